Source: an optimization exercise on an open RTL-to-GDS flow (aim: small area and a short achievable clock period). Production flows keep margins and buffers that such runs may drop. Where RTL was checked, it was by simulation tests only, not by an equivalence proof against the original. The runs stand in the order in which they began. Some may have run side by side, so a run need not build on the results above it, and the first need not be the original design. Some runs may be left out. An edit can pass the tests and still lose a function that they never use. Function not checked in run 2: the RTL went through the layout flow alone. Power figures rest on the tool's default switching activity, not on a simulated workload.

`flow/config.mk`:
```
export PLATFORM = sky130hd
export DESIGN_NAME = MIPS
export DESIGN_NICKNAME = MIPS
export VERILOG_FILES = /design/flow/design.v
export SDC_FILE = /design/flow/constraint.sdc
export NUM_CORES = 4
export LEC_CHECK = 0
export CAP_MARGIN = 20
export CORE_MARGIN = 2
export CORE_UTILIZATION = 40
export SLEW_MARGIN = 20
```
`flow/design.v`:
```
module fetch_PC_REG ( clk, rst, hold_pc, old_pc, new_pc );
	input clk, rst, hold_pc;
	input [31:0] new_pc;
	output reg [31:0] old_pc;
	always_ff @( posedge clk, posedge rst )
		begin
			if (rst)
				old_pc <= 0;
			else if ( hold_pc==0 )
				old_pc <= new_pc;
		end
endmodule  
module fetch_MUX ( inc_pc, pc_branch, br, except, new_pc );
	input [31:0] inc_pc;	 
	input [31:0] pc_branch;
	input br, except;
	output reg [31:0] new_pc;
	always_comb
		begin
			case ( {br,except} )
				0: new_pc = inc_pc + 4;
				1: new_pc = 32'h8000_0180;
				2: new_pc = pc_branch;
				default: new_pc = inc_pc + 4;
			endcase
		end
endmodule  
module IF ( clk, inst_rom, rst, hold_pc, hold_if, pc_branch, br, except, pc_rom, pc_out, inst_out );
	input clk, rst, hold_pc, hold_if;
	input [31:0] pc_branch;
	input [31:0] inst_rom;
	input br, except;
	output [31:0] pc_rom;
	output reg [31:0] pc_out;
	output reg [31:0] inst_out;
	wire [31:0] pc;
	reg [31:0] pc_4;
	reg [31:0] inst_out_mux;
	fetch_PC_REG pc_REG(
      	.clk    	(	clk   	  ),  
      	.rst    	(	rst   	  ),  
      	.hold_pc  (	hold_pc   ),  
      	.old_pc 	(	pc    	  ),  
      	.new_pc 	(	pc_4  	  )   
	);
	fetch_MUX mux(
		.inc_pc   	(	pc				),  
		.pc_branch  (	pc_branch	),  
		.br  				(	br   			),  
		.except 		(	except  	),  
		.new_pc 		(	pc_4    	)   
	);
	assign pc_rom = pc;
	always_comb
		begin
			case( br )
					1: inst_out_mux = 0;
					0: inst_out_mux = inst_rom;
					default: inst_out_mux = inst_rom;
      endcase
		end
	always_ff @( posedge clk, posedge rst )
		begin
			if ( rst )
				begin
					pc_out <= 0;
					inst_out <= 0;
				end
			else
				begin
					pc_out <= pc;
					if ( hold_if==0 )
						inst_out <= inst_out_mux;
				end
		end
endmodule  
module decode_HAZARD_UNIT ( rt_id, rs_id, rt_ex, mem_Read, mux_ctrl_unit, hold_pc, hold_if );
	input [4:0] rt_id, rs_id, rt_ex;
	input mem_Read;
	output reg mux_ctrl_unit;
	output reg hold_pc, hold_if;
	always_comb
		begin
			hold_pc = 0;
			hold_if = 0;
			mux_ctrl_unit = 0;
			if ( mem_Read && (rt_ex==rs_id || rt_ex==rt_id) )
				begin
					hold_pc = 1;
					hold_if = 1;
					mux_ctrl_unit = 1;
				end
		end
endmodule  
module decode_REG_MAPP ( clk, rst, rs, rt, write_register, write_data_reg, reg_write, data_1, data_2 );
	input clk, rst;
	input [4:0] rs, rt;
	input reg_write;
	input [4:0] write_register;
	input [31:0] write_data_reg;
	output [31:0] data_1, data_2;
	reg [31:0] reg_file [0:31];
	integer i;
	assign data_1 = reg_file[rs]; 
	assign data_2 = reg_file[rt];
	always_ff @( negedge clk, posedge rst )  
		begin
			if ( rst )
				begin
					for ( i = 0; i < 32; i++ )
						reg_file[i] <= 0;
				end
			else if ( reg_write )
				reg_file[write_register] <= write_data_reg;
		end
endmodule  
module decode_CONTROL_UNIT ( inst_in, mux_ctrl_unit, flush_id, exception, jump, flush_ex, wb, m, ex );
	input mux_ctrl_unit, flush_id;
	input [31:26] inst_in;
	output flush_ex;
	output reg exception, jump;
	output reg [5:0] ex;
	output reg [3:0] m;
	output reg [1:0] wb;
	parameter R = 6'b000000;
	parameter J = 6'b000010;
	parameter JAL = 6'b000011;
	parameter BEQ = 6'b000100;
	parameter BNE = 6'b000101;
	parameter ADDI = 6'b001000;
	parameter ADDIU = 6'b001001;
	parameter SLTI = 6'b001010;
	parameter SLTIU = 6'b001011;
	parameter ANDI = 6'b001100;
	parameter ORI = 6'b001101;
	parameter XORI = 6'b001110;
	parameter LUI = 6'b001111;
	parameter LB = 6'b100000;
	parameter LW = 6'b100011;
	parameter LHU = 6'b100101;
	parameter SB = 6'b101000;
	parameter SH = 6'b101001;
	parameter SW = 6'b101011;
	parameter LBU = 6'b100100;
	assign flush_ex = flush_id;
	always_comb
		begin
			if ( mux_ctrl_unit || flush_id )
				begin
					ex = 6'b000000;
					m = 4'b0000;
					wb = 2'b00;
					jump = 0;
					exception = 0;
				end
			else begin
			case (inst_in[31:26])
				R:
				begin
					ex = 6'b100100;
					m = 4'b0000;
					wb = 2'b10;
					jump = 0;
					exception = 0;
				end
				ADDI:
				begin
					ex = 6'b000001;
					m = 4'b0000;
					wb = 2'b10;
					jump = 0;
					exception = 0;
				end
				ADDIU:
				begin
					ex = 6'b000001;
					m = 4'b0000;
					wb = 2'b10;
					jump = 0;
					exception = 0;
				end
				ANDI:
				begin
					ex = 6'b000111;
					m = 4'b0000;
					wb = 2'b10;
					jump = 0;
					exception = 0;
				end
				BEQ:
				begin
					ex = 6'b000010;
					m = 4'b0000;
					wb = 2'b00;
					jump = 1;
					exception = 0;
				end
				BNE:
				begin
					ex = 6'b000100;
					m = 4'b0000;
					wb = 2'b00;
					jump = 1;
					exception = 0;
				end
				J:
				begin
					ex = 6'b000110;
					m = 4'b0000;
					wb = 2'b00;
					jump = 1;
					exception = 0;
				end
				JAL:
				begin
					ex = 6'b001110;
					m = 4'b0000;
					wb = 2'b10;
					jump = 1;
					exception = 0;
				end
				ORI:
				begin
					ex = 6'b001001;
					m = 4'b0000;
					wb = 2'b10;
					jump = 0;
					exception = 0;
				end
				LUI:
				begin
					ex = 6'b001101;
					m = 4'b0000;
					wb = 2'b10;
					jump = 0;
					exception = 0;
				end
				SLTI:
				begin
					ex = 6'b001011;
					m = 4'b0000;
					wb = 2'b10;
					jump = 0;
					exception = 0;
				end
				SLTIU:
				begin
					ex = 6'b001011;
					m = 4'b0000;
					wb = 2'b10;
					jump = 0;
					exception = 0;
				end
				LB:
				begin
					ex = 6'b000001;
					m = 4'b0110;
					wb = 2'b11;
					jump = 0;
					exception = 0;
				end
				LW:
				begin
					ex = 6'b000001;
					m = 4'b0010;
					wb = 2'b11;
					jump = 0;
					exception = 0;
				end
				LHU:
				begin
					ex = 6'b000001;
					m = 4'b1010;
					wb = 2'b11;
					jump = 0;
					exception = 0;
				end
				LBU:
				begin
					ex = 6'b000001;
					m = 4'b1110;
					wb = 2'b11;
					jump = 0;
					exception = 0;
				end
				SB:
				begin
					ex = 6'b000001;
					m = 4'b0101;
					wb = 2'b00;
					jump = 0;
					exception = 0;
				end
				SH:
				begin
					ex = 6'b000001;
					m = 4'b1001;
					wb = 2'b00;
					jump = 0;
					exception = 0;
				end
				SW:
				begin
					ex = 6'b000001;
					m = 4'b0001;
					wb = 2'b00;
					jump = 0;
					exception = 0;
				end
				default:
				begin
					ex = 6'b000000;
					m = 4'b0000;
					wb = 2'b00;
					jump = 0;
					exception = 0;
				end
			endcase
		end
	end
endmodule  
module ID ( clk, rst, pc, inst_in, write_register, write_data_reg, reg_write, exception, jump, rs, rt, rd, imm, data_1, data_2, flush_id, wb, m, ex, br, pc_branch, hold_pc, hold_if, flush_ex, pc_ex );
	input clk, rst;
	input [31:0] inst_in, write_data_reg, pc;
	input reg_write, flush_id;
	input [4:0] write_register;
	output reg [31:0] pc_ex;
	output reg hold_pc, hold_if;
	output exception, jump, flush_ex;
	output reg [4:0] rs, rt, rd;
	output reg [31:0] imm, data_1, data_2;
	output reg br;
	output reg [31:0] pc_branch;
	output reg [5:0] ex;
	output reg [3:0] m;
	output reg [1:0] wb;
	reg mux_ctrl_unit;
	wire [4:0] old_rs, old_rt, old_rd;
	wire [31:0] old_imm;
	reg [5:0] old_ex;
	reg [3:0] old_m;
	reg [1:0] old_wb;
	reg [31:0] old_data_1, old_data_2;
	decode_REG_MAPP reg_MAPP ( clk, rst, old_rs, old_rt, write_register, write_data_reg, reg_write, old_data_1, old_data_2 );
	decode_CONTROL_UNIT control_UNIT ( inst_in[31:26], mux_ctrl_unit, flush_id, exception, jump, flush_ex, old_wb, old_m, old_ex );
	decode_HAZARD_UNIT hazard_unit ( old_rt, old_rs, rt, m[1], mux_ctrl_unit, hold_pc, hold_if);
	parameter ADDIU = 6'b001001;
	parameter SLTIU = 6'b001011;
	parameter LUI = 6'b001111;
	parameter LHU = 6'b100101;
	parameter LBU = 6'b100100;
	assign old_rs = inst_in[25:21];
	assign old_rt = inst_in[20:16];
	assign old_rd = ( old_ex == 6'b001110 ) ? 31 : inst_in[15:11];
	assign old_imm = ( inst_in[31:26] == ADDIU || inst_in[31:26] == SLTIU || inst_in[31:26] == LUI || inst_in[31:26] == LHU || inst_in[31:26] == LBU ) ? {16'h0000, inst_in[15:0]} : $signed(({inst_in[15:0], 16'h0000} >>> 16));
	always_comb
		begin
			pc_branch = {pc[31:16], pc[15:0] + (inst_in[15:0] << 2)};
			case ( old_ex[4:0] )
				5'b00010: br = (old_data_1 == old_data_2) & jump;
				5'b00100: br = (old_data_1 != old_data_2) & jump;
				5'b00110, 5'b01110: br = jump;
				default: br = 0;
			endcase
			if (old_ex == 6'b000110 || old_ex == 6'b001110 ) begin
				pc_branch = (pc & 32'hf0000000) | (inst_in[25:0] << 2);
			end
		end
	always_ff @( posedge clk, posedge rst )
		begin
			if ( rst )
				begin
					ex <= 0;
					m <= 0;
					wb <= 0;
					imm <= 0;
					rs <= 0;
					rt <= 0;
					rd <= 0;
					data_1 <= 0;
					data_2 <= 0;
					pc_ex <= 0;
				end
			else
				begin
			ex <= old_ex;
			m <= old_m;
			wb <= old_wb;
			imm <= old_imm;
			rs <= old_rs;
			rt <= old_rt;
			rd <= old_rd;
			data_1 <= old_data_1;
			data_2 <= old_data_2;
			pc_ex <= pc;
				end
		end
endmodule  
module forwarding_unit ( rs_id, rt_id, rd_ex, reg_write_ex, rd_wb, reg_write_wb, forward_a, forward_b );
	input [4:0] rs_id, rt_id, rd_ex, rd_wb;
	input reg_write_ex, reg_write_wb;
	output [1:0] forward_a, forward_b;
	reg [1:0] fw_a, fw_b;
	always_comb
		begin
			fw_a = 0;
			fw_b = 0;
			if ( reg_write_ex && (rd_ex!=0) && (rd_ex==rs_id) )
				fw_a = 2;
          if ( (reg_write_wb && (rd_wb!=0)) && !(reg_write_ex && rd_ex!=0 && rd_ex==rs_id) && (rd_wb==rs_id) )
				fw_a = 1;
			if ( reg_write_ex && (rd_ex!=0) && (rd_ex==rt_id) )
				fw_b = 2;
          if ( (reg_write_wb && (rd_wb!=0)) && !(reg_write_ex && rd_ex!=0 && rd_ex==rt_id) && (rd_wb==rt_id) )
				fw_b = 1;
		end
	assign forward_a = fw_a;
	assign forward_b = fw_b;
endmodule  
module execute_MUX_RTRD ( rt, rd, ex, write_register );
	input [4:0] rt, rd;
	input [5:0] ex;
	output [4:0] write_register;
	assign write_register = ( ex == 6'b001110 ) ? rd : (ex[5] ? rd : rt);
endmodule  
module ALU_ctrl_unit ( ALU_op, fnc_code, ALU_ctrl );
	input [3:0] ALU_op;
	input [5:0] fnc_code;
	output reg [3:0] ALU_ctrl;
	parameter ADD = 4'b0000;
	parameter SUB = 4'b0001;
	parameter AND = 4'b0010;
	parameter  OR = 4'b0011;
	parameter XOR = 4'b0100;
	parameter NOR = 4'b0101;
	parameter SLT = 4'b0110;
	parameter SLL = 4'b1010;
	parameter SRL = 4'b1011;
	parameter SRA = 4'b1100;
	parameter LUI = 4'b1101;
	always_comb
		begin
        	case( ALU_op )
				0: ALU_ctrl = ADD;
				1: ALU_ctrl = SUB;
				2: begin
						case(fnc_code)
							0: ALU_ctrl = SLL;  
							2: ALU_ctrl = SRL;  
							3: ALU_ctrl = SRA;  
							4: ALU_ctrl = SLL;  
							6: ALU_ctrl = SRL;  
							7: ALU_ctrl = SRA;  
							32: ALU_ctrl = ADD;  
							6'b100001: ALU_ctrl = ADD;  
							34: ALU_ctrl = SUB;  
							36: ALU_ctrl = AND;  
							37: ALU_ctrl = OR;   
							38: ALU_ctrl = XOR;
							39: ALU_ctrl = NOR;  
							42: ALU_ctrl = SLT;  
							default: ALU_ctrl = 4'b1111;
						endcase
					end
				3: ALU_ctrl = AND;
				4: ALU_ctrl = OR;
				5: ALU_ctrl = SLT;
				6: ALU_ctrl = LUI;
				7: ALU_ctrl = ADD;
				default: ALU_ctrl = 4'b1111;
			endcase
		end
endmodule  
module ALU ( op_1, fnc_code, op_2, ALU_ctrl, zero, over, res );
	input [3:0] ALU_ctrl;
	input [5:0] fnc_code;
	input signed [31:0] op_1, op_2;
	output zero;
	output reg over;
	output reg [31:0] res;
	parameter ADD = 4'b0000;
	parameter SUB = 4'b0001;
	parameter AND = 4'b0010;
	parameter  OR = 4'b0011;
	parameter XOR = 4'b0100;
	parameter NOR = 4'b0101;
	parameter SLT = 4'b0110;
	parameter SLL = 4'b1010;
	parameter SRL = 4'b1011;
	parameter SRA = 4'b1100;
	parameter LUI = 4'b1101;
	assign zero = (res==0);  
	always_comb
		begin
			case(ALU_ctrl)
				AND: res =   	op_1 & op_2;
				OR:  res =   	op_1 | op_2;
				ADD: res = 		op_1 + op_2;
				SUB: res = 		op_1 - op_2;
				XOR: res = 		op_1 ^ op_2;
				NOR: res =    ~(op_1 | op_2);
				SLT: res =   	op_1 < op_2 ? 1 : 0;   
				SLL: res =	  op_2 << op_1;
				SRA: res =	 	op_2 >>> op_1;
				SRL: res =	 	op_2 >> op_1;
				LUI: res = 		op_2 << 16;
			   default: res = 0;
			endcase
			if( fnc_code==32 || fnc_code==34 )
				over = (op_1[31] == op_2[31]) && (res[31] == ~op_1[31]);
			else
				over = 0;
		end
endmodule  
module EX ( clk, rst, pc, data_1, data_2, rs, rt, rd, ex, m_EX, wb_EX, wb_WB, rd_WB, flush_ex, write_data_reg, imm, zero, over, res, write_register_ex, write_data_ex, m_MEM, wb_MEM );
	input clk, rst;
	input [31:0] pc;
	input [4:0] rs, rt, rd, rd_WB;
	input [31:0] imm, data_1, data_2;
	input [5:0] ex;
	input [3:0] m_EX;
	input wb_WB;
	input [1:0] wb_EX;
	input flush_ex;
  input [31:0] write_data_reg;
	output reg zero;
  output over;
	output reg [31:0] res;
	output reg [4:0] write_register_ex;
	output reg [3:0] m_MEM;
	output reg [1:0] wb_MEM;
	output reg [31:0] write_data_ex;
	wire overflow, old_zero;
	wire [1:0] forward_a, forward_b;
	wire [3:0] ALU_op;
	wire [3:0] ALU_ctrl;
	wire [5:0] fnc_code;
	reg [31:0] op_1, op_2, op_21;
	wire [3:0] m_EX_mux;
	wire [1:0] wb_EX_mux;
	reg [31:0] old_res;
	reg [4:0] old_write_register_ex;
	execute_MUX_RTRD mux_RTRD ( rt, rd, ex, old_write_register_ex );
	ALU_ctrl_unit alu_ctrl_unit(
  		.ALU_op   	(	ALU_op	  ),  
  		.fnc_code   (	fnc_code  ),  
  		.ALU_ctrl  	(	ALU_ctrl  )   
	);
	ALU alu(
		.op_1 	  (	op_1		  ),  
		.fnc_code (	imm[5:0]	),  
		.op_2 	  (	op_2  		),  
		.ALU_ctrl (	ALU_ctrl	),  
		.zero 	  (	old_zero	),  
		.over 	  (	overflow	    ),  
		.res 	  	(	old_res		)   
	);
	forwarding_unit fw_unit ( rs, rt, write_register_ex, wb_MEM[1], rd_WB, wb_WB, forward_a, forward_b );
	assign over = ex==6'b100100 ? overflow : 0;
	assign ALU_op 	= ex[4:1];		   
	assign fnc_code = imm[5:0]; 	   
	always_comb
		begin
			if ( ex == 6'b001110 ) begin
				op_1 = pc;
				op_21 = 8;
			end
			else
				begin
					if ( ex == 6'b100100 && fnc_code <= 3 )
						op_1 = imm[10:6];
					else
						begin
							case(forward_a)
								0: op_1 = data_1;
								1: op_1 = write_data_reg;
								2: op_1 = res;
								default: op_1 = data_1;
							endcase
						end
					case(forward_b)
						0: op_21 = data_2;
						1: op_21 = write_data_reg;
						2: op_21 = res;
						default: op_21 = data_2;
					endcase
				end
				case(ex[0])
						1: op_2 = imm;
						0: op_2 = op_21;
						default: op_2 = op_21;
					endcase
			end
	assign m_EX_mux  = flush_ex ? 0 : m_EX;
	assign wb_EX_mux = flush_ex ? 0 : wb_EX;
	always_ff @( posedge clk, posedge rst )
		begin
			if ( rst )
				begin
					m_MEM <= 0;
					wb_MEM <= 0;
					res <= 0;
					write_register_ex <= 0;
					zero <= 0;
					write_data_ex <= 0;
				end
			else
				begin
			m_MEM <= m_EX_mux;
			wb_MEM <= wb_EX_mux;
			res <= old_res;
			write_register_ex <= old_write_register_ex;
			zero <= old_zero;
			write_data_ex <= op_21;
				end
		end
endmodule  
module MEM ( clk, rst, ram_word, wb_MEM, m, address_MEM, write_data_mem, write_register_ex, wb, read_data, address_WB, write_register_mem, ram_data, ram_adr, ram_read, ram_write, ram_size );
	input clk, rst;
	input [3:0] m;
	input [1:0] wb_MEM;
	input [4:0] write_register_ex;
	input [31:0] address_MEM, write_data_mem;
	input [31:0] ram_word;
	output ram_read, ram_write;
	output [1:0] ram_size;
	output reg [31:0] read_data, address_WB;
	output reg [1:0] wb;
	output reg [4:0] write_register_mem;
	output [31:0] ram_data;
	output [31:0] ram_adr;
	wire [31:0] old_address_WB;
	wire [31:0] old_read_data;
	assign old_address_WB = address_MEM;
	assign old_read_data = ram_word;
	assign ram_size = m[3:2];
	assign ram_read = m[1];
	assign ram_write = m[0];
  assign ram_adr = address_MEM;
	assign ram_data = write_data_mem;
  always_ff @ ( posedge clk, posedge rst )
		begin
			if ( rst )
				begin
					wb <= 0;
					write_register_mem <= 0;
					address_WB <= 0;
					read_data <= 0;
				end
			else
				begin
			wb <= wb_MEM;
			write_register_mem <= write_register_ex;
			address_WB <= old_address_WB;
			read_data <= old_read_data;
				end
		end
endmodule  
module WB ( wb, read_data, address_WB, write_register_mem, write_data_reg, write_register, reg_write );
	input [31:0] read_data, address_WB;
	input [1:0] wb;
	input [4:0] write_register_mem;
	output  [31:0] write_data_reg;
	output  [4:0] write_register;
	output reg_write;
	assign reg_write = wb[1];
	assign write_data_reg = wb[0] ? read_data : address_WB;
	assign write_register = write_register_mem;
endmodule  
module MIPS (clk, rst, pc_rom, inst_rom, ram_size, ram_read, ram_write, ram_data, ram_word, ram_adr);
    input clk, rst;
    input [31:0] inst_rom;
    input [31:0] ram_word;
    output [31:0] pc_rom;
    output [1:0] ram_size;
    output ram_read, ram_write;
    output [31:0] ram_data;
    output [31:0] ram_adr;
      reg hold_pc, hold_if;
      reg [31:0] pc_out;
      reg [31:0] inst_out;
      wire br;
      reg [31:0] pc_ex;
      wire [31:0] write_data_reg;
      wire reg_write;
      reg [4:0] write_register;
      wire [4:0] rs, rt, rd;
      wire [31:0] imm, pc_branch;
      reg [31:0] data_1, data_2;
      reg jump;
      reg exception;
      reg [5:0] ex;
      reg [3:0] m;
      reg [1:0] wb;
      reg flush_ex;
      reg [3:0] m_MEM;
      reg [1:0] wb_MEM;
      reg [31:0] res;
      reg [31:0] write_data_ex;
      reg [4:0] write_register_ex;
      wire zero, over;
      reg [4:0] write_register_mem;
      reg [1:0] wb_WB;
      reg [31:0] address_WB, read_data;
  IF instruction_fetch ( clk, inst_rom, rst, hold_pc, hold_if, pc_branch, br, exception, pc_rom, pc_out, inst_out );
  ID instruction_decode ( .clk(clk), .rst(rst), .pc(pc_out), .inst_in (inst_out), .write_register(write_register),
              .write_data_reg(write_data_reg), .reg_write(reg_write), .exception(exception),
              .jump(jump), .rs(rs), .rt(rt), .rd(rd), .imm(imm), .data_1(data_1), .data_2(data_2),
              .flush_id(over), .wb(wb), .m(m), .ex(ex), .pc_branch(pc_branch), .br(br), .hold_pc(hold_pc),
              .hold_if(hold_if), .flush_ex(flush_ex), .pc_ex(pc_ex)
              );
  EX execute ( clk, rst, pc_ex, data_1, data_2, rs, rt, rd, ex, m, wb, wb_WB[1], write_register_mem, flush_ex, write_data_reg, imm, zero, over, res, write_register_ex, write_data_ex, m_MEM, wb_MEM );
  MEM memory ( clk, rst, ram_word, wb_MEM, m_MEM, res, write_data_ex, write_register_ex, wb_WB, read_data, address_WB, write_register_mem, ram_data, ram_adr, ram_read, ram_write, ram_size );
  WB writeback ( wb_WB, read_data, address_WB, write_register_mem, write_data_reg, write_register, reg_write );
endmodule
```
`flow/constraint.sdc`:
```
create_clock -name core_clock -period 10.0 [get_ports {clk}]
set_input_delay 2.0000 -clock core_clock [delete_from_list [all_inputs] [get_ports {clk}]]
set_output_delay 2.0000 -clock core_clock [all_outputs]
set_load 0.01 [all_outputs]
```
`flow/run.sh`:
```
#!/bin/bash
# synth_recipe.tcl (not shown) runs the flow's synth.tcl, then flattens the netlist and writes it again
# the make line also repeats each setting of config.mk as NAME=value (left out here)
make -C /OpenROAD-flow-scripts/flow DESIGN_CONFIG=/design/flow/config.mk WORK_HOME=/design/flow/orfs CLKGATE_MAP_FILE= SYNTH_SCRIPT=/design/flow/synth_recipe.tcl finish
```
==> summary.txt, run 1 <==
- The clock net in this run drives a total of approximately 1,400 sinks.
- Wire length of the first global-routing pass: 573,000 um
- Delay contributed by the slowest stage of the critical path: 690 ps
- Transition time of the tightest slew-check pin: between 1000 and 1500 ps
* Core box area: about 190,000 um2
* Worst setup path class: flip-flop to flip-flop
* Area of combinational cells with multiple inputs: 38,900 um2
- Antenna viol nets, final: 0
- After detailed routing, the total wire length is 406,000 um.
* Synthesized cell area: 77,000 um2
- For this run, asynchronously set or reset flops after synthesis account for 100%.
- Drc violations: 0
* Req. time, crit path: 10,670 ps
- Setup repair after global routing left no endpoint under its margin.
* Master of the slowest instance on the critical path: a2111oi_1
- DR vias/cell: slightly below 7
- The synthesized design contains 1,402 register bits.
- For the final routed database, the setup TNS stands at 0 ps.
- Counting both buffers and inverters, the worst setup path holds a total of 2.
* Number of vias after detailed routing: 80,400
- Hold Buf Count CTS: 0
- Type of origin of the critical path: flip-flop
- Final Slew Violations: 0
* Maximum fanout count along the critical path: 39
- VDD sags by at most 0.159 mV.
- The share of synthesized area in the top cell type comes to 33.3%.
- Post-synth cell types: 100
- Grouping stages by cell kind, the critical path spends the most delay in compound AO/OA/AOI/OAI gates.
- Between clock sinks in the finished design, the worst skew comes to ~130 ps.
* Capturing element of the worst setup path: instruction_fetch.pc_REG.old_pc[2]
- R2R setup slack: between 300 and 400 ps
* Number of port buffers: 165
* H-tree level count: 4
- Net count reported at finish: 9,181
* RR Endpoint: instruction_fetch.pc_REG.old_pc[2]
- Num ports: between 150 and 200
* Number of global-route vias before repair: between 70,000 and 80,000
- Pwr dens: 250 nW/um2
- During synthesis, Yosys emitted a total of 13 warnings.
* Worst setup EP type: flip-flop
* Maximum number of buffers from clock root to sink: 3
- Area growth from synthesis to layout: 14.3%
- Initial cell density of the core: 40.1%
- Largest net degree at the start of global routing: around 160
- The number of antenna violations at the first check in global routing was 33.
- Clock root cell: clkbuf_16
- The most numerous cell type found on the critical path is nand4_1.
- TritonCTS created 159 clock buffers.
- Summing all non-filler instances in the final layout gives an area of 88,000 um2.
* Area of the die: roughly 200,000 um2
- Detailed Routing Iterations Pass 1: 11
- In this run the worst hold path is classified as flip-flop to flip-flop.
- Counting cells, the worst reg-to-reg path comes to 15.
- Measured against its own limit, the worst slew margin works out to between 10% and 20%.
- The largest total area in the synthesized netlist belongs to dfrtn_1.
- TritonCTS clock tree: built
* Crit Reg-Reg Startpoint: instruction_decode.reg_MAPP.reg_file[28][31]
- At the end of routability-driven placement, the weighted congestion stood at 1.03.
- Final hold analysis gives a worst-case slack of 379 ps.
- Arrival time reported for the critical path endpoint: between 10,000 and 15,000 ps
- From left edge to right edge, the die measures 443 um.
* Grt total ovfl: 0
- Number of hold violations in the final report: 0
- Setup violations remaining at the end of the flow were counted as 0.
* Die span in y: around 440 um
- Leakage power figure: about 38 nW
- In this run the core area contains ~160 standard-cell rows.
- Number of buffers inserted by post-CTS setup repair: 0
* Max_cap viols: 0
* Synthesized netlist cell count: approximately 9,200
* Estimated wirelength of the detail-placed design: 261,000 um
* Area after DPL: just over 80,000 um2
- In the post-route analysis, the smallest setup slack over all paths is between 300 and 400 ps.
* All-Layer GR Usage: around two fifths
- Clock transition at path regs: roughly 60 ps
- Yosys mapped a number of flops with a built-in enable equal to 0.
- The later pin in the worst-skew pair is clocked with a latency of 850 ps.
- The detailed router finished its first iteration with 14,000 violations.
* Sequential element share of the synthesized area: 45.5%
- Dominant synthesized flop cell: dfrtn_1
- Wire length per cell: 34.8 um
- Fraction of layout cells with a size suffix above 1: 9.23%
* Sequential cell area in the final layout: roughly 35,000 um2
- Number of logic stages on the critical path including buffering: 15
- Traced cell by cell, the critical path runs through and3_1, a2111oi_0, nand4_1, o22ai_1, xor2_1, a2111oi_1, buf_4, nand4_1, and4b_1, mux2i_1, a21oi_4, nand3b_4, buf_12, o41ai_1, a211oi_1.
- FILL cells: 18,600
* Cells taking the most area after synthesis: dfrtn_1 (33%), dfrtp_1 (12%), nand3_1 (6.8%)
* Start point of the critical path: instruction_decode.reg_MAPP.reg_file[28][31]
- The run finished with no timing, DRC or antenna violations.
- After clock tree synthesis, the repair step resized 0 gates.
- In this run the mean area of a mapped cell was 8.37 um2.
- Setup WS pre-CTS: 474 ps
-- worst min path at each step --
stage,startpoint,to,slack (ps),cells after the start
2_1_floorplan,instruction_fetch.pc_out[16],instruction_decode.pc_ex[16],350,0
3_3_place_gp,instruction_fetch.pc_out[2],instruction_decode.pc_ex[2],360,0
3_5_place_dp,instruction_fetch.pc_out[2],instruction_decode.pc_ex[2],360,0
4_1_cts,instruction_fetch.pc_out[2],instruction_decode.pc_ex[2],380,0
5_1_grt,instruction_fetch.pc_out[9],instruction_decode.pc_ex[9],390,0
6_report,instruction_fetch.pc_out[2],instruction_decode.pc_ex[2],380,0
-- cell usage in the layout (no fill, tap or decap), drive strengths merged, types with 29 or more instances in the layout --
cell           instances
a211oi                61
a2111oi               68
ha                   120
mux2i                109
nand3               1047
nor3                  90
nor2b                 29
clkbuf               228
a22oi                278
o211ai                50
nand2b                35
dfrtn               1024
and3                 252
buf                  335
clkinv                42
xnor2                 63
a21oi                959
mux2                  41
a221oi                55
nand3b                33
nor2                1133
o21ai                639
inv                  151
xor2                  36
clkdlybuf4s50        165
nand2                772
dfrtp                378
nand4                327
nor4                  95
-- registers in the layout, summed over array words and instances, names as in the netlist, 2 cells and up --
name / cells
instruction_decode.reg_MAPP.reg_file: 1024
execute.res: 32
execute.write_data_ex: 32
instruction_decode.data_1: 32
instruction_decode.data_2: 32
instruction_decode.pc_ex: 32
instruction_fetch.inst_out: 32
instruction_fetch.pc_REG.old_pc: 32
instruction_fetch.pc_out: 32
memory.address_WB: 32
memory.read_data: 32
instruction_decode.imm: 16
execute.write_register_ex: 5
instruction_decode.ex: 5
instruction_decode.rd: 5
instruction_decode.rs: 5
instruction_decode.rt: 5
memory.write_register_mem: 5
execute.m_MEM: 4
instruction_decode.m: 4
memory.wb: 2
-- cells by family after synthesis --
logic type	after synthesis	share of synthesized area, %
and+or+nand+nor	3944	24.4
AOI/OAI and AO/OA	2466	19.5
DFF	1402	45.5
buffers and inverters	1014	5.30
muxes	150	2.02
adders and majority gates	123	2.03
xor gates and xnor gates	99	1.13
-- synth_stat cells, drive strengths merged (33+ instances only) --
cell	instances
a221oi	55
buf	227
and3	252
xnor2	63
dfrtp	378
dfrtn	1024
ha	120
mux2i	109
nand3	1047
nand3b	33
nor2	1133
nand4	327
nor4	95
a2111oi	68
inv	146
o211ai	50
a21oi	959
a211oi	61
nand2	772
nor3	90
xor2	36
nand2b	35
clkbuf	640
o21ai	639
a22oi	278
mux2	41
-- metal layers --
layer  vias up  routed length [um]  global-route usage (%)
met1     38700              146000                    50.0
met5         -                 128                       0
met2      6833              165000                    57.0
met3      2111               56700                    14.8
li1      32800                   -                       -
met4        18               38800                    30.6
-- final cells by class --
cell class                 count  share of cell area, %
multi-input combinational   6782                   44.2
sequential                  1402                   39.9
timing repair buffer         500                   5.43
clock buffer                 228                   5.24
tap                         2526                   3.59
clock inverter                64                  0.985
inverter                     147                  0.631
antenna                       22                 0.0626
-- metrics by stage --
stage / util (%) / cells / power, mW
after CTS: 45.7 / 11600 / 21.6
after floorplan: - / 9198 / 12.2
after global routing: 45.8 / 11700 / 22.8
final: 45.8 / 11700 / 22.0
after global placement: 42.9 / 11300 / 15.4
after detailed placement: 42.9 / 11400 / 15.5
-- power breakdown --
group | internal, mW | total, mW | switching (mW) | leakage (nW)
registers | 7.19 | 8.80 | 1.61 | 18.3
logic | 2.31 | 7.03 | 4.72 | 17.2
clock network | 3.53 | 6.20 | 2.67 | 2.68
==> run 2, diff against run 1 <==
==> flow/design.v (replaced) <==
module MIPS (clk, rst, pc_rom, inst_rom, ram_size, ram_read, ram_write, ram_data, ram_word, ram_adr);
  input clk, rst;
  input [31:0] inst_rom;
  input [31:0] ram_word;
  output [31:0] pc_rom;
  output [1:0] ram_size;
  output ram_read, ram_write;
  output [31:0] ram_data;
  output [31:0] ram_adr;
  reg [31:2] pc;
  reg [31:0] id_inst;
  reg [31:2] id_pc;
  reg        ex_we, ex_mrd, ex_mwr;
  reg [1:0]  ex_msz;
  reg        ex_useimm, ex_sub, ex_ovf;
  reg        ex_add, ex_and, ex_or, ex_xor, ex_nor, ex_slt, ex_sll, ex_srl, ex_sra, ex_lui;
  reg [15:0] ex_imm;
  reg [4:0]  ex_rt, ex_wreg;
  reg [31:0] ex_d1, ex_d2;
  reg        ex_fa_m, ex_fa_w, ex_fa_d, ex_fb_m, ex_fb_w, ex_fb_d;
  reg        mem_we, mem_rd, mem_wr;
  reg [1:0]  mem_sz;
  reg [4:0]  mem_wreg;
  reg [31:0] mem_res, mem_sd;
  reg        wb_we;
  reg [4:0]  wb_wreg;
  reg [31:0] wb_data;
  reg [31:0] rf [0:31];
  reg [31:0] rf_valid;
  assign ram_size  = mem_sz;
  assign ram_read  = mem_rd;
  assign ram_write = mem_wr;
  assign ram_adr   = mem_res;
  assign ram_data  = mem_sd;
  wire [31:0] mem_data = mem_rd ? ram_word : mem_res;
  always @(posedge clk) begin
    if (mem_we) rf[mem_wreg] <= mem_data;
  end
  integer k;
  always @(posedge clk or posedge rst) begin
    if (rst) rf_valid <= 32'b0;
    else if (mem_we)
      for (k = 0; k < 32; k = k + 1)
        if (mem_wreg == k) rf_valid[k] <= 1'b1;
  end
  always @(posedge clk or posedge rst) begin
    if (rst) wb_we <= 1'b0;
    else wb_we <= mem_we;
  end
  always @(posedge clk) begin
    wb_wreg <= mem_wreg;
    wb_data <= mem_data;
  end
  wire [5:0] op = id_inst[31:26];
  wire [5:0] fn = id_inst[5:0];
  wire [4:0] rs = id_inst[25:21];
  wire [4:0] rt = id_inst[20:16];
  wire [4:0] rd = id_inst[15:11];
  wire [31:0] rdA = rf_valid[rs] ? rf[rs] : 32'b0;
  wire [31:0] rdB = rf_valid[rt] ? rf[rt] : 32'b0;
  wire isR    = op == 6'b000000;
  wire isJ    = op == 6'b000010;
  wire isJAL  = op == 6'b000011;
  wire isBEQ  = op == 6'b000100;
  wire isBNE  = op == 6'b000101;
  wire isADDI = op == 6'b001000 || op == 6'b001001;
  wire isSLTI = op == 6'b001010 || op == 6'b001011;
  wire isANDI = op == 6'b001100;
  wire isORI  = op == 6'b001101;
  wire isLUI  = op == 6'b001111;
  wire isLB   = op == 6'b100000;
  wire isLW   = op == 6'b100011;
  wire isLHU  = op == 6'b100101;
  wire isLBU  = op == 6'b100100;
  wire isSB   = op == 6'b101000;
  wire isSH   = op == 6'b101001;
  wire isSW   = op == 6'b101011;
  wire isLoad  = isLB | isLW | isLHU | isLBU;
  wire isStore = isSB | isSH | isSW;
  wire fSLL  = fn == 6'd0 || fn == 6'd4;
  wire fSRL  = fn == 6'd2 || fn == 6'd6;
  wire fSRA  = fn == 6'd3 || fn == 6'd7;
  wire fADD  = fn == 6'd32 || fn == 6'd33;
  wire fSUB  = fn == 6'd34;
  wire fAND  = fn == 6'd36;
  wire fOR   = fn == 6'd37;
  wire fXOR  = fn == 6'd38;
  wire fNOR  = fn == 6'd39;
  wire fSLT  = fn == 6'd42;
  wire fShamt = fn[5:2] == 4'b0000;    
  wire stall = ex_mrd & ((ex_rt == rs) | (ex_rt == rt));
  wire over;
  wire eq = rdA == rdB;
  wire br_raw = (isBEQ & eq) | (isBNE & ~eq) | isJ | isJAL;
  wire br = br_raw & ~over;            
  wire [31:2] target = (isJ | isJAL) ? {id_pc[31:28], id_inst[25:0]}
                                     : {id_pc[31:16], id_pc[15:2] + id_inst[13:0]};
  wire kill = stall | over;
  wire [4:0] wreg = isJAL ? 5'd31 : (isR ? rd : rt);
  wire noFwdA = isJAL | (isR & fShamt);
  wire [31:3] link_hi = id_pc[31:3] + 29'd1;
  wire [31:0] d1 = isJAL ? {link_hi, id_pc[2], 2'b00}
                 : (isR & fShamt) ? {27'b0, id_inst[10:6]} : rdA;
  wire exw  = ex_we & ~over & (ex_wreg != 5'd0);
  wire memw = mem_we & (mem_wreg != 5'd0);
  wire fa_m = ~noFwdA & exw & (ex_wreg == rs);
  wire fa_w = ~noFwdA & ~fa_m & memw & (mem_wreg == rs);
  wire fb_m = exw & (ex_wreg == rt);
  wire fb_w = ~fb_m & memw & (mem_wreg == rt);
  always @(posedge clk or posedge rst) begin
    if (rst) begin
      ex_we <= 1'b0; ex_mrd <= 1'b0; ex_mwr <= 1'b0; ex_msz <= 2'b0;
      ex_useimm <= 1'b0; ex_sub <= 1'b0; ex_ovf <= 1'b0;
      ex_add <= 1'b0; ex_and <= 1'b0; ex_or <= 1'b0; ex_xor <= 1'b0; ex_nor <= 1'b0;
      ex_slt <= 1'b0; ex_sll <= 1'b0; ex_srl <= 1'b0; ex_sra <= 1'b0; ex_lui <= 1'b0;
    end else begin
      ex_we     <= ~kill & (isR | isADDI | isSLTI | isANDI | isORI | isLUI | isLoad | isJAL);
      ex_mrd    <= ~kill & isLoad;
      ex_mwr    <= ~kill & isStore;
      ex_msz    <= kill ? 2'b00 : {isLHU | isLBU | isSH, isLB | isLBU | isSB};
      ex_useimm <= ~kill & (isADDI | isSLTI | isANDI | isORI | isLUI | isLoad | isStore | isJAL);
      ex_sub    <= ~kill & ((isR & (fSUB | fSLT)) | isSLTI);
      ex_ovf    <= ~kill & isR & (fADD & ~fn[0] | fSUB);
      ex_add    <= ~kill & ((isR & (fADD | fSUB)) | isADDI | isLoad | isStore | isJAL);
      ex_and    <= ~kill & ((isR & fAND) | isANDI);
      ex_or     <= ~kill & ((isR & fOR) | isORI);
      ex_xor    <= ~kill & isR & fXOR;
      ex_nor    <= ~kill & isR & fNOR;
      ex_slt    <= ~kill & ((isR & fSLT) | isSLTI);
      ex_sll    <= ~kill & isR & fSLL;
      ex_srl    <= ~kill & isR & fSRL;
      ex_sra    <= ~kill & isR & fSRA;
      ex_lui    <= ~kill & isLUI;
    end
  end
  always @(posedge clk) begin
    ex_imm  <= isJAL ? 16'b0 : id_inst[15:0];
    ex_rt   <= rt;
    ex_wreg <= wreg;
    ex_d1   <= d1;
    ex_d2   <= rdB;
    ex_fa_m <= fa_m; ex_fa_w <= fa_w; ex_fa_d <= ~fa_m & ~fa_w;
    ex_fb_m <= fb_m; ex_fb_w <= fb_w; ex_fb_d <= ~fb_m & ~fb_w;
  end
  assign pc_rom = {pc, 2'b00};
  always @(posedge clk or posedge rst) begin
    if (rst) begin
      pc <= 30'b0;
      id_inst <= 32'b0;
    end else if (~stall) begin
      pc <= br ? target : pc + 30'd1;
      id_inst <= br ? 32'b0 : inst_rom;
    end
  end
  always @(posedge clk) id_pc <= pc;
  wire [31:0] op1  = ({32{ex_fa_m}} & mem_res) | ({32{ex_fa_w}} & wb_data) | ({32{ex_fa_d}} & ex_d1);
  wire [31:0] op21 = ({32{ex_fb_m}} & mem_res) | ({32{ex_fb_w}} & wb_data) | ({32{ex_fb_d}} & ex_d2);
  wire [31:0] op2  = ex_useimm ? {16'b0, ex_imm} : op21;
  wire [31:0] sum = op1 + (op2 ^ {32{ex_sub}}) + {31'b0, ex_sub};
  wire lt = (op1[31] ^ op2[31]) ? op1[31] : sum[31];
  function [31:0] rev32(input [31:0] x);
    integer i;
    for (i = 0; i < 32; i = i + 1) rev32[i] = x[31 - i];
  endfunction
  wire        big  = |op1[31:5];
  wire        fill = ex_sra & op2[31];
  wire [31:0] shin = ex_sll ? rev32(op2) : op2;
  wire signed [32:0] shx = $signed({fill, shin}) >>> op1[4:0];
  wire [31:0] shr  = big ? {32{fill}} : shx[31:0];
  wire [31:0] shres = ex_sll ? rev32(shr) : shr;
  wire [31:0] res = ({32{ex_add}} & sum)
                  | ({32{ex_and}} & (op1 & op2))
                  | ({32{ex_or}}  & (op1 | op2))
                  | ({32{ex_xor}} & (op1 ^ op2))
                  | ({32{ex_nor}} & ~(op1 | op2))
                  | {31'b0, ex_slt & lt}
                  | ({32{ex_sll | ex_srl | ex_sra}} & shres)
                  | ({32{ex_lui}} & {ex_imm, 16'b0});
  assign over = ex_ovf & (op1[31] == op2[31]) & (sum[31] != op1[31]);
  always @(posedge clk or posedge rst) begin
    if (rst) begin
      mem_we <= 1'b0; mem_rd <= 1'b0; mem_wr <= 1'b0; mem_sz <= 2'b0;
    end else begin
      mem_we <= ex_we & ~over;
      mem_rd <= ex_mrd;
      mem_wr <= ex_mwr;
      mem_sz <= ex_msz;
    end
  end
  always @(posedge clk) begin
    mem_wreg <= ex_wreg;
    mem_res  <= res;
    mem_sd   <= op21;
  end
endmodule
==> run 2 against run 1 <==
Against the previous run:
- critical path depth rose by 2
- synthesized area shrank 11%
- via count decreased by 41%
- critical endpoint is now pc[21]
- register-to-register slack gained 3100 ps
- utilization shrank 0.64 points
- sequential cell count shrank 34
- sequential power shrank about 20%
- critical path type unchanged
- first-iteration DRC count shrank 48%
- sequential share of layout area grew 9.6 points
- largest cell class is now registers
==> summary.txt, run 2 <==
- Area growth from synthesis to layout: 12.6% (was 14.3%)
- The number of CTS-inserted buffers is 150 (was 159).
- Core box area: 171,000 um2 (was 192,000 um2)
* #FFs+latches synth: 1,368 (was 1,402)
- The post-synthesis cell count was 4,844 (was 9,198).
- The timing startpoint of the critical path is id_inst[24] (was instruction_decode.reg_MAPP.reg_file[28][31]).
- Sum of negative setup slack: 0 ps (unchanged)
* DR vias/cell: 6.54 (was 6.89)
- Number of global-route vias before repair: 46,100 (was 75,200)
* Largest net degree at the start of global routing: 128 (was 157)
- Final cycle utilization of the critical path: 65.6%
- Standard-cell rows: 152 (was 161)
- The die area is 175,000 um2 (was 196,000 um2).
- The number of buffers inserted for hold repair after clock tree synthesis came to 0 (unchanged).
- Worst vdd ir: 0.129 mV (was 0.159 mV)
* Transition time of the tightest slew-check pin: 1260 ps (was 1290 ps)
* Width of the chip: 418 um (was 443 um)
- Number of hold violations in the final report: 0 (unchanged)
* Cells taking the most area after synthesis: edfxtp_1 (45%), mux4_2 (15%), dfxtp_1 (6.6%) (was dfrtn_1 (33%), dfrtp_1 (12%), nand3_1 (6.8%))
* Routed Wire Length: 250,000 um (was 406,000 um)
- Highest-count cells in the layout ignoring fill and taps: edfxtp_1 (1,024), mux4_2 (451), nand2_1 (338) (was nor2_1 (1,072), nand3_1 (1,047), dfrtn_1 (1,024))
- The area occupied by multi-input gates came to 28,300 um2 (was 38,900 um2).
- The sequential group share of total power is 43.5% (was 39.9%).
- The first-pass GRT wire length is 349,000 um (was 573,000 um).
- The filler cell count was 15,000 (was 18,600).
- Detailed Routing Iterations Pass 1: 12 (was 11)
* Number of enable flip-flop cells after synthesis: 1,024 (was 0)
- The startpoint type of the worst setup path is a flip-flop (unchanged).
- Clock transition at path regs: 60 ps (about the same)
- The root buffer cell is clkbuf_16 (unchanged).
- Cell internal power dissipation: 11.0 mW (was 13.0 mW)
- Initial cell density of the core: 40.1% (about the same)
- The startpoint of the worst register-to-register path was id_inst[24] (was instruction_decode.reg_MAPP.reg_file[28][31]).
- Maximum fanout count along the critical path: 50 (was 39)
- The area of all sequential standard cells was 38,300 um2 (was 35,100 um2).
- Worst min-delay path startpoint: ex_msz[1] (was instruction_fetch.pc_out[2])
* Dominant synthesized flop cell: edfxtp_1 (was dfrtn_1)
- The global-route usage over all layers came to 28.1% (was 40.3%).
* Number of buffers inserted by post-CTS setup repair: 0 (unchanged)
* Total chip power: 16.1 mW (was 22.0 mW)
- Leakage power figure: 27.5 nW (was 38.2 nW)
- Syn Area/Cell: 14.2 um2 (was 8.37 um2)
* TritonCTS clock tree: built (unchanged)
- Fraction of power consumed by the clock network: 33.4% (was 28.1%)
* Cell breakdown of the critical path: buf_4, and3b_2, buf_4, a22oi_1, nand2_1, nor3_1, a21oi_1, o22ai_1, o22ai_1, nor4_2, nand3_1, mux2i_1, o21ai_2, nor2_4, buf_4, a21oi_1, a311o_1 (was and3_1, a2111oi_0, nand4_1, o22ai_1, xor2_1, a2111oi_1, buf_4, nand4_1, and4b_1, mux2i_1, a21oi_4, nand3b_4, buf_12, o41ai_1, a211oi_1)
- The worst setup slack for register-to-register paths is 3440 ps (was 350 ps).
- Number of endpoints failing setup at the final stage: 0 (unchanged)
- Max_cap viols: 0 (unchanged)
- The most repeated cell in the gate-level netlist after synthesis is edfxtp_1 (was nor2_1).
- Total number of yosys warnings: 1 (was 13)
- Number of instances on the worst hold path: 0 (unchanged)
- The routed wirelength normalized by instance count was 34.2 um (was 34.8 um).
- Sequential element share of the synthesized area: 55.7% (was 45.5%)
* Flip-flop count of the largest register, all copies and words added: 1,024 (unchanged)
- Register ranked first by flip-flop count: rf (was instruction_decode.reg_MAPP.reg_file)
- Switching power of the nets: 5.09 mW (was 9.01 mW)
- R2R cell count: 17 (was 15)
- Net count reported at finish: 5,122 (was 9,181)
* Number of vias after detailed routing: 47,800 (was 80,400)
* Cell total after placement: 7,025 (was 11,400)
- The vertical die dimension was 418 um (was 443 um).
* Area after DPL: 72,500 um2 (was 82,300 um2)
- Estimated wirelength of the detail-placed design: 161,000 um (was 261,000 um)
* Top-area cell type share of the netlist area: 44.8% (was 33.3%)
- Cell accounting for the most synthesized area: edfxtp_1 (was dfrtn_1)
- Drc violations: 0 (unchanged)
- Antenna viol nets, final: 0 (unchanged)
- Commonest cells in the synthesized netlist: edfxtp_1 (1,024), mux4_2 (451), nand2_1 (340) (was nor2_1 (1,126), nand3_1 (1,047), dfrtn_1 (1,024))
- The worst setup skew after layout is 36.2 ps (was 131 ps).
* Fraction of layout cells with a size suffix above 1: 19.3% (was 9.23%)
- Arrival time reported for the critical path endpoint: 7210 ps (was 10,310 ps)
- The capturing point of the worst reg2reg path is pc[21] (was instruction_fetch.pc_REG.old_pc[2]).
- Minimum period implied by the final worst setup slack: 6560 ps
- The remaining max-slew budget at the tightest pin is 15.7% (was 13.7%).
* Worst-skew pair later-pin latency: 800 ps (was 850 ps)
- The maximum count of clock buffers along a single path was 3 (unchanged).
- The area of all placed cells without fillers came to 77,300 um2 (was 88,000 um2).
* Hold crit path type: flip-flop to flip-flop (unchanged)
- Post-CTS sizing: 0 (unchanged)
* H-tree level count: 4 (unchanged)
* Most common cell after layout, fill and taps aside: edfxtp_1 (was nor2_1)
* Req. time, crit path: 10,660 ps (was 10,670 ps)
- Max Fclk: 153 MHz
- The combinational group share of total power came to 23.1% (was 31.9%).
- The critical path capture point type is a flip-flop (unchanged).
* Iter 0 DRT Violations: 7,330 (was 14,000)
- The power per standard cell area is 209 nW/um2 (was 250 nW/um2).
* Most used cell, CP: buf_4 (was nand4_1)
- Final Wtd Congestion: 0.965 (was 1.03)
- RSZ-0062 raised after global routing: false (unchanged)
* Switching portion of total power: 31.6% (was 40.9%)
- The critical path's slowest cell is nor3_1 (was a2111oi_1).
- The number of I/O port buffers was 163 (was 165).
* Synthesized cell area: 68,600 um2 (was 77,000 um2)
- The async set or reset register ratio after synthesis came to 8.55% (was 100%).
- Capturing element of the worst setup path: pc[21] (was instruction_fetch.pc_REG.old_pc[2])
* Status: no timing/DRC/antenna violations (unchanged)
- The final-report max-slew violation count came to 0 (unchanged).
- Clock sink total: 1,368 (was 1,402)
* Final cell count without fillers: 7,303 (was 11,700)
- The total congestion overflow after global routing came to 0 (unchanged).
- The delay of the slowest cell on the worst path was 980 ps (was 690 ps).
- Num ports: 166 (unchanged)
- The type of the worst setup path is flip-flop to flip-flop (unchanged).
- The count of distinct cell types in the synthesized netlist is 97 (was 100).
* Initial antenna violation count: 16 (was 33)
==> run 2: cell types whose count changed after synthesis, sizes merged, moves of 227 or more <==
cell	previous run	this run
o21ai	639	178
dfxtp	0	227
clkbuf	640	144
dfrtn	1024	0
nand4	327	36
a21oi	959	142
edfxtp	0	1024
mux4	0	452
nand3	1047	69
nor2	1133	241
nand2	772	340
dfrtp	378	117
==> run 2: kinds of logic after synthesis <==
kind of cell | Yosys count | synth area share, %
buffers and inverters | 473 | 3.53
muxes | 816 | 20.3
xor gates and xnor gates | 142 | 1.81
other | 1 | 0.00546
AOI/OAI and AO/OA | 949 | 9.63
adders and majority gates | 111 | 2.05
and+or+nand+nor | 984 | 7.01
DFF | 1368 | 55.7
==> run 2: worst min-delay path by stage <==
stage	endpoint	slack, ps
5_1_grt	mem_sz[1]	370
2_1_floorplan	mem_sz[0]	330
3_5_place_dp	mem_sz[1]	330
6_report	mem_sz[1]	350
4_1_cts	mem_sz[1]	350
3_3_place_gp	mem_wr	330
==> run 2: critical path: cells and delay by family (launching register included) <==
family / cells / cell delay, ps
AND/OR/NAND/NOR: 6 / 2300
buffers and inverters: 3 / 1560
AO/OA/AOI/OAI: 7 / 1430
flip-flops: 1 / 780
multiplexers: 1 / 190
==> run 2: stage by stage <==
step                      hold slack, ps  worst slack, ps  util [%]
after global placement               334             3790      42.4
after detailed placement             335             3650      42.4
after floorplan                      331             4900         -
after global routing                 368             3150      45.2
after CTS                            347             3620      45.2
final                                346             3440      45.2
==> run 2: final cells by class <==
class,count,share of cell area [%]
multi-input combinational,3004,36.6
tap,2233,3.61
timing repair buffer,284,3.41
clock buffer,201,5.34
clock inverter,72,0.811
antenna,4,0.0130
sequential,1368,49.5
inverter,137,0.669
==> run 2: power by group through the flow <==
stage,Sequential [mW],Combinational (mW),Clock (mW)
floorplan,6.95,2.30,0
global placement,7.11,3.62,0
detailed placement,7.12,3.64,0
CTS,7.00,3.65,5.44
global route,7.04,3.93,5.67
finish,7.02,3.73,5.38
==> run 2: per-layer routing <==
metal | wire length (um) | vias to the layer above | global-route usage (%)
met2 | 116000 | 2979 | 44.1
li1 | - | 19500 | -
met3 | 24900 | 651 | 6.13
met5 | 30 | - | 0
met1 | 95200 | 24600 | 36.8
met4 | 14400 | 4 | 14.2
==> run 3, diff against run 2 <==
==> flow/design.v (replaced) <==
module MIPS (clk, rst, pc_rom, inst_rom, ram_size, ram_read, ram_write, ram_data, ram_word, ram_adr);
  input clk, rst;
  input [31:0] inst_rom;
  input [31:0] ram_word;
  output [31:0] pc_rom;
  output [1:0] ram_size;
  output ram_read, ram_write;
  output [31:0] ram_data;
  output [31:0] ram_adr;
  reg [31:2] pc_a, pc_b;
  reg        br_q;
  reg [31:0] id_inst;
  reg        id_nop;
  reg [31:2] id_pc;
  reg [31:0] id_selA, id_selB;    
  reg        ex_we, ex_mrd, ex_mwr, ex_ovf;      
  reg [1:0]  ex_msz;
  reg        ex_useimm, ex_sub;
  reg        ex_add, ex_and, ex_or, ex_xor, ex_nor, ex_slt, ex_sll, ex_srl, ex_sra, ex_lui;
  reg [15:0] ex_imm;
  reg [4:0]  ex_rt, ex_wreg;
  reg [31:0] ex_d1, ex_d2;
  reg        ex_fa_m, ex_fb_m;
  reg        mem_we, mem_rd, mem_wr;
  reg [1:0]  mem_sz;
  reg [4:0]  mem_wreg;
  reg [31:0] mem_res, mem_sd;
  reg [31:0] rf [0:31];
  reg [31:0] rf_valid;
  assign ram_size  = mem_sz;
  assign ram_read  = mem_rd;
  assign ram_write = mem_wr;
  assign ram_adr   = mem_res;
  assign ram_data  = mem_sd;
  wire [31:0] mem_data = mem_rd ? ram_word : mem_res;
  wire [31:0] mem_wsel = mem_we ? (32'b1 << mem_wreg) : 32'b0;
  wire [31:0] valid_next = rf_valid | mem_wsel;
  always @(posedge clk) begin
    if (mem_we) rf[mem_wreg] <= mem_data;
  end
  always @(posedge clk or posedge rst) begin
    if (rst) rf_valid <= 32'b0;
    else rf_valid <= valid_next;
  end
  wire [31:0] inst = id_nop ? 32'b0 : id_inst;
  wire [5:0] op = inst[31:26];
  wire [5:0] fn = inst[5:0];
  wire [4:0] rs = inst[25:21];
  wire [4:0] rt = inst[20:16];
  wire [4:0] rd = inst[15:11];
  reg [31:0] rdA, rdB;
  integer j;
  always @* begin
    rdA = 32'b0;
    rdB = 32'b0;
    for (j = 0; j < 32; j = j + 1) begin
      rdA = rdA | ({32{id_selA[j]}} & rf[j]);
      rdB = rdB | ({32{id_selB[j]}} & rf[j]);
    end
  end
  wire [31:0] r0val = rf_valid[0] ? rf[0] : 32'b0;
  wire isR    = op == 6'b000000;
  wire isJ    = op == 6'b000010;
  wire isJAL  = op == 6'b000011;
  wire isBEQ  = op == 6'b000100;
  wire isBNE  = op == 6'b000101;
  wire isADDI = op == 6'b001000 || op == 6'b001001;
  wire isSLTI = op == 6'b001010 || op == 6'b001011;
  wire isANDI = op == 6'b001100;
  wire isORI  = op == 6'b001101;
  wire isLUI  = op == 6'b001111;
  wire isLB   = op == 6'b100000;
  wire isLW   = op == 6'b100011;
  wire isLHU  = op == 6'b100101;
  wire isLBU  = op == 6'b100100;
  wire isSB   = op == 6'b101000;
  wire isSH   = op == 6'b101001;
  wire isSW   = op == 6'b101011;
  wire isLoad  = isLB | isLW | isLHU | isLBU;
  wire isStore = isSB | isSH | isSW;
  wire fSLL  = fn == 6'd0 || fn == 6'd4;
  wire fSRL  = fn == 6'd2 || fn == 6'd6;
  wire fSRA  = fn == 6'd3 || fn == 6'd7;
  wire fADD  = fn == 6'd32 || fn == 6'd33;
  wire fSUB  = fn == 6'd34;
  wire fAND  = fn == 6'd36;
  wire fOR   = fn == 6'd37;
  wire fXOR  = fn == 6'd38;
  wire fNOR  = fn == 6'd39;
  wire fSLT  = fn == 6'd42;
  wire fShamt = fn[5:2] == 4'b0000;    
  wire stall = ex_mrd & ((ex_rt == rs) | (ex_rt == rt));
  wire over;
  wire kill = stall | over;
  wire eq = rdA == rdB;
  wire br = ((isBEQ & eq) | (isBNE & ~eq) | isJ | isJAL) & ~over;
  wire [31:2] target = (isJ | isJAL) ? {id_pc[31:28], inst[25:0]}
                                     : {id_pc[31:16], id_pc[15:2] + inst[13:0]};
  wire [4:0] wreg = isJAL ? 5'd31 : (isR ? rd : rt);
  wire noFwdA = isJAL | (isR & fShamt);
  wire memw = mem_we & (mem_wreg != 5'd0);
  wire byA = memw & (mem_wreg == rs);
  wire byB = memw & (mem_wreg == rt);
  wire [31:3] link_hi = id_pc[31:3] + 29'd1;
  wire [31:0] d1 = isJAL ? {link_hi, id_pc[2], 2'b00}
                 : (isR & fShamt) ? {27'b0, inst[10:6]}
                 : byA ? mem_data : rdA;
  wire [31:0] d2 = byB ? mem_data : id_nop ? r0val : rdB;
  wire exw  = ex_we & ~over & (ex_wreg != 5'd0);
  wire fa_m = ~noFwdA & exw & (ex_wreg == rs);
  wire fb_m = exw & (ex_wreg == rt);
  always @(posedge clk or posedge rst) begin
    if (rst) begin
      ex_we <= 1'b0; ex_mrd <= 1'b0; ex_mwr <= 1'b0; ex_ovf <= 1'b0;
    end else begin
      ex_we  <= ~kill & (isR | isADDI | isSLTI | isANDI | isORI | isLUI | isLoad | isJAL);
      ex_mrd <= ~kill & isLoad;
      ex_mwr <= ~kill & isStore;
      ex_ovf <= ~kill & isR & (fADD & ~fn[0] | fSUB);
    end
  end
  always @(posedge clk) begin
    ex_msz    <= {isLHU | isLBU | isSH, isLB | isLBU | isSB};
    ex_useimm <= isADDI | isSLTI | isANDI | isORI | isLUI | isLoad | isStore | isJAL;
    ex_sub    <= (isR & (fSUB | fSLT)) | isSLTI;
    ex_add    <= (isR & (fADD | fSUB)) | isADDI | isLoad | isStore | isJAL;
    ex_and    <= (isR & fAND) | isANDI;
    ex_or     <= (isR & fOR) | isORI;
    ex_xor    <= isR & fXOR;
    ex_nor    <= isR & fNOR;
    ex_slt    <= (isR & fSLT) | isSLTI;
    ex_sll    <= isR & fSLL;
    ex_srl    <= isR & fSRL;
    ex_sra    <= isR & fSRA;
    ex_lui    <= isLUI;
    ex_imm  <= isJAL ? 16'b0 : inst[15:0];
    ex_rt   <= rt;
    ex_wreg <= wreg;
    ex_d1   <= d1;
    ex_d2   <= d2;
    ex_fa_m <= fa_m;
    ex_fb_m <= fb_m;
  end
  wire [31:2] pc = br_q ? pc_a : pc_b;
  assign pc_rom = {pc, 2'b00};
  always @(posedge clk or posedge rst) begin
    if (rst) begin
      pc_b   <= 30'b0;
      br_q   <= 1'b0;
      id_nop <= 1'b1;
    end else begin
      pc_b   <= stall ? pc : pc + 30'd1;
      br_q   <= ~stall & br;
      if (~stall) id_nop <= br;
    end
  end
  wire [4:0] nrs = stall ? rs : inst_rom[25:21];
  wire [4:0] nrt = stall ? rt : inst_rom[20:16];
  always @(posedge clk) begin
    pc_a    <= target;
    id_pc   <= pc;
    if (~stall) id_inst <= inst_rom;
    id_selA <= (32'b1 << nrs) & valid_next;
    id_selB <= (32'b1 << nrt) & valid_next;
  end
  wire [31:0] op1  = ex_fa_m ? mem_res : ex_d1;
  wire [31:0] op21 = ex_fb_m ? mem_res : ex_d2;
  wire [31:0] op2  = ex_useimm ? {16'b0, ex_imm} : op21;
  wire [31:0] sum = op1 + (op2 ^ {32{ex_sub}}) + {31'b0, ex_sub};
  wire lt = (op1[31] ^ op2[31]) ? op1[31] : sum[31];
  function [31:0] rev32(input [31:0] x);
    integer i;
    for (i = 0; i < 32; i = i + 1) rev32[i] = x[31 - i];
  endfunction
  wire        big  = |op1[31:5];
  wire        fill = ex_sra & op2[31];
  wire [31:0] shin = ex_sll ? rev32(op2) : op2;
  wire signed [32:0] shx = $signed({fill, shin}) >>> op1[4:0];
  wire [31:0] shr  = big ? {32{fill}} : shx[31:0];
  wire [31:0] shres = ex_sll ? rev32(shr) : shr;
  wire [31:0] res = ({32{ex_add}} & sum)
                  | ({32{ex_and}} & (op1 & op2))
                  | ({32{ex_or}}  & (op1 | op2))
                  | ({32{ex_xor}} & (op1 ^ op2))
                  | ({32{ex_nor}} & ~(op1 | op2))
                  | {31'b0, ex_slt & lt}
                  | ({32{ex_sll | ex_srl | ex_sra}} & shres)
                  | ({32{ex_lui}} & {ex_imm, 16'b0});
  assign over = ex_ovf & (op1[31] == op2[31]) & (sum[31] != op1[31]);
  always @(posedge clk or posedge rst) begin
    if (rst) begin
      mem_we <= 1'b0; mem_rd <= 1'b0; mem_wr <= 1'b0;
    end else begin
      mem_we <= ex_we & ~over;
      mem_rd <= ex_mrd;
      mem_wr <= ex_mwr;
    end
  end
  always @(posedge clk) begin
    mem_sz   <= ex_msz;
    mem_wreg <= ex_wreg;
    mem_res  <= res;
    mem_sd   <= op21;
  end
endmodule
--- a/flow/config.mk
+++ b/flow/config.mk
@@ -7,5 +7,6 @@
 export LEC_CHECK = 0
 export CAP_MARGIN = 20
 export CORE_MARGIN = 2
-export CORE_UTILIZATION = 40
+export CORE_UTILIZATION = 60
+export SETUP_SLACK_MARGIN = 5
 export SLEW_MARGIN = 20
==> run 3 against run 2 <==
Against the previous run:
- still clean
- sequential power is 1% higher
- sequential share of layout area rose by 4.4 points
- final cell count decreased by 6.5%
- combinational power fell by 21%
- worst setup slack better by 1400 ps
- sequential cell count grew 60
- via count up 20%
- utilization grew 23 points
- count of clock-buffer cells in the layout fell by 1
- fmax grew 28%
- hold slack got worse by 19 ps
- critical endpoint is now id_nop
- largest cell class unchanged
- largest power group unchanged
==> summary.txt, run 3 <==
* Status: no timing/DRC/antenna violations (unchanged)
- The final routed DRC violation total is 0 (unchanged).
* Maximum fanout count along the critical path: 19 (was 50)
- The clock transition at the registers of the reported paths came to 60 ps (about the same).
* Synthesized cell area: 64,900 um2 (was 68,600 um2)
- The simple-gate area share of the yosys netlist is 8.60% (was 7.01%).
* Wire length per cell: 44.8 um (was 34.2 um)
- The violation count after the first detailed-route iteration was 14,700 (was 7,330).
- Worst vdd ir: 0.207 mV (was 0.129 mV)
- The complex-gate fraction of the synthesized area came to 17.2% (was 9.63%).
- Multiplexer area fraction after synthesis: 5.55% (was 20.3%)
- The die area was 111,000 um2 (was 175,000 um2).
* Max Fclk: 196 MHz (was 153 MHz)
- The fraction of post-synthesis cell area in the top cell type by area is 48.8% (was 44.8%).
* Total number of yosys warnings: 1 (unchanged)
- The clock latency at the later pin of the worst-skew pair came to 790 ps (was 800 ps).
- The count of standard-cell rows came to 120 (was 152).
- The most common cell after layout, fill and taps aside is edfxtp_1 (unchanged).
- The capturing point of the worst reg2reg path is id_nop (was pc[21]).
- The final period utilization came to 51.1% (was 65.6%).
- H-tree level count: 4 (unchanged)
- The global-route usage over all layers is 53.9% (was 28.1%).
- The number of global-route vias before repair came to 52,500 (was 46,100).
- The worst path arrival time came to 5790 ps (was 7210 ps).
- The number of I/O port buffers is 163 (unchanged).
* Num ports: 166 (unchanged)
- The power per standard cell area came to 214 nW/um2 (was 209 nW/um2).
- The time the final worst path needs with I/O delays and setup came to 5110 ps (was 6560 ps).
- The worst hold path endpoint is mem_sz[0] (was mem_sz[1]).
* #FFs+latches synth: 1,428 (was 1,368)
- Final cell count without fillers: 6,826 (was 7,303)
- The final-report max-slew violation count was 0 (unchanged).
* Adder-Cell Fraction of Synth Area: 2.18% (was 2.05%)
* Number of enable flip-flop cells after synthesis: 1,056 (was 1,024)
* Dominant synthesized flop cell: edfxtp_1 (unchanged)
- Final Wtd Congestion: 1.04 (was 0.965)
* Hold Buf Count CTS: 0 (unchanged)
- The post-synthesis cell type with the largest combined area is edfxtp_1 (unchanged).
- The average size of a mapped cell came to 12.6 um2 (was 14.2 um2).
- Xor/xnor share of the synthesized area: 2.44% (was 1.81%)
- The largest net degree at the start of global routing is 74 (was 128).
- The worst setup skew after layout is 34.8 ps (was 36.2 ps).
- The chip width came to 333 um (was 418 um).
- The setup TNS after final layout was 0 ps (unchanged).
* Clock root cell: clkbuf_16 (unchanged)
* Core box area: 107,000 um2 (was 171,000 um2)
- The number of placed instances with taps included was 6,520 (was 7,025).
- Type of origin of the critical path: flip-flop (unchanged)
- The number of antenna violations at the first check in global routing is 22 (was 16).
* Number of instances on the worst hold path: 0 (unchanged)
- Worst setup path class: flip-flop to flip-flop (unchanged)
* Highest-count cells in the layout ignoring fill and taps: edfxtp_1 (1,056), a22oi_1 (975), nand4_1 (243) (was edfxtp_1 (1,024), mux4_2 (451), nand2_1 (338))
- Clock sink total: 1,428 (was 1,368)
- The HPWL after detailed placement is 179,000 um (was 161,000 um).
- The TritonCTS clock tree was built (unchanged).
- Transition time of the tightest slew-check pin: 1340 ps (was 1260 ps)
* Maximum number of buffers from clock root to sink: 3 (unchanged)
- Leakage power figure: 25.9 nW (was 27.5 nW)
- Initial cell density of the core: 60.6% (was 40.1%)
- The async set or reset register ratio after synthesis came to 4.97% (was 8.55%).
* R2R cell count: 11 (was 17)
- Worst min-delay path startpoint: ex_msz[0] (was ex_msz[1])
* Net count reported at finish: 5,444 (was 5,122)
* Detailed Routing Iterations Pass 1: 14 (was 12)
* Antenna viol nets, final: 0 (unchanged)
* Die span in y: 333 um (was 418 um)
* Req. time, crit path: 10,680 ps (was 10,660 ps)
- Crit Reg-Reg Startpoint: id_selA[26] (was id_inst[24])
- The number of CTS-inserted buffers came to 146 (was 150).
- FILL cells: 7,782 (was 15,000)
- Total chip power: 15.8 mW (was 16.1 mW)
* Post-synth cell types: 97 (unchanged)
- Grt total ovfl: 0 (unchanged)
- Number of hold violations in the final report: 0 (unchanged)
* Max_cap viols: 0 (unchanged)
- The total routed wirelength came to 306,000 um (was 250,000 um).
- Max-slew headroom: 9.62% (was 15.7%)
- The ratio of cells with drive above 1 in the final layout came to 12.7% (was 19.3%).
* DR vias/cell: 8.39 (was 6.54)
- Cells taking the most area after synthesis: edfxtp_1 (49%), a22oi_1 (11%), dfxtp_1 (9.3%) (was edfxtp_1 (45%), mux4_2 (15%), dfxtp_1 (6.6%)).
- The post-synthesis cell count came to 5,141 (was 4,844).
* RSZ-0062 raised after global routing: true (was false)
- R2R setup slack: 4890 ps (was 3440 ps)
- The number of flip-flops in the largest register came to 1,024 (unchanged).
- Most frequent cell after synthesis: edfxtp_1 (unchanged)
- The combinational family with the most area after synthesis is compound AO/OA/AOI/OAI gates (was multiplexers).
- Commonest cells in the synthesized netlist: edfxtp_1 (1,056), a22oi_1 (975), dfxtp_1 (301) (was edfxtp_1 (1,024), mux4_2 (451), nand2_1 (340)).
- Number of vias after detailed routing: 57,300 (was 47,800)
- Register ranked first by flip-flop count: rf (unchanged)
- The sequential-to-total area share from yosys stat came to 60.9% (was 55.7%).
* Area growth from synthesis to layout: 13.3% (was 12.6%)
* Hold crit path type: flip-flop to flip-flop (unchanged)
- The critical path capture point type was a flip-flop (unchanged).
* Wire length of the first global-routing pass: 413,000 um (was 349,000 um)
- The number of setup violations in the final report is 0 (unchanged).
run 3: cell count changes in the layout (fill, tap and decap cells not counted), sizes merged, moves of 74 or more:
cell / change
nand2: -149
mux4: -424
dfxtp: +74
nand4: +207
mux2i: -137
a22oi: +787
run 3: report_power, final:
group | internal, mW | total (mW) | leakage (nW) | switching [mW]
registers | 6.78 | 7.12 | 13.2 | 0.335
logic | 1.01 | 2.96 | 10.3 | 1.94
clock network | 3.26 | 5.68 | 2.41 | 2.42
total | 11.1 | 15.8 | 25.9 | 4.70
run 3: logic make-up after synthesis:
kind of cell,after synthesis
buf+inv,514
xor+xnor,181
other cells,1
flops,1428
fa+ha+maj,112
simple gates,1068
mux,304
compound gates,1533
run 3: repair_timing:
action                                  4_1_cts  5_1_grt
pin swaps                                     0        0
endpoints found under the setup margin       11       14
cloned                                        0        0
buffers inserted                              0        0
gates resized for setup                       4       10
run 3: worst max-delay path by stage:
stage | cells after the start | end | startpoint
detailed placement | 14 | mem_res[30] | ex_fa_m
floorplan | 17 | id_nop | ex_fa_m
CTS | 16 | mem_res[30] | ex_fa_m
global placement | 14 | id_nop | ex_fa_m
finish | 11 | id_nop | id_selA[26]
global route | 14 | mem_res[30] | ex_fa_m
run 3: cell type report:
class                   instances  area (um2)  area share (%)
diodes                         34        85.1           0.116
multi-input cells            3200       23700            32.2
repair buffers                313        2770            3.76
clock inverters                70         795            1.08
inverters                     178         681           0.926
clock buffers                 200        4150            5.64
well taps                    1403        1760            2.39
flip-flops and latches       1428       39600            53.9
run 3: through the flow:
stage	utilization, %	setup WS [ps]	hold WS, ps	area (um2)
6_report	68.6	4890	327	73500
5_1_grt	68.5	4960	334	73500
4_1_cts	68.4	5060	330	73400
3_5_place_dp	63.8	4830	315	68400
3_3_place_gp	63.8	4730	316	68400
2_1_floorplan	-	5960	310	64900
run 3: per-layer routing:
metal | global-route usage, % | routed length (um) | share of wire (%) | vias up
met5 | 2.48 | 608 | 0.20 | -
met4 | 37.6 | 30700 | 10 | 36
met3 | 28.5 | 59000 | 19 | 2250
met2 | 70.4 | 117000 | 38 | 7049
met1 | 67.9 | 99000 | 32 | 27100
li1 | - | - | - | 20900
run 3: critical path: stages, from the launching register on:
cell and delay (ps):
dfxtp_2 640, buf_4 470, a22oi_1 260, nand4_1 130, nor4_1 1030, xor2_1 210
nor4_1 440, nand4_1 340, nor4_1 900, mux2i_1 270, a21boi_1 90, o21bai_1 190
==> run 4, diff against run 3 <==
--- a/flow/design.v
+++ b/flow/design.v
@@ -8,17 +8,19 @@
   output [31:0] ram_data;
   output [31:0] ram_adr;
   reg [31:2] pc_a, pc_b;
-  reg        br_q;
+  reg        br_q, nbr_q;          
   reg [31:0] id_inst;
   reg        id_nop;
   reg [31:2] id_pc;
   reg [31:0] id_selA, id_selB;    
   reg        ex_we, ex_mrd, ex_mwr, ex_ovf;      
   reg [1:0]  ex_msz;
-  reg        ex_useimm, ex_sub;
+  reg        ex_sub;
   reg        ex_add, ex_and, ex_or, ex_xor, ex_nor, ex_slt, ex_sll, ex_srl, ex_sra, ex_lui;
-  reg [15:0] ex_imm;
-  reg [4:0]  ex_rt, ex_wreg;
+  reg [31:0] ex_op2x;             
+  reg        ex_fb2;
+  reg [4:0]  ex_wreg;
+  reg        ex_rt_rs, ex_rt_rt, ex_rt_0;   
   reg [31:0] ex_d1, ex_d2;
   reg        ex_fa_m, ex_fb_m;
   reg        mem_we, mem_rd, mem_wr;
@@ -89,7 +91,7 @@
   wire fNOR  = fn == 6'd39;
   wire fSLT  = fn == 6'd42;
   wire fShamt = fn[5:2] == 4'b0000;    
-  wire stall = ex_mrd & ((ex_rt == rs) | (ex_rt == rt));
+  wire stall = ex_mrd & (id_nop ? ex_rt_0 : (ex_rt_rs | ex_rt_rt));
   wire over;
   wire kill = stall | over;
   wire eq = rdA == rdB;
@@ -119,10 +121,11 @@
       ex_ovf <= ~kill & isR & (fADD & ~fn[0] | fSUB);
     end
   end
+  wire useimm = isADDI | isSLTI | isANDI | isORI | isLUI | isLoad | isStore | isJAL;
+  wire sub    = (isR & (fSUB | fSLT)) | isSLTI;
   always @(posedge clk) begin
     ex_msz    <= {isLHU | isLBU | isSH, isLB | isLBU | isSB};
-    ex_useimm <= isADDI | isSLTI | isANDI | isORI | isLUI | isLoad | isStore | isJAL;
-    ex_sub    <= (isR & (fSUB | fSLT)) | isSLTI;
+    ex_sub    <= sub;
     ex_add    <= (isR & (fADD | fSUB)) | isADDI | isLoad | isStore | isJAL;
     ex_and    <= (isR & fAND) | isANDI;
     ex_or     <= (isR & fOR) | isORI;
@@ -133,24 +136,29 @@
     ex_srl    <= isR & fSRL;
     ex_sra    <= isR & fSRA;
     ex_lui    <= isLUI;
-    ex_imm  <= isJAL ? 16'b0 : inst[15:0];
-    ex_rt   <= rt;
+    ex_op2x <= (useimm ? {16'b0, isJAL ? 16'b0 : inst[15:0]} : d2) ^ {32{sub}};
+    ex_fb2  <= fb_m & ~useimm;
+    ex_rt_rs <= rt == inst_rom[25:21];
+    ex_rt_rt <= rt == inst_rom[20:16];
+    ex_rt_0  <= rt == 5'd0;
     ex_wreg <= wreg;
     ex_d1   <= d1;
     ex_d2   <= d2;
     ex_fa_m <= fa_m;
     ex_fb_m <= fb_m;
   end
-  wire [31:2] pc = br_q ? pc_a : pc_b;
+  wire [31:2] pc = ({30{br_q}} & pc_a) | ({30{nbr_q}} & pc_b);
   assign pc_rom = {pc, 2'b00};
   always @(posedge clk or posedge rst) begin
     if (rst) begin
       pc_b   <= 30'b0;
       br_q   <= 1'b0;
+      nbr_q  <= 1'b0;
       id_nop <= 1'b1;
     end else begin
       pc_b   <= stall ? pc : pc + 30'd1;
       br_q   <= ~stall & br;
+      nbr_q  <= stall | ~br;
       if (~stall) id_nop <= br;
     end
   end
@@ -165,9 +173,11 @@
   end
   wire [31:0] op1  = ex_fa_m ? mem_res : ex_d1;
   wire [31:0] op21 = ex_fb_m ? mem_res : ex_d2;
-  wire [31:0] op2  = ex_useimm ? {16'b0, ex_imm} : op21;
-  wire [31:0] sum = op1 + (op2 ^ {32{ex_sub}}) + {31'b0, ex_sub};
-  wire lt = (op1[31] ^ op2[31]) ? op1[31] : sum[31];
+  wire [31:0] op2x = ex_fb2 ? (mem_res ^ {32{ex_sub}}) : ex_op2x;
+  wire [31:0] op2  = op2x;           
+  wire        op2s = op2x[31] ^ ex_sub;
+  wire [31:0] sum = op1 + op2x + {31'b0, ex_sub};
+  wire lt = (op1[31] ^ op2s) ? op1[31] : sum[31];
   function [31:0] rev32(input [31:0] x);
     integer i;
     for (i = 0; i < 32; i = i + 1) rev32[i] = x[31 - i];
@@ -185,8 +195,8 @@
                   | ({32{ex_nor}} & ~(op1 | op2))
                   | {31'b0, ex_slt & lt}
                   | ({32{ex_sll | ex_srl | ex_sra}} & shres)
-                  | ({32{ex_lui}} & {ex_imm, 16'b0});
-  assign over = ex_ovf & (op1[31] == op2[31]) & (sum[31] != op1[31]);
+                  | ({32{ex_lui}} & {op2[15:0], 16'b0});
+  assign over = ex_ovf & (op1[31] == op2s) & (sum[31] != op1[31]);
   always @(posedge clk or posedge rst) begin
     if (rst) begin
       mem_we <= 1'b0; mem_rd <= 1'b0; mem_wr <= 1'b0;
==> flow/flow/run.sh (new file) <==
#!/bin/bash
# Layout flow: the standard ORFS flow (standard.sh) with two changes:
# repair_timing aims for 6 ns of setup slack (the clock and constraints are
# unchanged), and the port buffers are buf_4 cells.
set -euo pipefail
bash standard.sh SETUP_SLACK_MARGIN=6 "BUFFER_PORTS_ARGS=-buffer_cell sky130_fd_sc_hd__buf_4" finish > flow.log 2>&1
==> flow/standard.sh (new file) <==
#!/bin/bash
# synth_recipe.tcl (not shown) runs the flow's synth.tcl, then flattens the netlist and writes it again
# the make line also repeats each setting of config.mk as NAME=value (left out here)
make -C /OpenROAD-flow-scripts/flow DESIGN_CONFIG=/design/flow/config.mk WORK_HOME=/design/flow/orfs CLKGATE_MAP_FILE= SYNTH_SCRIPT=/design/flow/synth_recipe.tcl "${@:-finish}"
--- a/flow/config.mk
+++ b/flow/config.mk
@@ -8,5 +8,6 @@
 export CAP_MARGIN = 20
 export CORE_MARGIN = 2
 export CORE_UTILIZATION = 60
-export SETUP_SLACK_MARGIN = 5
+export CTS_CLUSTER_DIAMETER = 80
+export CTS_CLUSTER_SIZE = 24
 export SLEW_MARGIN = 20
removed: flow/run.sh
==> run 4 against run 3 <==
Against the previous run:
- highest routed layer unchanged
- design area fell by 2.2%
- still clean
- routed wire length is 0.90% higher
- clock power shrank 38%
- critical path type unchanged
- largest power group unchanged
==> summary.txt, run 4 <==
* Register ranked first by flip-flop count: rf (unchanged)
* Status: no timing/DRC/antenna violations (unchanged)
* Largest net degree at the start of global routing: 73 (was 74)
- Most common cell after layout, fill and taps aside: edfxtp_1 (unchanged)
- Total number of yosys warnings: 1 (unchanged)
- Arrival time reported for the critical path endpoint: 4850 ps (was 5790 ps)
- The fraction of post-synthesis cell area in the top cell type by area came to 48.8% (about the same).
- The ratio of routed vias to standard cells was 8.39 (about the same).
- Max-slew headroom: 12.9% (was 9.62%)
* Number of port buffers: 163 (unchanged)
- Net count reported at finish: 5,544 (was 5,444)
- Antenna viol nets, final: 0 (unchanged)
* Wire length of the first global-routing pass: 413,000 um (about the same)
- The layout overhead on the synthesized area was 10.7% (was 13.3%).
- Max Fclk: 238 MHz (was 196 MHz)
- The post-synthesis cell type with the largest combined area is edfxtp_1 (unchanged).
* Drc violations: 0 (unchanged)
* Req. time, crit path: 10,650 ps (was 10,680 ps)
- The post-route non-filler standard cell count is 6,854 (was 6,826).
- The startpoint type of the worst setup path is a flip-flop (unchanged).
- Final Wtd Congestion: 1.05 (was 1.04)
- The leakage power summed over all cells came to 25.0 nW (was 25.9 nW).
- Number of global-route vias before repair: 52,400 (was 52,500)
- The filler cell count came to 7,994 (was 7,782).
- The starting density of the core was 60.6% (about the same).
- Number of hold violations in the final report: 0 (unchanged)
- The number of setup violations in the final report is 0 (unchanged).
- Minimum period implied by the final worst setup slack: 4200 ps (was 5110 ps)
- Grt total ovfl: 0 (unchanged)
* Most frequent cell after synthesis: edfxtp_1 (unchanged)
* Transition time of the tightest slew-check pin: 1290 ps (was 1340 ps)
* Final cycle utilization of the critical path: 42.0% (was 51.1%)
- Routed Wire Length: 309,000 um (was 306,000 um)
* Num ports: 166 (unchanged)
* H-tree level count: 3 (was 4)
* #FFs+latches synth: 1,443 (was 1,428)
- The count of distinct cell types in the synthesized netlist came to 90 (was 97).
* Clock Skew: 79.3 ps (was 34.8 ps)
- The clock latency at the later pin of the worst-skew pair was 730 ps (was 790 ps).
- Estimated wirelength of the detail-placed design: 177,000 um (was 179,000 um)
- Clock root cell: clkbuf_16 (unchanged)
- Iter 0 DRT Violations: 14,600 (was 14,700)
- The sequential-to-total area share from yosys stat is 61.3% (was 60.9%).
* Final Slew Violations: 0 (unchanged)
* Cell breakdown of the critical path: buf_4, a221oi_1, nand3_1, or4_1, xnor2_2, nand4_1, nor4_2, buf_4, mux2i_1, o211ai_2, nand2_1 (was buf_4, a22oi_1, nand4_1, nor4_1, xor2_1, nor4_1, nand4_1, nor4_1, mux2i_1, a21boi_1, o21bai_1)
- The delay of the slowest cell on the worst path came to 650 ps (was 1030 ps).
- Synthesized netlist cell count: 5,274 (was 5,141)
- Width of the chip: 333 um (about the same)
* CTS buffer count: 75 (was 146)
- Cell total after placement: 6,643 (was 6,520)
- Cells taking the most area after synthesis: edfxtp_1 (49%), a22oi_1 (12%), dfxtp_1 (9.7%) (was edfxtp_1 (49%), a22oi_1 (11%), dfxtp_1 (9.3%)).
- Hold Buf Count CTS: 0 (unchanged)
- Sum of negative setup slack: 0 ps (unchanged)
- The global-route usage over all layers is 54.0% (was 53.9%).
- The path type of the worst min-delay path is flip-flop to flip-flop (unchanged).
- The placeable core region came to 107,000 um2 (unchanged).
- Commonest cells in the synthesized netlist: edfxtp_1 (1,056), a22oi_1 (1,003), dfxtp_1 (315) (was edfxtp_1 (1,056), a22oi_1 (975), dfxtp_1 (301)).
* Async set-reset flop share out of synthesis: 4.99% (was 4.97%)
* Most used cell, CP: buf_4 (was nor4_1)
- The maximum net fanout on the critical path is 17 (was 19).
- The count of standard-cell rows was 120 (unchanged).
* Area of the die: 111,000 um2 (about the same)
* Initial antenna violation count: 21 (was 22)
* Max_cap viols: 0 (unchanged)
- The worst supply voltage drop on vdd is 0.175 mV (was 0.207 mV).
- Worst setup path class: flip-flop to flip-flop (unchanged)
- The final core utilization came to 67.1% (was 68.6%).
* Synthesized cell area: 65,000 um2 (was 64,900 um2)
- Highest-count cells in the layout ignoring fill and taps: edfxtp_1 (1,056), a22oi_1 (992), buf_4 (353) (was edfxtp_1 (1,056), a22oi_1 (975), nand4_1 (243)).
- The vertical die dimension came to 333 um (about the same).
* Number of enable flip-flop cells after synthesis: 1,056 (unchanged)
* Dominant synthesized flop cell: edfxtp_1 (unchanged)
* Clock sink total: 1,443 (was 1,428)
- The tightest hold margin was 343 ps (was 327 ps).
- The critical path's slowest cell is or4_1 (was nor4_1).
* TritonCTS clock tree: built (unchanged)
* Clock transition at path regs: 100 ps (was 60 ps)
- Syn Area/Cell: 12.3 um2 (was 12.6 um2)
- The ratio of cells with drive above 1 in the final layout is 15.4% (was 12.7%).
- Pwr dens: 194 nW/um2 (was 214 nW/um2)
- The routed wirelength normalized by instance count is 45.1 um (was 44.8 um).
- The critical path capture point type was a flip-flop (unchanged).
- RSZ-0062 raised after global routing: true (unchanged)
- Maximum number of buffers from clock root to sink: 3 (unchanged)
- The first-pass iteration count of the detailed router is 17 (was 14).
* Flip-flop count of the largest register, all copies and words added: 1,024 (unchanged)
- Number of vias after detailed routing: 57,500 (was 57,300)
[run 4: cell count changes after synthesis, moves of 26 or more]
cell,change
a21oi_1,+77
a211oi_1,+27
a22oi_1,+28
mux2_2,-37
ha_1,-30
a22o_1,+26
nand2_1,+85
nor2_1,+57
mux2i_1,-37
[run 4: area by class of cell]
cell class                      count  area, um2  area share, %
Multi-Input combinational cell   3317      24100           33.5
Timing Repair Buffer              384       3220           4.47
Inverter                          174        676          0.939
Clock buffer                      100       2020           2.81
Tap cell                         1403       1760           2.44
Clock inverter                     13        199          0.276
Sequential cell                  1443      39900           55.5
Timing Repair inverter              1       5.00        0.00696
Antenna cell                       19       47.5         0.0661
[run 4: power breakdown]
part	total (mW)	leakage, nW	internal [mW]	switching (mW)
Clock	3.50	1.08	1.47	2.02
Combinational	3.21	10.6	1.07	2.14
Sequential	7.28	13.3	6.92	0.361
Total	14.0	25.0	9.46	4.53
[run 4: stage by stage]
stage               total power, mW  area (um2)  worst slack (ps)
finish                         14.0       72000              5800
global route                   14.2       71900              5930
CTS                            13.6       70900              5900
detailed placement             10.2       68100              4380
global placement               10.2       68000              4490
floorplan                      8.95       65000              6010
[run 4: cell families after synthesis]
family                   share of synthesized area, %
AO/OA/AOI/OAI                                    18.5
XOR/XNOR                                         2.72
adder cells (fa/ha/maj)                          1.63
buffers and inverters                            3.19
flip-flops                                       61.3
multiplexers                                     3.70
other                                         0.00577
AND/OR/NAND/NOR                                  9.00
[run 4: timing repair]
item	in CTS	in global routing
buffers inserted	21	43
cloned	5	5
gates resized for setup	61	97
pin swaps	7	23
endpoints found under the setup margin	139	77
[run 4: final timing paths]
path | slack (ps) | from | end | depth (start not counted)
setup / recovery | 5800 | id_selA[27] | id_nop | 11
hold / removal | 340 | ex_msz[0] | mem_sz[0] | 0
setup reg to reg | 5800 | id_selA[27] | id_nop | 11
hold reg to reg | 340 | ex_msz[0] | mem_sz[0] | 0
max in group asynchronous | 7960 | rst | mem_rd | 3
min in group asynchronous | 1460 | rst | pc_b[7] | 3
[run 4: worst max-delay path: cells and delay by family (launching register included)]
family,cells,cell delay (ps)
AOI/OAI and AO/OA,2,510
buffers and inverters,2,710
xor gates and xnor gates,1,380
muxes,1,240
DFF,1,610
and+or+nand+nor,5,1610
[run 4: metal layers]
layer	global-route usage (%)	share of wire (%)	vias up
met5	1.13	0.18	-
met4	37.4	9.7	26
met3	28.3	20	2120
met2	70.8	38	7026
met1	68.1	32	27200
li1	-	-	21100
==> run 5, diff against run 4 <==
--- a/flow/design.v
+++ b/flow/design.v
@@ -13,7 +13,12 @@
   reg        id_nop;
   reg [31:2] id_pc;
   reg [31:0] id_selA, id_selB;    
-  reg        ex_we, ex_mrd, ex_mwr, ex_ovf;      
+  reg        ex_we_r, ex_mrd_r, ex_mwr_r, ex_ovf_r;  
+  reg        ex_okill;           
+  wire ex_we  = ex_we_r  & ~ex_okill;
+  wire ex_mrd = ex_mrd_r & ~ex_okill;
+  wire ex_mwr = ex_mwr_r & ~ex_okill;
+  wire ex_ovf = ex_ovf_r & ~ex_okill;
   reg [1:0]  ex_msz;
   reg        ex_sub;
   reg        ex_add, ex_and, ex_or, ex_xor, ex_nor, ex_slt, ex_sll, ex_srl, ex_sra, ex_lui;
@@ -93,9 +98,11 @@
   wire fShamt = fn[5:2] == 4'b0000;    
   wire stall = ex_mrd & (id_nop ? ex_rt_0 : (ex_rt_rs | ex_rt_rt));
   wire over;
-  wire kill = stall | over;
   wire eq = rdA == rdB;
-  wire br = ((isBEQ & eq) | (isBNE & ~eq) | isJ | isJAL) & ~over;
+  wire jmp = isJ | isJAL;
+  wire tEQ = ~over & (jmp | isBEQ);    
+  wire tNE = ~over & (jmp | isBNE);    
+  wire br  = eq ? tEQ : tNE;
   wire [31:2] target = (isJ | isJAL) ? {id_pc[31:28], inst[25:0]}
                                      : {id_pc[31:16], id_pc[15:2] + inst[13:0]};
   wire [4:0] wreg = isJAL ? 5'd31 : (isR ? rd : rt);
@@ -113,12 +120,14 @@
   wire fb_m = exw & (ex_wreg == rt);
   always @(posedge clk or posedge rst) begin
     if (rst) begin
-      ex_we <= 1'b0; ex_mrd <= 1'b0; ex_mwr <= 1'b0; ex_ovf <= 1'b0;
+      ex_we_r <= 1'b0; ex_mrd_r <= 1'b0; ex_mwr_r <= 1'b0; ex_ovf_r <= 1'b0;
+      ex_okill <= 1'b0;
     end else begin
-      ex_we  <= ~kill & (isR | isADDI | isSLTI | isANDI | isORI | isLUI | isLoad | isJAL);
-      ex_mrd <= ~kill & isLoad;
-      ex_mwr <= ~kill & isStore;
-      ex_ovf <= ~kill & isR & (fADD & ~fn[0] | fSUB);
+      ex_we_r  <= ~stall & (isR | isADDI | isSLTI | isANDI | isORI | isLUI | isLoad | isJAL);
+      ex_mrd_r <= ~stall & isLoad;
+      ex_mwr_r <= ~stall & isStore;
+      ex_ovf_r <= ~stall & isR & (fADD & ~fn[0] | fSUB);
+      ex_okill <= over;
     end
   end
   wire useimm = isADDI | isSLTI | isANDI | isORI | isLUI | isLoad | isStore | isJAL;
@@ -157,9 +166,9 @@
       id_nop <= 1'b1;
     end else begin
       pc_b   <= stall ? pc : pc + 30'd1;
-      br_q   <= ~stall & br;
-      nbr_q  <= stall | ~br;
-      if (~stall) id_nop <= br;
+      br_q   <= eq ? ~stall & tEQ : ~stall & tNE;
+      nbr_q  <= eq ? stall | ~tEQ : stall | ~tNE;
+      id_nop <= eq ? (stall ? id_nop : tEQ) : (stall ? id_nop : tNE);
     end
   end
   wire [4:0] nrs = stall ? rs : inst_rom[25:21];
==> run 5 against run 4 <==
Against the previous run:
- via count increased by 0.35%
- final cell count down 0.54%
- clock power is essentially flat
- highest routed layer unchanged
- critical path type unchanged
==> summary.txt, run 5 <==
- The count of antenna-violating nets left after detailed routing is 0 (unchanged).
- The routed wirelength normalized by instance count was 45.5 um (was 45.1 um).
* Worst-skew pair later-pin latency: 750 ps (was 730 ps)
* Status: no timing/DRC/antenna violations (unchanged)
* Worst setup path class: flip-flop to flip-flop (unchanged)
* Adder-Cell Fraction of Synth Area: 1.63% (about the same)
- Final cycle utilization of the critical path: 41.5% (was 42.0%)
* Maximum number of buffers from clock root to sink: 3 (unchanged)
* Number of port buffers: 163 (unchanged)
- Leakage power figure: 24.8 nW (was 25.0 nW)
* Top-area cell type share of the netlist area: 48.9% (was 48.8%)
* Final worst-path setup slack: 5850 ps (was 5800 ps)
- Post-synth cell types: 91 (was 90)
- Cells taking the most area after synthesis: edfxtp_1 (49%), a22oi_1 (11%), dfxtp_1 (9.7%) (was edfxtp_1 (49%), a22oi_1 (12%), dfxtp_1 (9.7%)).
- The vertical die dimension was 333 um (about the same).
- The remaining max-slew budget at the tightest pin is 8.02% (was 12.9%).
- Type of origin of the critical path: flip-flop (unchanged)
- Pwr dens: 191 nW/um2 (was 194 nW/um2)
* RSZ-0062 raised after global routing: true (unchanged)
* Number of vias after detailed routing: 57,700 (was 57,500)
- Grt total ovfl: 0 (unchanged)
- The weighted congestion at the end of routability-driven global placement is 1.04 (was 1.05).
* Commonest cells in the synthesized netlist: edfxtp_1 (1,056), a22oi_1 (983), dfxtp_1 (315) (was edfxtp_1 (1,056), a22oi_1 (1,003), dfxtp_1 (315))
* Number of instances on the worst hold path: 0 (unchanged)
* Number of enable flip-flop cells after synthesis: 1,056 (unchanged)
- The maximum net fanout on the critical path is 20 (was 17).
- Met2 Resource Use GR: 70.0% (was 70.8%)
* Sum of negative setup slack: 0 ps (unchanged)
- The worst setup skew after layout came to 64.3 ps (was 79.3 ps).
- Worst Hold Margin: 335 ps (was 343 ps)
- Minimum period implied by the final worst setup slack: 4150 ps (was 4200 ps)
- CTS buffer count: 74 (was 75)
- The number of nets in the layout came to 5,511 (was 5,544).
* All-Layer GR Usage: 54.5% (was 54.0%)
- The register name with the most flops was rf (unchanged).
* Synthesized cell area: 64,800 um2 (was 65,000 um2)
- Highest-count cells in the layout ignoring fill and taps: edfxtp_1 (1,056), a22oi_1 (971), buf_4 (328) (was edfxtp_1 (1,056), a22oi_1 (992), buf_4 (353)).
* Area growth from synthesis to layout: 10.6% (was 10.7%)
* #FFs+latches synth: 1,444 (was 1,443)
* Xor/xnor share of the synthesized area: 2.75% (was 2.72%)
- Hold crit path type: flip-flop to flip-flop (unchanged)
- Wire length of the first global-routing pass: 417,000 um (was 413,000 um)
- The TritonCTS clock tree is built (unchanged).
* Syn Area/Cell: 12.3 um2 (about the same)
- The critical path required time is 10,600 ps (was 10,650 ps).
- The count of clock tree sinks is 1,444 (was 1,443).
* Most common cell after layout, fill and taps aside: edfxtp_1 (unchanged)
- The placeable core region came to 107,000 um2 (unchanged).
* DR vias/cell: 8.46 (was 8.39)
- Largest net degree at the start of global routing: 74 (was 73)
* Cell accounting for the most synthesized area: edfxtp_1 (unchanged)
- Width of the chip: 333 um (about the same)
- Met1 layer usage reported by global route: 69.3% (was 68.1%)
- The number of flip-flops in the largest register was 1,024 (unchanged).
* Detailed Routing Iterations Pass 1: 15 (was 17)
- The simple-gate area share of the yosys netlist came to 9.16% (was 9.00%).
- The cell count of the worst reg-to-reg path is 13 (was 11).
* Initial cell density of the core: 60.5% (was 60.6%)
- Synthesized netlist cell count: 5,266 (was 5,274)
- The Yosys warning count is 1 (unchanged).
- The critical path capture point type is a flip-flop (unchanged).
* Clock transition at path regs: 100 ps (about the same)
- Routed Wire Length: 310,000 um (was 309,000 um)
- Arrival time reported for the critical path endpoint: 4740 ps (was 4850 ps)
- The combinational family with the most area after synthesis is compound AO/OA/AOI/OAI gates (unchanged).
- The final-report max-slew violation count was 0 (unchanged).
- The HPWL after detailed placement came to 181,000 um (was 177,000 um).
- The worst slack at placement is 4770 ps (was 4380 ps).
- The number of failing hold endpoints at the final stage is 0 (unchanged).
- Most heavily used metal layer in global routing: met2 (unchanged)
- Drc violations: 0 (unchanged)
* Num ports: 166 (unchanged)
- The max-capacitance violation count was 0 (unchanged).
* Transition time of the tightest slew-check pin: 1370 ps (was 1290 ps)
- Worst vdd ir: 0.194 mV (was 0.175 mV)
- Multiplexer area fraction after synthesis: 3.85% (was 3.70%)
- Initial antenna violation count: 20 (was 21)
* Global Route met3 Usage: 29.9% (was 28.3%)
- The root buffer cell is clkbuf_16 (unchanged).
* Sequential element share of the synthesized area: 61.4% (was 61.3%)
- Standard-cell rows: 120 (unchanged)
- Area of the die: 111,000 um2 (about the same)
- Fraction of layout cells with a size suffix above 1: 15.6% (was 15.4%)
* Max Fclk: 241 MHz (was 238 MHz)
* Area after DPL: 68,000 um2 (was 68,100 um2)
- The complex-gate fraction of the synthesized area was 18.1% (was 18.5%).
- Async set-reset flop share out of synthesis: 5.06% (was 4.99%)
- Number of endpoints failing setup at the final stage: 0 (unchanged)
- Number of global-route vias before repair: 52,500 (was 52,400)
* Dominant synthesized flop cell: edfxtp_1 (unchanged)
* Finished layout cell area: 71,700 um2 (was 72,000 um2)
- H-tree level count: 3 (unchanged)
* Iter 0 DRT Violations: 15,200 (was 14,600)
* Most frequent cell after synthesis: edfxtp_1 (unchanged)
- The overall power after layout came to 13.7 mW (was 14.0 mW).
run 5: path summary, 6_finish.rpt:
path                            startpoint        end  slack (ps)
min in group asynchronous              rst   pc_b[17]        1470
worst max-delay path            id_selA[6]      nbr_q        5850
worst min register to register   ex_msz[0]  mem_sz[0]         330
worst min-delay path             ex_msz[0]  mem_sz[0]         330
max in group asynchronous              rst     mem_rd        7950
worst max register to register  id_selA[6]      nbr_q        5850
run 5: metal layers:
metal | vias up | routed length [um]
li1 | 21000 | -
met1 | 27200 | 99600
met2 | 7239 | 116000
met3 | 2199 | 63000
met4 | 28 | 31300
met5 | - | 380
run 5: cells by family after synthesis:
logic type,Yosys count
other,1
XOR/XNOR,203
AND/OR/NAND/NOR,1187
flip-flops,1444
adder cells (fa/ha/maj),83
buffers and inverters,509
AO/OA/AOI/OAI,1625
multiplexers,214
run 5: where the power goes:
part	total, mW	internal (mW)	leakage [nW]	switching, mW
combinational	2.99	1.01	10.4	1.99
clock	3.49	1.47	1.07	2.03
sequential	7.17	6.84	13.4	0.332
run 5: area by class of cell:
cell class / instances / area, um2
timing repair inverter: 2 / 10.0
sequential: 1444 / 40000
antenna: 12 / 30.0
timing repair buffer: 375 / 3240
clock inverter: 15 / 225
multi-input combinational: 3314 / 23900
tap: 1403 / 1760
inverter: 152 / 583
fill: 8019 / 35500
clock buffer: 100 / 1990
run 5: what timing repair did:
action,in CTS,in global routing
pin swaps,15,12
cloned,10,3
setup buffers,28,22
hold buffers,0,0
resized for setup,87,81
endpoints found under the setup margin,55,25
run 5: through the flow:
step / utilization [%] / cells
6_report: 66.9 / 6817
2_1_floorplan: - / 5267
5_1_grt: 66.9 / 6805
4_1_cts: 66.3 / 6779
3_3_place_gp: 63.4 / 6625
3_5_place_dp: 63.4 / 6626
run 5: worst max-delay path, cell delays in order, from the launching register on:
cell and delay (ps):
dfxtp_2 800, buf_4 670, a22oi_1 210, nand4_1 170, nor4_1 80, buf_4 180
xnor2_1 220, nand4_1 140, nor2_2 370, nand3_1 250, nor2_4 240, xnor2_1 140
a21oi_1 120, or3_1 370
==> run 6, diff against run 5 <==
==> flow/flow/run.sh (replaced) <==
#!/bin/bash
# Layout flow: the standard ORFS flow (standard.sh) with two changes:
# repair_timing aims for 6.3 ns of setup slack (the clock and constraints are
# unchanged), and the port buffers are buf_4 cells.
set -euo pipefail
bash standard.sh SETUP_SLACK_MARGIN=6.3 "BUFFER_PORTS_ARGS=-buffer_cell sky130_fd_sc_hd__buf_4" finish > flow.log 2>&1
==> run 6 against run 5 <==
Against the previous run:
- sequential power is essentially flat
- critical path depth is 1 lower
- clock skew fell by 2.5 ps
- routed wire length increased by 0.28%
- utilization rose by 1.1 points
- design area up 1.7%
- fmax rose by 0.52%
- critical endpoint unchanged
- combinational power is 5% higher
- sequential cell count stayed put
- die area unchanged
- count of clock-buffer cells in the layout decreased by 1
- clock power is essentially flat
==> summary.txt, run 6 <==
* Status: no timing/DRC/antenna violations (unchanged)
* Maximum fanout count along the critical path: 19 (was 20)
- The post-synthesis cell type with the largest combined area is edfxtp_1 (unchanged).
- The chip width is 333 um (unchanged).
- Synthesized netlist cell count: 5,266 (unchanged)
- Switching portion of total power: 31.9% (was 31.8%)
* H-tree level count: 3 (unchanged)
- The worst path arrival time came to 4720 ps (was 4740 ps).
- The ratio of cells with drive above 1 in the final layout came to 18.1% (was 15.6%).
- The weighted congestion at the end of routability-driven global placement was 1.04 (about the same).
- The sequential-to-total area share from yosys stat came to 61.4% (unchanged).
- The hold path startpoint is ex_msz[0] (unchanged).
- Grt total ovfl: 0 (unchanged)
- The number of antenna violations at the first check in global routing came to 17 (was 20).
- Number of endpoints failing setup at the final stage: 0 (unchanged)
- Flip-flop count of the largest register, all copies and words added: 1,024 (unchanged)
* Number of enable flip-flop cells after synthesis: 1,056 (unchanged)
- Syn Area/Cell: 12.3 um2 (unchanged)
* Minimum period implied by the final worst setup slack: 4130 ps (was 4150 ps)
- The most common cell after layout, fill and taps aside is edfxtp_1 (unchanged).
* Type of origin of the critical path: flip-flop (unchanged)
- The final-report max-slew violation count was 0 (unchanged).
- Crit Reg-Reg Startpoint: id_selB[22] (was id_selA[6])
- Estimated wirelength of the detail-placed design: 175,000 um (was 181,000 um)
* Delay contributed by the slowest stage of the critical path: 650 ps (was 800 ps)
- Sum of negative setup slack: 0 ps (unchanged)
- The async set or reset register ratio after synthesis came to 5.06% (unchanged).
* Largest net degree at the start of global routing: 74 (unchanged)
* Req. time, crit path: 10,590 ps (was 10,600 ps)
- Total chip power: 13.8 mW (was 13.7 mW)
- Number of port buffers: 163 (unchanged)
* Number of hold violations in the final report: 0 (unchanged)
- The count of antenna-violating nets left after detailed routing was 0 (unchanged).
- Cell internal power dissipation: 9.42 mW (was 9.32 mW)
* Buffer and inverter count on the worst path: 1 (was 2)
- Number of vias after detailed routing: 57,600 (was 57,700)
- Cells taking the most area after synthesis: edfxtp_1 (49%), a22oi_1 (11%), dfxtp_1 (9.7%) (unchanged)
- Cell family with the largest share of critical-path delay: simple AND/OR/NAND/NOR gates (unchanged)
* Standard-cell rows: 120 (unchanged)
- Die span in y: 333 um (unchanged)
* Initial cell density of the core: 60.5% (unchanged)
* Post-synth cell types: 91 (unchanged)
* Fraction of power consumed by the clock network: 25.5% (was 25.6%)
* Max_cap viols: 0 (unchanged)
* Clock Skew: 61.8 ps (was 64.3 ps)
- Clock transition at path regs: 100 ps (about the same)
* R2R setup slack: 5870 ps (was 5850 ps)
- The maximum count of clock buffers along a single path was 3 (unchanged).
- Leakage power figure: 25.2 nW (was 24.8 nW)
- Total number of yosys warnings: 1 (unchanged)
* Register ranked first by flip-flop count: rf (unchanged)
* Switching power of the nets: 4.41 mW (was 4.34 mW)
- Share of total power in combinational logic: 22.7% (was 21.9%)
- Cell total after placement: 6,623 (was 6,626)
* Max Fclk: 242 MHz (was 241 MHz)
* Worst vdd ir: 0.186 mV (was 0.194 mV)
- Start point of the critical path: id_selB[22] (was id_selA[6])
- The fraction of post-synthesis cell area in the top cell type by area is 48.9% (unchanged).
- The area of all placed cells without fillers came to 72,900 um2 (was 71,700 um2).
- The post-placement cell area came to 68,000 um2 (about the same).
* RR Endpoint: nbr_q (unchanged)
* Worst setup path class: flip-flop to flip-flop (unchanged)
* Number of global-route vias before repair: 53,000 (was 52,500)
- Synthesized cell area: 64,800 um2 (unchanged)
* Dominant synthesized flop cell: edfxtp_1 (unchanged)
- CTS buffer count: 74 (unchanged)
- The violation count after the first detailed-route iteration came to 15,300 (was 15,200).
* Most frequent cell after synthesis: edfxtp_1 (unchanged)
- The clock latency at the later pin of the worst-skew pair is 760 ps (was 750 ps).
- Drc violations: 0 (unchanged)
- The TritonCTS clock tree is built (unchanged).
* Final cell count without fillers: 6,868 (was 6,817)
- Commonest cells in the synthesized netlist: edfxtp_1 (1,056), a22oi_1 (983), dfxtp_1 (315) (unchanged).
- DR vias/cell: 8.39 (was 8.46)
- Area of the die: 111,000 um2 (unchanged)
* Highest-count cells in the layout ignoring fill and taps: edfxtp_1 (1,056), a22oi_1 (965), buf_4 (355) (was edfxtp_1 (1,056), a22oi_1 (971), buf_4 (328))
* Core box area: 107,000 um2 (unchanged)
* Pwr dens: 190 nW/um2 (was 191 nW/um2)
* Number of logic stages on the critical path including buffering: 12 (was 13)
* Net count reported at finish: 5,555 (was 5,511)
- Hold crit path type: flip-flop to flip-flop (unchanged)
- Detailed Routing Iterations Pass 1: 12 (was 15)
- Cell breakdown of the critical path: buf_4, a22oi_1, nand4_1, nor4_1, xnor2_1, nand4_1, nor2_1, nand3_1, nor2_4, xnor2_1, a21oi_1, or3_1 (was buf_4, a22oi_1, nand4_1, nor4_1, buf_4, xnor2_1, nand4_1, nor2_2, nand3_1, nor2_4, xnor2_1, a21oi_1, or3_1)
- All-Layer GR Usage: 54.8% (was 54.5%)
- Master of the slowest instance on the critical path: nor4_1 (was dfxtp_2)
- Capturing element of the worst setup path: nbr_q (unchanged)
* Sequential fraction of design power: 51.9% (was 52.5%)
- Hold Buf Count CTS: 0 (unchanged)
- Clock sink total: 1,444 (unchanged)
* Area growth from synthesis to layout: 12.4% (was 10.6%)
* Wire length per cell: 45.3 um (was 45.5 um)
- The number of I/O pins came to 166 (unchanged).
* R2R cell count: 12 (was 13)
- The first-pass GRT wire length is 419,000 um (was 417,000 um).
- RSZ-0062 raised after global routing: true (unchanged)
* Routed Wire Length: 311,000 um (was 310,000 um)
- The remaining max-slew budget at the tightest pin was 17.2% (was 8.02%).
* #FFs+latches synth: 1,444 (unchanged)
- Clock root cell: clkbuf_16 (unchanged)
- Final cycle utilization of the critical path: 41.3% (was 41.5%)
- The transition time at the pin with the least slew margin is 1230 ps (was 1370 ps).
- The critical path capture point type is a flip-flop (unchanged).
- The tightest hold margin came to 361 ps (was 335 ps).
==> run 6: worst min path at each step <==
| stage | cells past startpoint | end | slack, ps |
|---|---|---|---|
| after floorplan | 0 | mem_sz[0] | 310 |
| after global placement | 0 | mem_sz[0] | 310 |
| after detailed placement | 0 | mem_sz[0] | 330 |
| after CTS | 0 | mem_sz[0] | 360 |
| after global routing | 0 | mem_sz[0] | 360 |
| final | 0 | mem_sz[0] | 360 |
==> run 6: what timing repair did <==
item                                    4_1_cts  5_1_grt
endpoints found under the setup margin      171      134
gates cloned                                 11        1
pin swaps                                    38       34
resized for setup                           181      157
buffers inserted                             59       40
endpoints found under the hold margin         0        0
==> run 6: per-stage QoR <==
| step | utilization (%) | worst slack (ps) |
|---|---|---|
| after floorplan | - | 6190 |
| after global placement | 63.4 | 4320 |
| after detailed placement | 63.4 | 4350 |
| after CTS | 67.0 | 6170 |
| after global routing | 68.0 | 6050 |
| final | 68.0 | 5870 |
==> run 6: cells by family (layout without fill, tap and decap cells) <==
family,after synthesis,count (layout),synth area share (%)
AO/OA/AOI/OAI,1625,1625,18.1
flip-flops,1444,1444,61.4
AND/OR/NAND/NOR,1187,1187,9.16
buffers and inverters,509,684,3.09
multiplexers,214,216,3.85
XOR/XNOR,203,203,2.75
adder cells (fa/ha/maj),83,83,1.63
other,1,23,0.00578
==> run 6: final cells by class <==
class,instances,area [um2]
timing repair inverter,2,10.0
antenna,21,52.6
fill,7911,34300
clock buffer,99,2040
sequential,1444,40000
tap,1403,1760
clock inverter,14,194
timing repair buffer,417,3660
multi-input combinational,3316,24600
inverter,152,604
==> run 6: power groups by stage <==
stage / Combinational (mW) / Sequential (mW) / Clock (mW)
after floorplan: 1.61 / 7.11 / 0
after global placement: 2.62 / 7.26 / 0
after detailed placement: 2.63 / 7.26 / 0
after CTS: 2.83 / 7.14 / 3.46
after global routing: 3.22 / 7.18 / 3.65
final: 3.13 / 7.18 / 3.52
==> run 6: routing by layer <==
metal / GRT usage [%] / share of wire (%) / vias up
li1: - / - / 21100
met1: 68.3 / 31 / 26900
met2: 71.8 / 38 / 7233
met3: 29.2 / 20 / 2306
met4: 39.9 / 11 / 23
met5: 1.30 / 0.11 / -
==> run 7, diff against run 6 <==
--- a/flow/design.v
+++ b/flow/design.v
@@ -23,7 +23,7 @@
   reg        ex_sub;
   reg        ex_add, ex_and, ex_or, ex_xor, ex_nor, ex_slt, ex_sll, ex_srl, ex_sra, ex_lui;
   reg [31:0] ex_op2x;             
-  reg        ex_fb2;
+  reg        ex_fb2p, ex_fb2n, ex_fb2d;    
   reg [4:0]  ex_wreg;
   reg        ex_rt_rs, ex_rt_rt, ex_rt_0;   
   reg [31:0] ex_d1, ex_d2;
@@ -146,7 +146,9 @@
     ex_sra    <= isR & fSRA;
     ex_lui    <= isLUI;
     ex_op2x <= (useimm ? {16'b0, isJAL ? 16'b0 : inst[15:0]} : d2) ^ {32{sub}};
-    ex_fb2  <= fb_m & ~useimm;
+    ex_fb2p <= fb_m & ~useimm & ~sub;
+    ex_fb2n <= fb_m & ~useimm & sub;
+    ex_fb2d <= ~(fb_m & ~useimm);
     ex_rt_rs <= rt == inst_rom[25:21];
     ex_rt_rt <= rt == inst_rom[20:16];
     ex_rt_0  <= rt == 5'd0;
@@ -182,7 +184,7 @@
   end
   wire [31:0] op1  = ex_fa_m ? mem_res : ex_d1;
   wire [31:0] op21 = ex_fb_m ? mem_res : ex_d2;
-  wire [31:0] op2x = ex_fb2 ? (mem_res ^ {32{ex_sub}}) : ex_op2x;
+  wire [31:0] op2x = ({32{ex_fb2p}} & mem_res) | ({32{ex_fb2n}} & ~mem_res) | ({32{ex_fb2d}} & ex_op2x);
   wire [31:0] op2  = op2x;           
   wire        op2s = op2x[31] ^ ex_sub;
   wire [31:0] sum = op1 + op2x + {31'b0, ex_sub};
==> flow/flow/run.sh (replaced) <==
#!/bin/bash
# Layout flow: the standard ORFS flow (standard.sh) with two changes:
# repair_timing aims for 6 ns of setup slack (the clock and constraints are
# unchanged), and the port buffers are buf_4 cells.
set -euo pipefail
bash standard.sh SETUP_SLACK_MARGIN=6 "BUFFER_PORTS_ARGS=-buffer_cell sky130_fd_sc_hd__buf_4" finish > flow.log 2>&1
==> run 7 against run 6 <==
Against the previous run:
- design area shrank 2.3%
- die area is essentially flat
- count of clock-buffer cells in the layout grew 15
- non-clock buffer count shrank 80
- worst setup slack lost 110 ps
- power shrank 1.9%
- combinational power shrank 6.7%
- critical path type unchanged
==> summary.txt, run 7 <==
- Die span in y: 333 um (about the same)
- The final routed DRC violation total came to 0 (unchanged).
- The critical path's slowest cell is nor4_2 (was nor4_1).
- The root buffer cell was clkbuf_16 (unchanged).
* Detailed Routing Iterations Pass 1: 14 (was 12)
- Number of port buffers: 163 (unchanged)
* Synthesized netlist cell count: 5,189 (was 5,266)
- Cells taking the most area after synthesis: edfxtp_1 (49%), a22oi_1 (12%), dfxtp_1 (9.8%) (was edfxtp_1 (49%), a22oi_1 (11%), dfxtp_1 (9.7%))
- The most used flip-flop cell after synthesis is edfxtp_1 (unchanged).
- Width of the chip: 333 um (about the same)
- Cell breakdown of the critical path: buf_4, a22oi_1, nand4_1, nor4_2, xor2_1, nor4_1, nand4_1, nor4_4, mux2i_1, a211o_1, nand2_1 (was buf_4, a22oi_1, nand4_1, nor4_1, xnor2_1, nand4_1, nor2_1, nand3_1, nor2_4, xnor2_1, a21oi_1, or3_1).
- The overall power after layout came to 13.6 mW (was 13.8 mW).
- Worst vdd ir: 0.217 mV (was 0.186 mV)
- Largest net degree at the start of global routing: 64 (was 74)
- The HPWL after detailed placement was 178,000 um (was 175,000 um).
- Area of combinational cells with multiple inputs: 23,800 um2 (was 24,600 um2)
- The post-placement cell area was 67,800 um2 (was 68,000 um2).
- The total via count in the routed design is 57,400 (was 57,600).
* Register ranked first by flip-flop count: rf (unchanged)
* Transition time of the tightest slew-check pin: 1310 ps (was 1230 ps)
- Worst-skew pair later-pin latency: 720 ps (was 760 ps)
- Async set-reset flop share out of synthesis: 5.05% (was 5.06%)
- The most repeated cell in the gate-level netlist after synthesis is edfxtp_1 (unchanged).
- Final cycle utilization of the critical path: 42.3% (was 41.3%)
* Cell family with the largest share of critical-path delay: simple AND/OR/NAND/NOR gates (unchanged)
- The count of clock tree sinks is 1,446 (was 1,444).
- Max Fclk: 236 MHz (was 242 MHz)
- Hold crit path type: flip-flop to flip-flop (unchanged)
- The number of flip-flops in the largest register is 1,024 (unchanged).
- Most common cell after layout, fill and taps aside: edfxtp_1 (unchanged)
- The number of flops mapped to enable cells by yosys is 1,056 (unchanged).
- Clock Skew: 43.6 ps (was 61.8 ps)
- Initial antenna violation count: 27 (was 17)
- The placeable core region came to 107,000 um2 (unchanged).
* Sequential cell area in the final layout: 40,000 um2 (about the same)
- The count of antenna-violating nets left after detailed routing was 0 (unchanged).
- Highest-count cells in the layout ignoring fill and taps: edfxtp_1 (1,056), a22oi_1 (998), buf_4 (303) (was edfxtp_1 (1,056), a22oi_1 (965), buf_4 (355)).
- Maximum fanout count along the critical path: 19 (unchanged)
* Sum of negative setup slack: 0 ps (unchanged)
- The final-report max-slew violation count is 0 (unchanged).
- Clock transition at path regs: 100 ps (about the same)
- The area of all placed cells without fillers was 71,200 um2 (was 72,900 um2).
- The number of setup violations in the final report came to 0 (unchanged).
- The routing layer with the top usage in global route was met2 (unchanged).
- The layout overhead on the synthesized area was 9.76% (was 12.4%).
- Number of global-route vias before repair: 51,700 (was 53,000)
- The total buffers and inverters traversed by the critical path came to 1 (unchanged).
- Num ports: 166 (unchanged)
- Worst setup EP type: flip-flop (unchanged)
- Worst setup path class: flip-flop to flip-flop (unchanged)
- The max-capacitance violation count is 0 (unchanged).
- The starting density of the core came to 60.5% (about the same).
- Commonest cells in the synthesized netlist: edfxtp_1 (1,056), a22oi_1 (1,003), dfxtp_1 (317) (was edfxtp_1 (1,056), a22oi_1 (983), dfxtp_1 (315))
* Type of origin of the critical path: flip-flop (unchanged)
- The global-route usage over all layers is 54.0% (was 54.8%).
- The leakage power summed over all cells came to 24.7 nW (was 25.2 nW).
- The global routing met2 resource utilization is 70.4% (was 71.8%).
- The ratio of routed vias to standard cells was 8.53 (was 8.39).
- The time the final worst path needs with I/O delays and setup came to 4230 ps (was 4130 ps).
* Standard-cell rows: 120 (unchanged)
- Most used cell, CP: nand4_1
* Met1 layer usage reported by global route: 68.6% (was 68.3%)
- The remaining max-slew budget at the tightest pin was 11.7% (was 17.2%).
- The sequential-to-total area share from yosys stat is 61.4% (about the same).
- The flop and latch count out of synthesis came to 1,446 (was 1,444).
* RSZ-0062 raised after global routing: true (unchanged)
- The power per standard cell area came to 190 nW/um2 (about the same).
- The TritonCTS clock tree is built (unchanged).
- Status: no timing/DRC/antenna violations (unchanged)
* Grt total ovfl: 0 (unchanged)
- Worst Hold Margin: 329 ps (was 361 ps)
- Routed Wire Length: 307,000 um (was 311,000 um)
* CTS buffer count: 73 (was 74)
- The violation count after the first detailed-route iteration was 14,400 (was 15,300).
* Arrival time reported for the critical path endpoint: 4870 ps (was 4720 ps)
- The count of distinct cell types in the synthesized netlist was 87 (was 91).
- The number of nets in the layout is 5,402 (was 5,555).
- The number of failing hold endpoints at the final stage was 0 (unchanged).
* FILL cells: 8,027 (was 7,911)
- Top-area cell type share of the netlist area: 48.9% (about the same)
* Syn Area/Cell: 12.5 um2 (was 12.3 um2)
* Final Wtd Congestion: 1.09 (was 1.04)
- The delay of the slowest cell on the worst path came to 580 ps (was 650 ps).
- The critical path required time came to 10,640 ps (was 10,590 ps).
- The number of buffers inserted for hold repair after clock tree synthesis came to 0 (unchanged).
- Area of the die: 111,000 um2 (about the same)
- The ratio of cells with drive above 1 in the final layout is 14.7% (was 18.1%).
- The met3 demand-to-capacity share in global routing was 27.8% (was 29.2%).
- The post-synthesis cell type with the largest combined area is edfxtp_1 (unchanged).
- The routed wirelength normalized by instance count was 45.7 um (was 45.3 um).
* Maximum number of buffers from clock root to sink: 3 (unchanged)
* Synthesized cell area: 64,900 um2 (was 64,800 um2)
- Total number of yosys warnings: 1 (unchanged)
- The total number of H-tree levels was 3 (unchanged).
* Wire length of the first global-routing pass: 414,000 um (was 419,000 um)
run 7: area by class of cell:
type | count | share of cell area [%]
Clock inverter | 12 | 0.227
Sequential cell | 1446 | 56.2
Multi-Input combinational cell | 3232 | 33.3
Clock buffer | 114 | 2.87
Timing Repair inverter | 2 | 0.0141
Timing Repair Buffer | 337 | 3.94
Antenna cell | 24 | 0.0843
Tap cell | 1403 | 2.46
Inverter | 162 | 0.878
run 7: logic make-up after synthesis:
kind of cell             synth area share (%)
AO/OA/AOI/OAI                            18.0
XOR/XNOR                                 2.23
adder cells (fa/ha/maj)                  1.63
buffers and inverters                    3.15
flip-flops                               61.4
multiplexers                             4.40
other                                 0.00578
AND/OR/NAND/NOR                          9.12
run 7: where the power goes:
part | leakage (nW) | switching, mW | internal [mW]
registers | 13.4 | 0.308 | 6.87
clock network | 1.06 | 2.00 | 1.45
logic | 10.3 | 1.91 | 1.01
total | 24.7 | 4.22 | 9.34
run 7: metal layers:
layer  wire, um  vias up
li1           -    20800
met1      99400    27100
met2     116000     7213
met3      59600     2266
met4      32400       26
met5        431        -
run 7: worst paths after layout:
| path | cells after the start | to | startpoint | slack (ps) |
|---|---|---|---|---|
| setup / recovery | 11 | id_nop | id_selB[26] | 5770 |
| hold / removal | 0 | mem_sz[1] | ex_msz[1] | 330 |
| setup reg to reg | 11 | id_nop | id_selB[26] | 5770 |
| hold reg to reg | 0 | mem_sz[1] | ex_msz[1] | 330 |
| max in group asynchronous | 3 | rf_valid[21] | rst | 7630 |
| min in group asynchronous | 2 | ex_mwr_r | rst | 1200 |
run 7: worst reg2reg max path: cells and delay by family, from the launching register on:
kind            cells  cell delay, ps
compound gates      2             610
simple gates        6            2230
buf+inv             1             410
flops               1             540
mux                 1             150
xor+xnor            1             230
run 7: metrics by stage:
stage	worst slack [ps]	instances	util, %
2_1_floorplan	6050	5190	-
3_3_place_gp	4690	6540	63.3
5_1_grt	5990	6710	66.4
3_5_place_dp	4700	6540	63.3
6_report	5770	6732	66.5
4_1_cts	5940	6674	65.6
run 7: repair_timing:
item                       4_1_cts  5_1_grt
setup endpoints to repair       76       53
buffers inserted                 4       31
resized for setup               50      110
gates cloned                     4        3
pin swaps                        1       19
==> run 8, diff against run 7 <==
--- a/flow/design.v
+++ b/flow/design.v
@@ -23,7 +23,7 @@
   reg        ex_sub;
   reg        ex_add, ex_and, ex_or, ex_xor, ex_nor, ex_slt, ex_sll, ex_srl, ex_sra, ex_lui;
   reg [31:0] ex_op2x;             
-  reg        ex_fb2p, ex_fb2n, ex_fb2d;    
+  reg        ex_fb2;
   reg [4:0]  ex_wreg;
   reg        ex_rt_rs, ex_rt_rt, ex_rt_0;   
   reg [31:0] ex_d1, ex_d2;
@@ -146,9 +146,7 @@
     ex_sra    <= isR & fSRA;
     ex_lui    <= isLUI;
     ex_op2x <= (useimm ? {16'b0, isJAL ? 16'b0 : inst[15:0]} : d2) ^ {32{sub}};
-    ex_fb2p <= fb_m & ~useimm & ~sub;
-    ex_fb2n <= fb_m & ~useimm & sub;
-    ex_fb2d <= ~(fb_m & ~useimm);
+    ex_fb2  <= fb_m & ~useimm;
     ex_rt_rs <= rt == inst_rom[25:21];
     ex_rt_rt <= rt == inst_rom[20:16];
     ex_rt_0  <= rt == 5'd0;
@@ -184,7 +182,7 @@
   end
   wire [31:0] op1  = ex_fa_m ? mem_res : ex_d1;
   wire [31:0] op21 = ex_fb_m ? mem_res : ex_d2;
-  wire [31:0] op2x = ({32{ex_fb2p}} & mem_res) | ({32{ex_fb2n}} & ~mem_res) | ({32{ex_fb2d}} & ex_op2x);
+  wire [31:0] op2x = ex_fb2 ? (mem_res ^ {32{ex_sub}}) : ex_op2x;
   wire [31:0] op2  = op2x;           
   wire        op2s = op2x[31] ^ ex_sub;
   wire [31:0] sum = op1 + op2x + {31'b0, ex_sub};
==> flow/flow/run.sh (replaced) <==
#!/bin/bash
# Layout flow: the standard ORFS flow (standard.sh) with three changes:
# repair_timing aims for 6 ns of setup slack (the clock and constraints are
# unchanged), the port buffers are buf_4 cells, and the flow's parasitic
# estimates use flow/rc.tcl (the platform's wire RC, scaled up).
set -euo pipefail
bash standard.sh SETUP_SLACK_MARGIN=6 "BUFFER_PORTS_ARGS=-buffer_cell sky130_fd_sc_hd__buf_4" "LAYER_PARASITICS_FILE=$PWD/flow/rc.tcl" finish > flow.log 2>&1
==> flow/flow/rc.tcl (new file) <==
set_layer_rc -layer li1 -capacitance 0.000187375 -resistance 0.10764
set_layer_rc -layer met1 -capacitance 0.000215469 -resistance 0.00133935
set_layer_rc -layer met2 -capacitance 0.000170291 -resistance 0.00133935
set_layer_rc -layer met3 -capacitance 0.000268703 -resistance 0.00023505
set_layer_rc -layer met4 -capacitance 0.00018516 -resistance 0.00023505
set_layer_rc -layer met5 -capacitance 0.000192609 -resistance 2.6715e-05
# end correlate

set_layer_rc -via mcon -resistance 0.0138737
set_layer_rc -via via -resistance 0.00675
set_layer_rc -via via2 -resistance 0.00505318
set_layer_rc -via via3 -resistance 0.000564953
set_layer_rc -via via4 -resistance 8.7e-06

set_wire_rc -signal -layer met1
set_wire_rc -clock -layer met3
==> run 8 against run 7 <==
Against the previous run:
- die area hardly changed
- global-route usage is 1.3 points higher
- sequential cell count is 2 lower
- synthesized area hardly changed
- combinational power is 11% higher
- clock power is 2% higher
- critical endpoint is now nbr_q
==> summary.txt, run 8 <==
- Start point of the critical path: id_selA[5] (was id_selB[26])
- Async set-reset flop share out of synthesis: 5.06% (was 5.05%)
- Worst vdd ir: 0.291 mV (was 0.217 mV)
- The violation count after the first detailed-route iteration is 15,200 (was 14,400).
- Initial cell density of the core: 60.5% (about the same)
- The worst setup skew after layout came to 47.2 ps (was 43.6 ps).
* Highest-count cells in the layout ignoring fill and taps: edfxtp_1 (1,056), a22oi_1 (966), buf_4 (381) (was edfxtp_1 (1,056), a22oi_1 (998), buf_4 (303))
- Capturing element of the worst setup path: nbr_q (was id_nop)
- Leakage power figure: 25.6 nW (was 24.7 nW)
* Area of the die: 111,000 um2 (about the same)
* Minimum period implied by the final worst setup slack: 4040 ps (was 4230 ps)
* R2R setup slack: 5960 ps (was 5770 ps)
- Number of enable flip-flop cells after synthesis: 1,056 (unchanged)
- Hold crit path type: flip-flop to flip-flop (unchanged)
* Commonest cells in the synthesized netlist: edfxtp_1 (1,056), a22oi_1 (983), dfxtp_1 (315) (was edfxtp_1 (1,056), a22oi_1 (1,003), dfxtp_1 (317))
* CTS buffer count: 75 (was 73)
- Largest net degree at the start of global routing: 50 (was 64)
* Cells taking the most area after synthesis: edfxtp_1 (49%), a22oi_1 (11%), dfxtp_1 (9.7%) (was edfxtp_1 (49%), a22oi_1 (12%), dfxtp_1 (9.8%))
- Worst setup EP type: flip-flop (unchanged)
* Max-slew headroom: 25.2% (was 11.7%)
- Worst-skew pair later-pin latency: 750 ps (was 720 ps)
* Clock root cell: clkbuf_16 (unchanged)
- Maximum fanout count along the critical path: 21 (was 19)
* H-tree level count: 3 (unchanged)
- Flip-flop count of the largest register, all copies and words added: 1,024 (unchanged)
* Register ranked first by flip-flop count: rf (unchanged)
- The first-pass GRT wire length came to 422,000 um (was 414,000 um).
- Total number of yosys warnings: 1 (unchanged)
- The ratio of routed vias to standard cells is 8.46 (was 8.53).
* Synthesized netlist cell count: 5,266 (was 5,189)
* Final cycle utilization of the critical path: 40.4% (was 42.3%)
- RSZ-0062 raised after global routing: true (unchanged).
- The maximum count of clock buffers along a single path came to 3 (unchanged).
- Max_cap viols: 0 (unchanged)
- All-Layer GR Usage: 55.3% (was 54.0%)
- The capturing point of the worst reg2reg path is nbr_q (was id_nop).
* Number of logic stages on the critical path including buffering: 12 (was 11)
- Status: no timing/DRC/antenna violations (unchanged)
- Antenna viol nets, final: 0 (unchanged)
* Fraction of layout cells with a size suffix above 1: 18.6% (was 14.7%)
- The count of standard-cell rows came to 120 (unchanged).
- Sequential element share of the synthesized area: 61.4% (about the same)
- Width of the chip: 333 um (about the same)
- The number of I/O pins came to 166 (unchanged).
- Type of origin of the critical path: flip-flop (unchanged)
- The average size of a mapped cell was 12.3 um2 (was 12.5 um2).
- The final core utilization is 68.6% (was 66.5%).
- The number of I/O port buffers is 163 (unchanged).
- Finished layout cell area: 73,500 um2 (was 71,200 um2)
- The vertical die dimension was 333 um (about the same).
* Switching power of the nets: 4.46 mW (was 4.22 mW)
* Delay contributed by the slowest stage of the critical path: 770 ps (was 580 ps)
- Final Wtd Congestion: 1.04 (was 1.09)
- Arrival time reported for the critical path endpoint: 4630 ps (was 4870 ps)
- Max Fclk: 248 MHz (was 236 MHz)
* Switching portion of total power: 32.1% (was 31.1%)
- Worst setup path class: flip-flop to flip-flop (unchanged)
* #FFs+latches synth: 1,444 (was 1,446)
- The total routed wirelength came to 316,000 um (was 307,000 um).
* Clock sink total: 1,444 (was 1,446)
- Cell breakdown of the critical path: buf_4, a22oi_1, nand4_1, nor4_4, xnor2_1, nand4_1, nor2_4, nand3_2, nor2_4, xnor2_1, a21oi_1, or3_1 (was buf_4, a22oi_1, nand4_1, nor4_2, xor2_1, nor4_1, nand4_1, nor4_4, mux2i_1, a211o_1, nand2_1)
- The synthesized area came to 64,800 um2 (was 64,900 um2).
* Top-area cell type share of the netlist area: 48.9% (about the same)
- Pwr dens: 189 nW/um2 (was 190 nW/um2)
- The setup TNS after final layout is 0 ps (unchanged).
* Core box area: 107,000 um2 (unchanged)
* Initial antenna violation count: 22 (was 27)
- The number of failing hold endpoints at the final stage is 0 (unchanged).
- The final routed DRC violation total is 0 (unchanged).
- The routed wirelength normalized by instance count came to 45.6 um (was 45.7 um).
- The cell count of the worst reg-to-reg path was 12 (was 11).
- The startpoint of the worst register-to-register path is id_selA[5] (was id_selB[26]).
* Sequential fraction of design power: 51.5% (was 53.0%)
- The combinational group share of total power was 23.2% (was 21.5%).
- The layout overhead on the synthesized area came to 13.3% (was 9.76%).
- Net count reported at finish: 5,603 (was 5,402)
- The clock transition at the registers of the reported paths was 90 ps (was 100 ps).
* Most common cell after layout, fill and taps aside: edfxtp_1 (unchanged)
- Transition time of the tightest slew-check pin: 1120 ps (was 1310 ps)
* Cell internal power dissipation: 9.45 mW (was 9.34 mW)
- Most frequent cell after synthesis: edfxtp_1 (unchanged)
- The total congestion overflow after global routing came to 0 (unchanged).
- The share of total power in the clock network came to 25.3% (was 25.5%).
- Cell family with the largest share of critical-path delay: simple AND/OR/NAND/NOR gates (unchanged)
* Post-synth cell types: 91 (was 87)
* Estimated wirelength of the detail-placed design: 184,000 um (was 178,000 um)
- Dominant synthesized flop cell: edfxtp_1 (unchanged)
- Final Slew Violations: 0 (unchanged)
- Number of global-route vias before repair: 52,800 (was 51,700)
- The TritonCTS clock tree was built (unchanged).
* Number of vias after detailed routing: 58,600 (was 57,400)
- The number of setup violations in the final report came to 0 (unchanged).
- Area after DPL: 68,200 um2 (was 67,800 um2)
- The post-synthesis cell type with the largest combined area is edfxtp_1 (unchanged).
- The first-pass iteration count of the detailed router came to 17 (was 14).
- Master of the slowest instance on the critical path: dfxtp_2 (was nor4_2)
- The critical path required time came to 10,600 ps (was 10,640 ps).
* Buffer and inverter count on the worst path: 1 (unchanged)
run 8: logic make-up (layout without fill, tap and decap cells):
group	count (synthesis)	count (layout)	share of synthesized area, %
buffers and inverters	509	735	3.09
muxes	214	214	3.85
other	1	27	0.00578
adders and majority gates	83	83	1.63
AOI/OAI and AO/OA	1625	1625	18.1
xor gates and xnor gates	203	203	2.75
DFF	1444	1444	61.4
and+or+nand+nor	1187	1187	9.16
run 8: area by class of cell:
class                           count  area, um2
Sequential cell                  1444      40000
Fill cell                        7774      33700
Multi-Input combinational cell   3314      24600
Timing Repair Buffer              468       4270
Clock buffer                       98       2010
Tap cell                         1403       1760
Inverter                          152        588
Clock inverter                     17        230
Antenna cell                       25       62.6
run 8: how the worst min path moves through the flow:
stage / from / end / depth (start not counted)
3_3_place_gp: ex_msz[1] / mem_sz[1] / 0
3_5_place_dp: ex_msz[1] / mem_sz[1] / 0
5_1_grt: ex_msz[1] / mem_sz[1] / 0
2_1_floorplan: ex_msz[0] / mem_sz[0] / 0
6_report: ex_msz[1] / mem_sz[1] / 0
4_1_cts: ex_msz[1] / mem_sz[1] / 0
run 8: layer usage:
metal	part of all wire [%]	up-vias	track usage (%)
met5	0.11	-	1.35
met4	10	26	39.6
met3	20	2329	30.5
met2	38	7428	71.0
met1	32	27600	69.8
li1	-	21200	-
run 8: repair_timing:
item                                    in CTS  in global routing
hold buffers                                 0                  0
endpoints found under the setup margin      71                 68
gates resized for setup                    155                207
pin swaps                                   25                 53
cloned                                      10                  4
endpoints found under the hold margin        0                  0
buffers inserted                            56                 52
run 8: through the flow:
stage / cells / setup slack, ps / power, mW / hold slack [ps]
after floorplan: 5267 / 6040 / 8.71 / 310
after global placement: 6650 / 4070 / 10.2 / 321
after detailed placement: 6653 / 4500 / 9.91 / 315
after CTS: 6834 / 5870 / 13.9 / 336
after global routing: 6901 / 5780 / 14.7 / 348
final: 6921 / 5960 / 13.9 / 336
run 8: power groups by stage:
stage | Combinational (mW) | Sequential (mW) | Clock, mW
after floorplan | 1.60 | 7.11 | 0
after global placement | 2.86 | 7.30 | 0
after detailed placement | 2.65 | 7.26 | 0
after CTS | 3.09 | 7.17 | 3.67
after global routing | 3.60 | 7.22 | 3.89
final | 3.23 | 7.17 | 3.52

[afterwards: timing with drivers on the ports]
Ports are ideal in the flow. The routed layouts listed here were re-timed in OpenROAD.
Step 1 assumes that a clkbuf_16 drives the clock port and a buf_2 every other input.
Step 2 times the ports against the registers' clock, not the clock port: input delays grow and output delays shrink by t, the midpoint of the rising clock arrivals with the driver on.
Three values: no drivers, after step 1, after step 2; two values: the first two.
run | t, ns | slack for setup (ns) | hold slack, ns | worst slew at a driven data input, ns
run 2 | 0.864 | 3.445 / 3.445 / 3.445 | 0.346 / 0.346 / 0.346 | 0.06
run 3 | 0.857 | 4.891 / 4.891 / 4.891 | 0.327 / 0.327 / 0.327 | 0.08
run 4 | 0.782 | 5.803 / 5.803 / 5.370 | 0.343 / 0.343 / 0.343 | 0.10
run 5 | 0.794 | 5.851 / 5.851 / 5.443 | 0.335 / 0.335 / 0.335 | 0.09
run 6 | 0.798 | 5.872 / 5.872 / 5.653 | 0.361 / 0.361 / 0.361 | 0.06
run 7 | 0.788 | 5.765 / 5.765 / 5.485 | 0.329 / 0.329 / 0.329 | 0.24
After both steps setup and hold are still met in every run listed. The setup slack of run 4, which loses most, moves by 0.000 ns with the drivers and by -0.433 ns with both steps.
